This is an optimization exercise on Yosys and OpenROAD, whose aim is small area, not a production implementation. Only simulation tests tie the RTL to the original design; equivalence was not proved. Order is by start time. A run may have started before the one above it ended, and the first run may already hold edits. Some runs may be left out. An edit can pass the tests and still lose a function that they never use. Power and IR drop assume default switching activity.

`flow/run.sh`:
```
#!/bin/bash
# synth_recipe.tcl (not shown) runs the flow's synth.tcl, then flattens the netlist and writes it again
# the make line also repeats each setting of config.mk as NAME=value (left out here)
make -C /OpenROAD-flow-scripts/flow DESIGN_CONFIG=/design/flow/config.mk WORK_HOME=/design/flow/orfs CLKGATE_MAP_FILE= SYNTH_SCRIPT=/design/flow/synth_recipe.tcl finish
```
`flow/config.mk`:
```
export PLATFORM = sky130hd
export DESIGN_NAME = NoC_flattened_butterfly
export DESIGN_NICKNAME = NoC_flattened_butterfly
export VERILOG_FILES = /design/flow/design.v
export SDC_FILE = /design/flow/constraint.sdc
export NUM_CORES = 8
export LEC_CHECK = 0
export CAP_MARGIN = 20
export CORE_MARGIN = 2
export CORE_UTILIZATION = 40
export SLEW_MARGIN = 20
```
`flow/constraint.sdc`:
```
create_clock -name core_clock -period 10.0 [get_ports {clk}]
set_input_delay 2.0000 -clock core_clock [delete_from_list [all_inputs] [get_ports {clk}]]
set_output_delay 2.0000 -clock core_clock [all_outputs]
set_load 0.01 [all_outputs]
```
`flow/design.v`:
```
`timescale 1ns / 1ps
module fifo #(
    parameter DATA_W = 8,
    parameter DEPTH = 8
)(
    input clk,
    input rst,
    input wr_en,
    input rd_en,
    input [0:DATA_W-1] data_i,
    output empty,
    output almost_full,
    output [0:DATA_W-1] data_o
    );
localparam ADDR_W = $clog2(DEPTH);
reg [0:DATA_W-1] fifo_memory [0 : DEPTH-1];
reg [0:ADDR_W-1] wr_addr;
reg [0:ADDR_W-1] rd_addr;
wire [0:ADDR_W-1] wr_addr_plus_one, wr_addr_plus_two;
wire wr_valid, rd_valid, full;
assign wr_valid =(full) ? 0 : wr_en;
assign rd_valid =(empty) ? 0 : rd_en;
genvar i;
always@(posedge clk) begin
    if(rst) begin
        wr_addr <= 0;
        rd_addr <= 0;
    end
    else begin
        if(wr_valid) begin
            wr_addr <= wr_addr + 1; 
        end
        if(rd_valid) begin
            rd_addr <= rd_addr + 1;
        end
    end
end
generate begin
for(i = 0; i < DEPTH; i = i+1) begin
    always@(posedge clk)
        if(rst) begin
            fifo_memory[i] <= 0;        
        end
        else begin
            if((wr_addr == i) & (wr_valid)) begin
                fifo_memory[i] <= data_i;    
            end
        end
    end
end
endgenerate
assign data_o = fifo_memory[rd_addr];
assign empty = (wr_addr == rd_addr) ? 1:0;
assign wr_addr_plus_one = wr_addr + 1;
assign wr_addr_plus_two = wr_addr + 2;
assign full = (wr_addr_plus_one == rd_addr) ? 1:0;
assign almost_full = (wr_addr_plus_two == rd_addr) ? 1:full;
endmodule
`timescale 1ns / 1ps
module roundrobin_arbiter #(
    parameter INPORT = 5
)(
    input clk,
    input rst,
    input off_sig,
    input [0:INPORT-1] requests,
    output [0:INPORT-1] grants_out
    );
wire [0:INPORT-1] grants_raw, grants_masked, mask, requests_masked, grants;
reg [0:INPORT-1] grants_reg;
assign mask = ~((grants_reg - 1) | grants_reg );
assign requests_masked = requests & mask;
assign grants = (grants_masked == 0) ? grants_raw : grants_masked;
assign grants_out = (off_sig == 1'b1) ? 'd0 : grants;
always @ (posedge clk) begin
    if (rst) begin
        grants_reg <= 0;
    end
    else begin
        if(off_sig) begin
            grants_reg <= grants_reg;
        end
        else begin
            grants_reg <= grants;
        end
    end
end
assign grants_raw = requests & (-requests);
assign grants_masked = requests_masked & (-requests_masked);
endmodule
`timescale 1ns / 1ps
module route_compute #(
    parameter NODE_PER_ROW = 4,
    parameter NODE_PER_COL = 4,
    parameter DESTID_W = $clog2(NODE_PER_ROW*NODE_PER_ROW),
    parameter OUTPORT = NODE_PER_ROW + NODE_PER_COL -1,
    parameter curr_dim0 = 1,
    parameter curr_dim1 = 1
)(
    input valid,
    input [DESTID_W-1:0] dest_node,
    output reg [0:OUTPORT-1] request_vec
    );
localparam OUTPORT_IDX_W = $clog2(OUTPORT);
localparam DIM0_W = $clog2(NODE_PER_ROW);
localparam DIM1_W = $clog2(NODE_PER_COL);
wire [DIM0_W-1:0] dim0_idx;
wire [DIM1_W-1:0] dim1_idx;
reg [0: OUTPORT_IDX_W-1] outport_idx;
wire [0:OUTPORT-1] outport_onehot;
assign dim0_idx = dest_node[0 +: DIM0_W];
assign dim1_idx = dest_node[DIM0_W +: DIM1_W];
always@(*) begin
    if(dim0_idx < curr_dim0) begin
        outport_idx <= {{(OUTPORT_IDX_W - DIM0_W){1'b0}}, dim0_idx};  
    end
    else if (dim0_idx > curr_dim0) begin
        outport_idx <= {{(OUTPORT_IDX_W - DIM0_W){1'b0}}, (dim0_idx-1) };  
    end
    else begin
        if(dim1_idx < curr_dim1) begin
            outport_idx <= {{(OUTPORT_IDX_W - DIM1_W){1'b0}}, dim1_idx} + 2**DIM0_W - 1;  
        end
        else if (dim1_idx > curr_dim1) begin
            outport_idx <= {{(OUTPORT_IDX_W - DIM1_W){1'b0}}, dim1_idx} + 2**DIM0_W - 2;  
        end
        else begin
            outport_idx <= OUTPORT-1;  
        end
    end
end
always @ (*) begin
    if (~valid) begin
        request_vec <= 0;
    end
    else begin
        request_vec <= outport_onehot;
    end
end
to_onehot #(
    .IDX_W(OUTPORT_IDX_W),
    .OUTPORT(OUTPORT)
) to_onehot_inst (
    .idx_i(outport_idx),
    .onehot_o(outport_onehot)
    );
endmodule
module to_onehot #(
    parameter IDX_W = 3,
    parameter OUTPORT = 7
) (
    input [0:IDX_W-1] idx_i,
    output reg [0:OUTPORT-1] onehot_o
    );
genvar i;
for ( i=0; i<OUTPORT; i = i+1) begin
    always@(*)begin
        if(idx_i == i) begin
            onehot_o[i] <= 'b1;
        end
        else begin
            onehot_o[i] <= 'b0;
        end
    end
end
endmodule
`timescale 1ns / 1ps
module xbar #(
    parameter DATA_W = 8,
    parameter INPORT = 5,
    parameter OUTPORT = 5
) (
    input [0:OUTPORT*INPORT-1] select_array,
    input [0:INPORT*DATA_W-1] data_i_array,
    output [0:OUTPORT*DATA_W-1] data_o_array
    );
genvar i;
for (i = 0; i < OUTPORT; i = i+1) begin
    MUX #(
        .DATA_W(DATA_W),
        .INPORT(INPORT),
        .OUTPORT(OUTPORT)
    ) MUX_inst(
        .select(select_array[i*INPORT +: INPORT]), 
        .data_i(data_i_array), 
        .data_o(data_o_array[i*DATA_W +: DATA_W])
        );
end
endmodule
module MUX #(
    parameter DATA_W = 8,
    parameter INPORT = 5,
    parameter OUTPORT = 5
) (
    input [0:INPORT-1] select,
    input [0:INPORT*DATA_W-1] data_i,
    output reg [0:DATA_W-1] data_o
    );
integer i;
always @ (*) begin
    data_o = 'd0;
    for(i = 0; i < INPORT; i = i+1) begin
        if (select[i]) begin
            data_o = data_i[i*DATA_W +: DATA_W];
        end
    end
end
endmodule
`timescale 1ns / 1ps
module router #(
    parameter DATA_W = 8,
    parameter FIFO_DEPTH = 8,
    parameter NODE_PER_ROW = 4,
    parameter NODE_PER_COL = 4,
    parameter INPORT = 7,  
    parameter OUTPORT = 7,  
    parameter curr_dim0 = 0,
    parameter curr_dim1 = 0
) (
    input clk,
    input rst,
    input [0:INPORT-1] valid_i,
    input [0:INPORT*DATA_W-1] data_i,
    input [0:OUTPORT-1] off_sigs_i,
    output reg [0:OUTPORT-1] valid_o,
    output [0:OUTPORT*DATA_W-1] data_o,
    output [0:INPORT-1] off_sigs_o
    );
localparam DIM0_W = $clog2(NODE_PER_ROW);
localparam DIM1_W = $clog2(NODE_PER_COL);
wire [0:INPORT*DATA_W-1] fifo_o;
reg [0:INPORT-1] rd_en;
wire [0:INPORT-1] fifo_invalid;
wire [0:INPORT*OUTPORT-1] request_inport;
wire [0:OUTPORT*INPORT-1] request_outport, grant_outport;
genvar v, w;
integer i, j;
always@(*) begin
    for(i = 0; i<INPORT; i=i+1) begin
        rd_en[i] = 'd0;
        for(j = 0; j<OUTPORT; j=j+1) begin
            rd_en[i] = rd_en[i] | grant_outport[j*INPORT+i];
        end
    end
end
always@(*) begin
    for(i = 0; i<OUTPORT; i=i+1) begin
        valid_o[i] = 'd0;
        for(j = 0; j<INPORT; j=j+1) begin
            valid_o[i] = valid_o[i] | grant_outport[i*INPORT+j];
        end
    end
end
for(v = 0; v<OUTPORT; v=v+1) begin
    for(w = 0; w<INPORT; w=w+1) begin
        assign request_outport[INPORT*v + w] = request_inport[OUTPORT*w + v];
    end
end    
for(v = 0; v<INPORT; v=v+1) begin
    fifo #( .DATA_W(DATA_W), .DEPTH(FIFO_DEPTH)
    ) fifo_inst ( .clk(clk), .rst(rst),
        .wr_en(valid_i[v]),
        .rd_en(rd_en[v]),
        .data_i(data_i[DATA_W*v +: DATA_W]),
        .empty(fifo_invalid[v]),
        .almost_full(off_sigs_o[v]),
        .data_o(fifo_o[DATA_W*v +: DATA_W])
        );
end
for(v = 0; v<INPORT; v=v+1) begin
    route_compute #( 
        .NODE_PER_ROW(NODE_PER_ROW), .NODE_PER_COL(NODE_PER_COL),
        .curr_dim0(curr_dim0), .curr_dim1(curr_dim1)
    ) route_compute_inst (
        .valid(~fifo_invalid[v]),
        .dest_node(fifo_o[DATA_W*v +: DIM0_W+DIM1_W]), 
        .request_vec(request_inport[OUTPORT*v +: OUTPORT])
        );
end
for(v = 0; v<OUTPORT; v=v+1) begin
    roundrobin_arbiter #(
        .INPORT(INPORT)
    ) rr_arbiter_inst ( .clk(clk), .rst(rst),
        .off_sig(off_sigs_i[v]),
        .requests(request_outport[v*INPORT +: INPORT]),
        .grants_out(grant_outport[v*INPORT +: INPORT])
        );
end
xbar #( .DATA_W(DATA_W),
        .INPORT(INPORT),
        .OUTPORT(OUTPORT)
) xbar_inst (
    .select_array(grant_outport),
    .data_i_array(fifo_o),
    .data_o_array(data_o)
    );
endmodule
`timescale 1ns / 1ps
module NoC_flattened_butterfly #(
    parameter DATA_W = 8,
    parameter FIFO_DEPTH = 8,
    parameter NODE_PER_ROW = 4,
    parameter NODE_PER_COL = 4
) (
    input clk,
    input rst,
    input [0:NODE_PER_ROW*NODE_PER_COL-1] valid_i_NoC,
    input [0:DATA_W*NODE_PER_ROW*NODE_PER_COL-1] data_i_NoC,
    input [0:NODE_PER_ROW*NODE_PER_COL-1] off_sigs_i_NoC,
    output [0:NODE_PER_ROW*NODE_PER_COL-1] valid_o_NoC,
    output [0:DATA_W*NODE_PER_ROW*NODE_PER_COL-1] data_o_NoC,
    output [0:NODE_PER_ROW*NODE_PER_COL-1] off_sigs_o_NoC
    );
localparam INPORT = NODE_PER_ROW + NODE_PER_COL -1;  
localparam OUTPORT = NODE_PER_ROW + NODE_PER_COL -1;  
localparam L_I = INPORT - 1;  
localparam L_O = OUTPORT - 1;  
localparam TOTAL_NODES = NODE_PER_ROW*NODE_PER_COL;
genvar i, j, k, m, n;
wire[0:INPORT-1] valid_i[0:TOTAL_NODES-1];
wire[0:INPORT*DATA_W-1] data_i[0:TOTAL_NODES-1];
wire[0:OUTPORT-1] off_sigs_i[0:TOTAL_NODES-1];
wire[0:OUTPORT-1] valid_o[0:TOTAL_NODES-1];
wire[0:OUTPORT*DATA_W-1] data_o[0:TOTAL_NODES-1];
wire[0:INPORT-1] off_sigs_o[0:TOTAL_NODES-1];
for (i = 0; i < TOTAL_NODES; i = i+1) begin
    assign off_sigs_i[i][L_O] = off_sigs_i_NoC[i];
    assign valid_i[i][L_I] = valid_i_NoC[i];
    assign data_i[i][L_I*DATA_W +: DATA_W] = data_i_NoC[DATA_W*i +: DATA_W];
    assign off_sigs_o_NoC[i] = off_sigs_o[i][L_I];
    assign valid_o_NoC[i] = valid_o[i][L_O];
    assign data_o_NoC[DATA_W*i +: DATA_W] = data_o[i][L_O*DATA_W +: DATA_W];
end
for (j = 0; j < NODE_PER_COL; j = j+1) begin
    for (i = 0; i < NODE_PER_ROW; i = i+1) begin  
        for (k = 0; k < NODE_PER_ROW; k = k+1) begin  
            if (k < i) begin
                localparam i_idx = k;
                localparam o_idx = i - 1;
                assign off_sigs_i[j*NODE_PER_ROW+i][i_idx] = off_sigs_o[j*NODE_PER_ROW+k][o_idx];
                assign valid_i[j*NODE_PER_ROW+i][i_idx] = valid_o[j*NODE_PER_ROW+k][o_idx];
                assign data_i[j*NODE_PER_ROW+i][i_idx*DATA_W +: DATA_W] = data_o[j*NODE_PER_ROW+k][o_idx*DATA_W +: DATA_W];
            end
            else if (k > i) begin
                localparam i_idx = k - 1;
                localparam o_idx = i;
                assign off_sigs_i[j*NODE_PER_ROW+i][i_idx] = off_sigs_o[j*NODE_PER_ROW+k][o_idx];
                assign valid_i[j*NODE_PER_ROW+i][i_idx] = valid_o[j*NODE_PER_ROW+k][o_idx];
                assign data_i[j*NODE_PER_ROW+i][i_idx*DATA_W +: DATA_W] = data_o[j*NODE_PER_ROW+k][o_idx*DATA_W +: DATA_W];
            end
        end
        for (k = 0; k < NODE_PER_COL; k = k+1) begin  
            if (k < j) begin
                localparam i_idx = k + NODE_PER_ROW - 1;
                localparam o_idx = j + NODE_PER_ROW - 2;
                assign off_sigs_i[j*NODE_PER_ROW+i][i_idx] = off_sigs_o[k*NODE_PER_ROW+i][o_idx];
                assign valid_i[j*NODE_PER_ROW+i][i_idx] = valid_o[k*NODE_PER_ROW+i][o_idx];
                assign data_i[j*NODE_PER_ROW+i][i_idx*DATA_W +: DATA_W] = data_o[k*NODE_PER_ROW+i][o_idx*DATA_W +: DATA_W];
            end
            else if (k > j) begin
                localparam i_idx = k + NODE_PER_ROW - 2;
                localparam o_idx = j + NODE_PER_ROW - 1;
                assign off_sigs_i[j*NODE_PER_ROW+i][i_idx] = off_sigs_o[k*NODE_PER_ROW+i][o_idx];
                assign valid_i[j*NODE_PER_ROW+i][i_idx] = valid_o[k*NODE_PER_ROW+i][o_idx];
                assign data_i[j*NODE_PER_ROW+i][i_idx*DATA_W +: DATA_W] = data_o[k*NODE_PER_ROW+i][o_idx*DATA_W +: DATA_W];
            end
        end
    end
end
for (j = 0; j < NODE_PER_COL; j = j+1) begin
    for (i = 0; i < NODE_PER_ROW; i = i+1) begin
        router #( 
            .DATA_W(DATA_W),
            .FIFO_DEPTH(FIFO_DEPTH),
            .NODE_PER_ROW(NODE_PER_ROW),
            .NODE_PER_COL(NODE_PER_COL),
            .INPORT(INPORT),
            .OUTPORT(OUTPORT),
            .curr_dim0(i), .curr_dim1(j)
        ) router_inst
            ( .clk(clk), .rst(rst),
            .valid_i(valid_i[j*NODE_PER_ROW+i]), 
            .data_i(data_i[j*NODE_PER_ROW+i]), 
            .off_sigs_i(off_sigs_i[j*NODE_PER_ROW+i]),
            .valid_o(valid_o[j*NODE_PER_ROW+i]), 
            .data_o(data_o[j*NODE_PER_ROW+i]), 
            .off_sigs_o(off_sigs_o[j*NODE_PER_ROW+i])
            );
    end
end
endmodule
```
==> tab_implementation.tex, run 1 <==
\begin{tabular}{lr}
\hline
Metric & Value \\
\hline
\multicolumn{2}{l}{\textbf{Outcome}} \\
\quad Result of the run & timing/DRC/antenna clean \\
\multicolumn{2}{l}{\textbf{Timing}} \\
\quad Final number of max-transition violations & 0 \\
\quad Final clock period utilization by the worst path & 98.4\% \\
\quad Worst Clk Skew & 0.150 ns \\
\quad Endpoints failing setup & 0 \\
\quad Worst slew slack as a fraction of its limit & 8.52\% \\
\quad Final hold violations & 0 \\
\quad Slew at the pin closest to its max-slew limit & 1.36 ns \\
\quad Post-route minimum period & 9.84 ns \\
\quad Achievable Freq & 0.102 GHz \\
\multicolumn{2}{l}{\textbf{Global route}} \\
\quad Aggregate global-route resource usage & 31.7\% \\
\quad Number of antenna violations at the first check in global routing & 84 \\
\quad Number of global-route vias before repair & 394,000 \\
\quad Maximum number of pins on one net before global-route repair & 192 \\
\quad First-pass GRT wire length & 2,730,000 um \\
\quad Overflow left after global routing & 0 \\
\multicolumn{2}{l}{\textbf{Drt}} \\
\quad Vias & 428,000 \\
\quad Average wire length per cell after detail routing & 27.5 um \\
\quad Number of design-rule violations left by the first detailed-router iteration & 54,200 \\
\quad Count of unresolved DRC violations after routing & 0 \\
\quad Routed vias/inst & 6.23 \\
\quad Number of detailed-routing iterations run before antenna repair & 14 \\
\quad Post-DRT Antenna Nets & 0 \\
\quad Total wire length & 1,890,000 um \\
\multicolumn{2}{l}{\textbf{Final layout}} \\
\quad Final cell count without fillers & 68,600 \\
\quad Area Growth Syn to Fin & 12.4\% \\
\quad Share of cells above drive strength 1 & 8.78\% \\
\quad Max reg flops & 7,168 \\
\quad Final layout net count & 54,700 \\
\quad Final Util & 45.1\% \\
\multicolumn{2}{l}{\textbf{Logic synthesis}} \\
\quad Top FF cell, synth & sky130\_fd\_sc\_hd\_\_dfxtp\_1 \\
\quad Most frequent cells after synthesis & 8,624 x sky130\_fd\_sc\_hd\_\_dfxtp\_1, 5,561 x sky130\_fd\_sc\_hd\_\_nor2\_1, 4,564 x sky130\_fd\_sc\_hd\_\_nand2\_1, 4,132 x sky130\_fd\_sc\_hd\_\_a21oi\_1, 2,937 x sky130\_fd\_sc\_hd\_\_clkbuf\_1 \\
\quad Yosys top cell by area & sky130\_fd\_sc\_hd\_\_dfxtp\_1 \\
\quad Number of instances in the synthesized netlist & 53,900 \\
\quad Syn Std Cell Area & 0.446 mm\^{}2 \\
\quad Mean post-synth cell area & 8.28 um\^{}2 \\
\quad Share of the synthesized area in the top cell type & 38.7\% \\
\quad Number of enable-type register cells in the synthesized netlist & 0 \\
\quad Largest cells by area after synthesis & sky130\_fd\_sc\_hd\_\_dfxtp\_1 39\%, sky130\_fd\_sc\_hd\_\_nor2\_1 4.7\%, sky130\_fd\_sc\_hd\_\_a21oi\_1 4.6\% \\
\quad Yosys cell types & 139 \\
\quad Cell with the most instances after synthesis & sky130\_fd\_sc\_hd\_\_dfxtp\_1 \\
\quad Synthesis Warnings & 38 \\
\quad Share of synthesized area occupied by flip-flops and latches & 38.7\% \\
\quad Register bit total from synthesis & 8,624 \\
\quad Proportion of register bits with asynchronous set or reset after synthesis & 0\% \\
\multicolumn{2}{l}{\textbf{Pwr}} \\
\quad Internal power summed over all cells & 86,700 uW \\
\quad Comb pwr share & 56.8\% \\
\quad Total net switching power & 93,800 uW \\
\quad Static power due to leakage & 0.184 uW \\
\quad Fraction of power consumed by sequential logic & 22.4\% \\
\quad Portion of total power attributed to the clock network & 20.8\% \\
\quad VDD IR max & 594 uV \\
\quad Net Sw Frac & 52.0\% \\
\quad Total power per unit cell area & 360 mW/mm\^{}2 \\
\multicolumn{2}{l}{\textbf{Floorplan}} \\
\quad Standard-cell rows & 387 \\
\quad Horizontal die dimension & 1060 um \\
\quad Io pins & 322 \\
\quad Core region area & 1.11 mm\^{}2 \\
\quad Starting utilization of the core area & 40.1\% \\
\quad Total die area & 1.12 mm\^{}2 \\
\quad Floorplan die height & 1060 um \\
\multicolumn{2}{l}{\textbf{Worst setup path}} \\
\quad Endpoint required time on the critical path & 8.00 ns \\
\quad Count of cell instances traversed by the critical path & 16 \\
\quad Critical path class & reg -> out \\
\quad Cell-by-cell listing of the critical path & ha\_1 -> ha\_1 -> or4\_4 -> or2\_1 -> o22ai\_4 -> inv\_2 -> ha\_1 -> or4\_4 -> o21a\_1 -> nand4\_1 -> o22ai\_1 -> o21a\_1 -> or3\_1 -> or3\_4 -> o211ai\_1 -> clkdlybuf4s50\_1 \\
\quad Category of the worst setup path launch point & register \\
\quad Longest individual stage delay on the worst path & 0.84 ns \\
\quad Most repeated library cell on the critical path & sky130\_fd\_sc\_hd\_\_ha\_1 \\
\quad CP Capture Type & primary output \\
\quad Highest fanout seen on the critical path & 13 \\
\quad Capture point of the worst path & data\_o\_NoC[116] \\
\quad WP data arrival & 7.84 ns \\
\quad Worst-path cell with the longest stage delay & sky130\_fd\_sc\_hd\_\_o211ai\_1 \\
\quad FF-to-FF path depth & 21 \\
\quad Buffers and inverters on the worst path & 2 \\
\quad Cell class contributing the biggest share of worst-path delay & simple AND/OR/NAND/NOR gates \\
\quad Reg-to-reg slack, setup & 1.96 ns \\
\multicolumn{2}{l}{\textbf{Placed design}} \\
\quad I/O Buffers & 298 \\
\quad Placed cell count & 66,800 \\
\quad Half-perimeter wire length after placement & 1,410,000 um \\
\quad Final GP Congestion & 1.05 \\
\multicolumn{2}{l}{\textbf{Clocking}} \\
\quad Number of buffers added by the clock tree synthesis step & 938 \\
\quad Number of buffers inserted for hold repair after clock tree synthesis & 0 \\
\quad Clock Tree Buf Depth & 5 \\
\quad Clock slew at the register clock pins of the worst setup and hold paths & 0.06 ns \\
\quad Htree depth & 6 \\
\quad Clock tree from TritonCTS & built \\
\quad TritonCTS Sinks & 8,624 \\
\quad Insertion delay to the later sink of the worst-skew pair & 1.25 ns \\
\quad Root buffer cell & sky130\_fd\_sc\_hd\_\_clkbuf\_16 \\
\multicolumn{2}{l}{\textbf{Hold path}} \\
\quad Class of the most critical hold timing path & reg -> reg \\
\multicolumn{2}{l}{\textbf{Job}} \\
\quad Max-cap violation count & 0 \\
\hline
\end{tabular}
[per-stage QoR]
stage	total power [uW]	worst slack, ns	TNS (ns)	area [um^2]	hold slack [ns]
final	180000	0.155	0	501000	0.432
after global routing	187000	-0.0380	-0.0380	501000	0.442
after CTS	177000	0.0141	0	501000	0.431
after detailed placement	139000	1.04	0	467000	0.421
after global placement	140000	1.06	0	467000	0.419
after floorplan	95000	2.24	0	446000	0.409
[layout make-up]
class | count | area, um^2
antenna | 40 | 100
clock buffer | 1288 | 26900
clock inverter | 448 | 6360
fill | 110000 | 610000
inverter | 1670 | 6280
multi-input combinational | 39900 | 255000
sequential | 8624 | 173000
tap | 14800 | 18500
timing repair buffer | 1863 | 15200
[timing repair]
item	CTS	global route
pin swaps	0	4
gates resized for setup	13	58
hold endpoints to repair	0	0
setup buffers	0	7
setup endpoints to repair	17	75
[worst min-delay path, stage by stage, from the launching register on]
cell                      delay (ns)
sky130_fd_sc_hd__dfxtp_1        0.31
sky130_fd_sc_hd__nand2_1        0.05
sky130_fd_sc_hd__a21oi_1        0.03
[routing by layer]
layer / up-vias / global-route usage (%) / wire length, um
met5: - / 0 / 296
met2: 18800 / 47.2 / 792000
met1: 207000 / 43.0 / 806000
li1: 198000 / - / -
met4: 40 / 16.5 / 118000
met3: 4152 / 6.93 / 173000
[cell usage in the layout (no fill, tap or decap), types with 645 or more instances in the layout]
cell type	n
sky130_fd_sc_hd__a22oi_1	893
sky130_fd_sc_hd__a21oi_1	4097
sky130_fd_sc_hd__inv_1	1630
sky130_fd_sc_hd__clkbuf_16	943
sky130_fd_sc_hd__nand3_1	2798
sky130_fd_sc_hd__buf_4	1514
sky130_fd_sc_hd__a22o_1	679
sky130_fd_sc_hd__nand2_1	4563
sky130_fd_sc_hd__o21ai_0	2266
sky130_fd_sc_hd__nor2_1	5536
sky130_fd_sc_hd__mux2i_1	1865
sky130_fd_sc_hd__ha_1	1543
sky130_fd_sc_hd__and3_1	829
sky130_fd_sc_hd__a221oi_1	896
sky130_fd_sc_hd__nor3_1	1050
sky130_fd_sc_hd__o22ai_1	845
sky130_fd_sc_hd__a222oi_1	671
sky130_fd_sc_hd__a211oi_1	1066
sky130_fd_sc_hd__dfxtp_1	8611
sky130_fd_sc_hd__and2_1	645
[worst min path at each step]
stage | end | slack, ns | cells after the start
after detailed placement | register | 0.42 | 2
after CTS | register | 0.43 | 2
after global routing | register | 0.44 | 2
after global placement | register | 0.42 | 2
after floorplan | register | 0.41 | 2
final | register | 0.43 | 2
[logic make-up after synthesis]
logic type,after synthesis,share of synthesized area [%]
buf+inv,5403,4.72
other cells,1,0.000841
mux,2261,5.18
xor+xnor,755,1.48
flops,8624,38.7
simple gates,19100,20.5
compound gates,16200,25.0
fa+ha+maj,1544,4.33
[power by group through the flow]
stage | Clock, uW | Combinational (uW) | Sequential, uW
after floorplan | 0 | 55200 | 39800
after global placement | 0 | 98500 | 41100
after detailed placement | 0 | 98300 | 41100
after CTS | 38000 | 98600 | 40400
after global routing | 39400 | 106000 | 40900
final | 37500 | 102000 | 40500
==> inputs of run 2 (changes only) <==
==> flow/design.v (replaced) <==
module fifo #(
    parameter DATA_W = 8
)(
    input clk,
    input rst,
    input wr_en,
    input rd_en,
    input [DATA_W-1:0] data_i,
    output empty,
    output almost_full,
    output reg [DATA_W-1:0] data_o
    );
reg [2:0] cnt;
reg [DATA_W-1:0] m0, m1, m2, m3, m4, m5;
always @(posedge clk) begin
    if (rst)
        cnt <= 3'd0;
    else if (wr_en & ~rd_en)
        cnt <= cnt + 3'd1;
    else if (rd_en & ~wr_en)
        cnt <= cnt - 3'd1;
end
always @(posedge clk) begin
    if (wr_en) begin
        m0 <= data_i;
        m1 <= m0;
        m2 <= m1;
        m3 <= m2;
        m4 <= m3;
        m5 <= m4;
    end
end
always @(*) begin
    case (cnt[1:0])
        2'd0: data_o = m3;
        2'd1: data_o = cnt[2] ? m4 : m0;
        2'd2: data_o = cnt[2] ? m5 : m1;
        default: data_o = m2;
    endcase
end
assign empty = (cnt == 3'd0);
assign almost_full = cnt[2] & cnt[1];
endmodule
module roundrobin_arbiter #(
    parameter N = 7,
    parameter PW = 3
)(
    input clk,
    input rst,
    input off_sig,
    input [N-1:0] requests,
    output [N-1:0] grants_out
    );
reg [PW-1:0] last;
reg [N-1:0] masked, grants;
reg [PW-1:0] idx;
integer k;
always @(*) begin
    for (k = 0; k < N; k = k + 1)
        masked[k] = requests[k] & (k < last);
    grants = {N{1'b0}};
    idx = {PW{1'b0}};
    if (|masked) begin
        for (k = 0; k < N; k = k + 1)
            if (masked[k]) begin
                grants = {N{1'b0}};
                grants[k] = 1'b1;
                idx = k;
            end
    end else begin
        for (k = 0; k < N; k = k + 1)
            if (requests[k]) begin
                grants = {N{1'b0}};
                grants[k] = 1'b1;
                idx = k;
            end
    end
end
assign grants_out = off_sig ? {N{1'b0}} : grants;
always @(posedge clk) begin
    if (rst)
        last <= {PW{1'b0}};
    else if (~off_sig)
        last <= idx;
end
endmodule
module router #(
    parameter ROW = 0,
    parameter COL = 0
) (
    input clk,
    input rst,
    input  [2:0]  row_v_i,
    input  [17:0] row_d_i,
    output [2:0]  row_af_o,
    input  [2:0]  col_v_i,
    input  [11:0] col_d_i,
    output [2:0]  col_af_o,
    input         loc_v_i,
    input  [7:0]  loc_d_i,
    output        loc_af_o,
    output [2:0]  row_v_o,
    output [5:0]  row_d_o,
    input  [2:0]  row_off_i,
    output [2:0]  col_v_o,
    output [11:0] col_d_o,
    input  [2:0]  col_off_i,
    output        loc_v_o,
    output [7:0]  loc_d_o,
    input         loc_off_i
    );
genvar p;
wire [2:0] row_empty, row_rd;
wire [17:0] row_head;
wire [2:0] col_empty, col_rd;
wire [11:0] col_head;
wire loc_empty, loc_rd;
wire [7:0] loc_head;
for (p = 0; p < 3; p = p + 1) begin : g_rowq
    fifo #(.DATA_W(6)) q (.clk(clk), .rst(rst),
        .wr_en(row_v_i[p]), .rd_en(row_rd[p]), .data_i(row_d_i[6*p +: 6]),
        .empty(row_empty[p]), .almost_full(row_af_o[p]),
        .data_o(row_head[6*p +: 6]));
end
for (p = 0; p < 3; p = p + 1) begin : g_colq
    fifo #(.DATA_W(4)) q (.clk(clk), .rst(rst),
        .wr_en(col_v_i[p]), .rd_en(col_rd[p]), .data_i(col_d_i[4*p +: 4]),
        .empty(col_empty[p]), .almost_full(col_af_o[p]),
        .data_o(col_head[4*p +: 4]));
end
fifo #(.DATA_W(8)) loc_q (.clk(clk), .rst(rst),
    .wr_en(loc_v_i), .rd_en(loc_rd), .data_i(loc_d_i),
    .empty(loc_empty), .almost_full(loc_af_o), .data_o(loc_head));
wire [1:0] loc_dr = loc_head[7:6];
wire [1:0] loc_dc = loc_head[5:4];
wire [2:0] loc_req_row, loc_req_col;
wire loc_req_loc;
for (p = 0; p < 3; p = p + 1) begin : g_lreq
    localparam integer NC = (p < COL) ? p : p + 1;
    localparam integer NR = (p < ROW) ? p : p + 1;
    assign loc_req_row[p] = ~loc_empty & (loc_dc == NC);
    assign loc_req_col[p] = ~loc_empty & (loc_dc == COL) & (loc_dr == NR);
end
assign loc_req_loc = ~loc_empty & (loc_dc == COL) & (loc_dr == ROW);
wire [2:0] row_req_loc;
wire [2:0] row_req_col [0:2];    
for (p = 0; p < 3; p = p + 1) begin : g_rreq
    wire [1:0] dr = row_head[6*p+4 +: 2];
    assign row_req_loc[p] = ~row_empty[p] & (dr == ROW);
    assign row_req_col[p][0] = ~row_empty[p] & (dr == ((0 < ROW) ? 0 : 1));
    assign row_req_col[p][1] = ~row_empty[p] & (dr == ((1 < ROW) ? 1 : 2));
    assign row_req_col[p][2] = ~row_empty[p] & (dr == ((2 < ROW) ? 2 : 3));
end
assign row_v_o = loc_req_row & ~row_off_i;
assign row_d_o = {loc_head[7:6], loc_head[3:0]};
wire [3:0] cg [0:2];
for (p = 0; p < 3; p = p + 1) begin : g_carb
    roundrobin_arbiter #(.N(4), .PW(2)) arb (.clk(clk), .rst(rst),
        .off_sig(col_off_i[p]),
        .requests({loc_req_col[p], row_req_col[2][p], row_req_col[1][p], row_req_col[0][p]}),
        .grants_out(cg[p]));
    assign col_v_o[p] = |cg[p];
    assign col_d_o[4*p +: 4] =
        ({4{cg[p][0]}} & row_head[3:0]) |
        ({4{cg[p][1]}} & row_head[9:6]) |
        ({4{cg[p][2]}} & row_head[15:12]) |
        ({4{cg[p][3]}} & loc_head[3:0]);
end
wire [6:0] lg;
roundrobin_arbiter #(.N(7), .PW(3)) loc_arb (.clk(clk), .rst(rst),
    .off_sig(loc_off_i),
    .requests({loc_req_loc, ~col_empty, row_req_loc}),
    .grants_out(lg));
assign loc_v_o = |lg;
wire [1:0] rowid = ROW;
wire [1:0] colid = COL;
assign loc_d_o[7:4] = {rowid, colid};
assign loc_d_o[3:0] =
    ({4{lg[0]}} & row_head[3:0]) |
    ({4{lg[1]}} & row_head[9:6]) |
    ({4{lg[2]}} & row_head[15:12]) |
    ({4{lg[3]}} & col_head[3:0]) |
    ({4{lg[4]}} & col_head[7:4]) |
    ({4{lg[5]}} & col_head[11:8]) |
    ({4{lg[6]}} & loc_head[3:0]);
assign col_rd = lg[5:3];
assign row_rd[0] = lg[0] | cg[0][0] | cg[1][0] | cg[2][0];
assign row_rd[1] = lg[1] | cg[0][1] | cg[1][1] | cg[2][1];
assign row_rd[2] = lg[2] | cg[0][2] | cg[1][2] | cg[2][2];
assign loc_rd = (|row_v_o) | cg[0][3] | cg[1][3] | cg[2][3] | lg[6];
endmodule
module NoC_flattened_butterfly #(
    parameter DATA_W = 8,
    parameter FIFO_DEPTH = 8,
    parameter NODE_PER_ROW = 4,
    parameter NODE_PER_COL = 4
) (
    input clk,
    input rst,
    input [0:NODE_PER_ROW*NODE_PER_COL-1] valid_i_NoC,
    input [0:DATA_W*NODE_PER_ROW*NODE_PER_COL-1] data_i_NoC,
    input [0:NODE_PER_ROW*NODE_PER_COL-1] off_sigs_i_NoC,
    output [0:NODE_PER_ROW*NODE_PER_COL-1] valid_o_NoC,
    output [0:DATA_W*NODE_PER_ROW*NODE_PER_COL-1] data_o_NoC,
    output [0:NODE_PER_ROW*NODE_PER_COL-1] off_sigs_o_NoC
    );
genvar r, c, p;
wire [2:0]  row_v_o  [0:15];
wire [5:0]  row_d_o  [0:15];
wire [2:0]  row_af_o [0:15];
wire [2:0]  col_v_o  [0:15];
wire [11:0] col_d_o  [0:15];
wire [2:0]  col_af_o [0:15];
wire [2:0]  row_v_i  [0:15];
wire [17:0] row_d_i  [0:15];
wire [2:0]  row_off_i[0:15];
wire [2:0]  col_v_i  [0:15];
wire [11:0] col_d_i  [0:15];
wire [2:0]  col_off_i[0:15];
for (r = 0; r < 4; r = r + 1) begin : g_r
    for (c = 0; c < 4; c = c + 1) begin : g_c
        localparam integer N = 4*r + c;
        for (p = 0; p < 3; p = p + 1) begin : g_p
            localparam integer NC = (p < c) ? p : p + 1;
            localparam integer BC = (c < NC) ? c : c - 1;
            localparam integer NR = (p < r) ? p : p + 1;
            localparam integer BR = (r < NR) ? r : r - 1;
            assign row_v_i[N][p]       = row_v_o[4*r + NC][BC];
            assign row_d_i[N][6*p +: 6] = row_d_o[4*r + NC];
            assign row_off_i[N][p]     = row_af_o[4*r + NC][BC];
            assign col_v_i[N][p]       = col_v_o[4*NR + c][BR];
            assign col_d_i[N][4*p +: 4] = col_d_o[4*NR + c][4*BR +: 4];
            assign col_off_i[N][p]     = col_af_o[4*NR + c][BR];
        end
        router #(.ROW(r), .COL(c)) router_inst (
            .clk(clk), .rst(rst),
            .row_v_i(row_v_i[N]), .row_d_i(row_d_i[N]), .row_af_o(row_af_o[N]),
            .col_v_i(col_v_i[N]), .col_d_i(col_d_i[N]), .col_af_o(col_af_o[N]),
            .loc_v_i(valid_i_NoC[N]), .loc_d_i(data_i_NoC[8*N +: 8]),
            .loc_af_o(off_sigs_o_NoC[N]),
            .row_v_o(row_v_o[N]), .row_d_o(row_d_o[N]), .row_off_i(row_off_i[N]),
            .col_v_o(col_v_o[N]), .col_d_o(col_d_o[N]), .col_off_i(col_off_i[N]),
            .loc_v_o(valid_o_NoC[N]), .loc_d_o(data_o_NoC[8*N +: 8]),
            .loc_off_i(off_sigs_i_NoC[N])
            );
    end
end
endmodule
--- a/flow/config.mk
+++ b/flow/config.mk
@@ -5,6 +5,7 @@
 export SDC_FILE = /design/flow/constraint.sdc
 export NUM_CORES = 8
 export LEC_CHECK = 0
+export ABC_AREA = 1
 export CAP_MARGIN = 20
 export CORE_MARGIN = 2
 export CORE_UTILIZATION = 40
==> tab_implementation.tex, run 2 <==
\begin{tabular}{lr}
\hline
Metric & Value \\
\hline
\multicolumn{2}{l}{\textbf{Logic synthesis}} \\
\quad Proportion of register bits with asynchronous set or reset after synthesis & 0\% (unchanged) \\
\quad Yosys cell types & 65 (-53\%) \\
\quad Yosys top cell by area & sky130\_fd\_sc\_hd\_\_edfxtp\_1 \\
\quad Number of instances in the synthesized netlist & 18,400 (-66\%) \\
\quad Mean post-synth cell area & 10.2 um\^{}2 (+23\%) \\
\quad Largest cells by area after synthesis & sky130\_fd\_sc\_hd\_\_edfxtp\_1 59\%, sky130\_fd\_sc\_hd\_\_nand2\_1 8.2\%, sky130\_fd\_sc\_hd\_\_dfxtp\_1 5.1\% \\
\quad Synthesis Warnings & 22 (-42\%) \\
\quad Top FF cell, synth & sky130\_fd\_sc\_hd\_\_edfxtp\_1 \\
\quad Share of the synthesized area in the top cell type & 58.7\% (+20 points) \\
\quad Number of enable-type register cells in the synthesized netlist & 3,648 (+3,648) \\
\quad Syn Std Cell Area & 0.187 mm\^{}2 (-58\%) \\
\quad Share of synthesized area occupied by flip-flops and latches & 63.8\% (+25 points) \\
\quad Most frequent cells after synthesis & 4,094 x sky130\_fd\_sc\_hd\_\_nand2\_1, 3,648 x sky130\_fd\_sc\_hd\_\_edfxtp\_1, 2,276 x sky130\_fd\_sc\_hd\_\_nor2\_1, 1,588 x sky130\_fd\_sc\_hd\_\_inv\_1, 1,510 x sky130\_fd\_sc\_hd\_\_o21ai\_0 \\
\quad Cell with the most instances after synthesis & sky130\_fd\_sc\_hd\_\_nand2\_1 \\
\quad Register bit total from synthesis & 4,128 (-52\%) \\
\multicolumn{2}{l}{\textbf{Clocking}} \\
\quad TritonCTS Sinks & 4,128 (-52\%) \\
\quad Insertion delay to the later sink of the worst-skew pair & 1.05 ns (-0.20 ns) \\
\quad Number of post-CTS setup repair buffers & 0 (unchanged) \\
\quad Number of buffers inserted for hold repair after clock tree synthesis & 0 (unchanged) \\
\quad PostCTS Resize Cnt & 0 (-13) \\
\quad Clock Tree Buf Depth & 4 (-1) \\
\quad Htree depth & 5 (-1) \\
\quad Root buffer cell & sky130\_fd\_sc\_hd\_\_clkbuf\_16 \\
\quad Number of buffers added by the clock tree synthesis step & 439 (-53\%) \\
\quad Clock slew at the register clock pins of the worst setup and hold paths & 0.06 ns (about the same) \\
\quad Clock tree from TritonCTS & built \\
\multicolumn{2}{l}{\textbf{Worst setup path}} \\
\quad Highest fanout seen on the critical path & 21 (+8) \\
\quad Cell-by-cell listing of the critical path & inv\_1 -> nand2\_1 -> nand2\_1 -> nand2\_1 -> nand2\_1 -> inv\_1 -> nand3\_1 -> nor2\_1 -> nand2\_1 -> nand2\_1 -> nor2\_1 -> nand2\_1 -> nand2\_1 -> nand3\_1 -> nand2\_1 -> nor2\_1 -> nand2\_1 -> clkdlybuf4s50\_1 \\
\quad Critical R2R Launch & g\_r[3].g\_c[0].router\_inst.loc\_q.cnt[2] \\
\quad Reg-to-reg slack, setup & 4.77 ns (+2.81 ns) \\
\quad CP Capture Type & primary output \\
\quad Critical path class & reg -> out \\
\quad Most repeated library cell on the critical path & sky130\_fd\_sc\_hd\_\_nand2\_1 \\
\quad FF-to-FF path depth & 21 (unchanged) \\
\quad Category of the worst setup path launch point & register \\
\quad WP data arrival & 5.30 ns (-2.54 ns) \\
\quad Endpoint required time on the critical path & 8.00 ns (about the same) \\
\quad Reg-to-reg critical path endpoint & g\_r[0].g\_c[0].router\_inst.g\_colq[2].q.cnt[2] \\
\quad Worst-path cell with the longest stage delay & sky130\_fd\_sc\_hd\_\_dfxtp\_1 \\
\quad Longest individual stage delay on the worst path & 0.75 ns (-0.09 ns) \\
\multicolumn{2}{l}{\textbf{Hold path}} \\
\quad Hold Path End & g\_r[2].g\_c[1].router\_inst.g\_colq[2].q.m3[1] \\
\quad Hold path depth & 0 (-2) \\
\quad Startpoint of the tightest hold check path & g\_r[2].g\_c[1].router\_inst.g\_colq[2].q.m2[1] \\
\quad Class of the most critical hold timing path & reg -> reg \\
\multicolumn{2}{l}{\textbf{Final layout}} \\
\quad Count of fill cells added during filler insertion & 43,100 (-61\%) \\
\quad Highest-count cells in the layout ignoring fill and taps & 4,094 x sky130\_fd\_sc\_hd\_\_nand2\_1, 3,648 x sky130\_fd\_sc\_hd\_\_edfxtp\_1, 2,270 x sky130\_fd\_sc\_hd\_\_nor2\_1 \\
\quad Area Growth Syn to Fin & 13.7\% \\
\quad Seq. cell area & 0.119 mm\^{}2 (-31\%) \\
\quad Leading cell type in the layout, fill and taps excluded & sky130\_fd\_sc\_hd\_\_nand2\_1 \\
\quad Final layout net count & 19,300 (-65\%) \\
\quad Area occupied by multi-input gates & 0.0597 mm\^{}2 (-77\%) \\
\quad Share of cells above drive strength 1 & 7.09\% (-1.7 points) \\
\multicolumn{2}{l}{\textbf{Floorplan}} \\
\quad Total die area & 0.472 mm\^{}2 (-58\%) \\
\quad Standard-cell rows & 250 (-35\%) \\
\quad Horizontal die dimension & 687 um (-35\%) \\
\quad Core region area & 0.464 mm\^{}2 (-58\%) \\
\quad Floorplan die height & 687 um (-35\%) \\
\quad Io pins & 322 (unchanged) \\
\quad Starting utilization of the core area & 40.2\% (+0.082 points) \\
\multicolumn{2}{l}{\textbf{Drt}} \\
\quad Post-DRT Antenna Nets & 0 (unchanged) \\
\quad Number of detailed-routing iterations run before antenna repair & 8 (-6) \\
\quad Count of unresolved DRC violations after routing & 0 (unchanged) \\
\quad Total wire length & 568,000 um (-70\%) \\
\quad Number of design-rule violations left by the first detailed-router iteration & 16,900 (-69\%) \\
\quad Vias & 139,000 (-68\%) \\
\quad Average wire length per cell after detail routing & 22.3 um (-19\%) \\
\quad Routed vias/inst & 5.43 (-13\%) \\
\multicolumn{2}{l}{\textbf{Placed design}} \\
\quad Half-perimeter wire length after placement & 409,000 um (-71\%) \\
\quad Final GP Congestion & 0.957 (-8.7\%) \\
\quad I/O Buffers & 257 (-14\%) \\
\multicolumn{2}{l}{\textbf{Global route}} \\
\quad Number of antenna violations at the first check in global routing & 67 (-20\%) \\
\quad Maximum number of pins on one net before global-route repair & 141 (-27\%) \\
\quad Aggregate global-route resource usage & 23.2\% (-8.5 points) \\
\quad First-pass GRT wire length & 830,000 um (-70\%) \\
\quad Number of global-route vias before repair & 128,000 (-68\%) \\
\quad Overflow left after global routing & 0 (unchanged) \\
\multicolumn{2}{l}{\textbf{Timing}} \\
\quad Worst slew slack as a fraction of its limit & 13.2\% (+4.7 points) \\
\quad Worst Clk Skew & 0.103 ns (-0.0466 ns) \\
\quad RSZ-0062 raised after global routing & false \\
\quad Final number of max-transition violations & 0 (unchanged) \\
\quad Post-route minimum period & 7.30 ns (-2.55 ns) \\
\quad Final sum of negative setup slack & 0 ns (unchanged) \\
\quad Slew at the pin closest to its max-slew limit & 1.30 ns (-0.0630 ns) \\
\quad Endpoints failing setup & 0 (unchanged) \\
\quad Final clock period utilization by the worst path & 73.0\% (-25 points) \\
\quad Achievable Freq & 0.137 GHz (+35\%) \\
\quad Final hold violations & 0 (unchanged) \\
\multicolumn{2}{l}{\textbf{Job}} \\
\quad Max-cap violation count & 0 (unchanged) \\
\multicolumn{2}{l}{\textbf{Outcome}} \\
\quad Result of the run & timing/DRC/antenna clean \\
\hline
\end{tabular}
[run 2: cell types whose count changed after synthesis, moves of 824 or more]
cell	before	now
sky130_fd_sc_hd__dfxtp_1	8624	480
sky130_fd_sc_hd__edfxtp_1	0	3648
sky130_fd_sc_hd__a21oi_1	4132	827
sky130_fd_sc_hd__nor2_1	5561	2276
sky130_fd_sc_hd__clkbuf_1	2937	267
sky130_fd_sc_hd__mux2i_1	1874	9
sky130_fd_sc_hd__ha_1	1544	112
sky130_fd_sc_hd__nand3_1	2806	1492
sky130_fd_sc_hd__a211oi_1	1083	27
sky130_fd_sc_hd__nor3_1	1082	81
sky130_fd_sc_hd__a221oi_1	912	9
sky130_fd_sc_hd__a22oi_1	896	1
sky130_fd_sc_hd__and3_1	829	5
[run 2: how the worst max path moves through the flow]
stage                                                 from                                      endpoint  slack, ns  depth (start not counted)
floorplan           g_r[3].g_c[1].router_inst.loc_q.cnt[0]  g_r[3].g_c[3].router_inst.g_rowq[1].q.cnt[2]       1.27                         13
global placement                         off_sigs_i_NoC[6]                                valid_o_NoC[6]       3.49                          9
detailed placement                       off_sigs_i_NoC[6]                                valid_o_NoC[6]       3.53                          9
CTS                 g_r[1].g_c[1].router_inst.loc_q.cnt[2]                                data_o_NoC[46]       2.59                         19
global route        g_r[1].g_c[1].router_inst.loc_q.cnt[2]                                data_o_NoC[47]       2.25                         18
finish              g_r[1].g_c[1].router_inst.loc_q.cnt[2]                                data_o_NoC[47]       2.70                         18
[run 2: final cells by class]
class / count / area share [%]
antenna: 23 / 0.0271
clock inverter: 271 / 1.56
multi-input combinational: 12200 / 28.1
sequential: 4128 / 56.1
tap: 6174 / 3.64
timing repair buffer: 463 / 1.92
clock buffer: 562 / 5.63
inverter: 1677 / 2.97
[run 2: per-stage QoR]
step                      instance area [um^2]  setup slack, ns  utilization, %  std cells  hold slack, ns
after global routing                    212000             2.25            45.7      25500           0.373
after global placement                  197000             3.49            42.4      24700           0.420
after detailed placement                197000             3.53            42.4      24700           0.424
final                                   212000             2.70            45.7      25500           0.360
after CTS                               212000             2.59            45.7      25500           0.353
after floorplan                         187000             1.27               -      18400           0.417
[run 2: metal layers]
layer  vias to the layer above  wire, um  track usage, %
met1                     66900    250000            33.4
met2                      5452    252000            35.7
met5                         -       126               0
li1                      65300         -               -
met3                       906     42100            3.09
met4                        18     23100            8.86
[run 2: cells by family after synthesis]
kind of cell | count (synthesis) | synth area share [%]
other cells | 2 | 0.00402
simple gates | 8668 | 19.7
buf+inv | 2100 | 4.48
fa+ha+maj | 224 | 1.95
xor+xnor | 51 | 0.239
compound gates | 3195 | 9.76
flops | 4128 | 63.8
mux | 9 | 0.0482
[run 2: critical path: cells and delay by family (launching register included)]
kind	cells	cell delay (ns)
and+or+nand+nor	15	2.43
buffers and inverters	3	1.04
DFF	1	0.75
Power of run 2 is not shown: the default activity estimate is doubtful for this run.
==> inputs of run 3 (changes only) <==
--- a/flow/design.v
+++ b/flow/design.v
@@ -1,45 +1,27 @@
-module fifo #(
-    parameter DATA_W = 8
-)(
-    input clk,
-    input rst,
-    input wr_en,
-    input rd_en,
-    input [DATA_W-1:0] data_i,
-    output empty,
-    output almost_full,
-    output reg [DATA_W-1:0] data_o
-    );
-reg [2:0] cnt;
+module fifo #(parameter DATA_W = 8)(input clk, input rst, input wr_en, input rd_en, input [DATA_W-1:0] data_i,
+    output empty, output almost_full, output [DATA_W-1:0] data_o);
+reg [2:0] b;
 reg [DATA_W-1:0] m0, m1, m2, m3, m4, m5;
+wire u = wr_en & ~rd_en;
+wire d = rd_en & ~wr_en;
+wire n0 = b[0] ? (b[1] ? ~u : ~d) : (b[1] ? (~b[2] & d) : u);
+wire n1 = b[1] ? ((b[0] & ~d) | (~b[0] & ~b[2]) | (b[2] & ~u)) : ((~b[2] & b[0] & u) | (b[2] & ~b[0] & d));
+wire n2 = (b[2] & ~(b[1] & d)) | (~b[2] & b[1] & ~b[0] & u);
 always @(posedge clk) begin
-    if (rst)
-        cnt <= 3'd0;
-    else if (wr_en & ~rd_en)
-        cnt <= cnt + 3'd1;
-    else if (rd_en & ~wr_en)
-        cnt <= cnt - 3'd1;
-end
-always @(posedge clk) begin
-    if (wr_en) begin
-        m0 <= data_i;
-        m1 <= m0;
-        m2 <= m1;
-        m3 <= m2;
-        m4 <= m3;
-        m5 <= m4;
-    end
-end
-always @(*) begin
-    case (cnt[1:0])
-        2'd0: data_o = m3;
-        2'd1: data_o = cnt[2] ? m4 : m0;
-        2'd2: data_o = cnt[2] ? m5 : m1;
-        default: data_o = m2;
-    endcase
-end
-assign empty = (cnt == 3'd0);
-assign almost_full = cnt[2] & cnt[1];
+    if (rst) b <= 3'b000;
+    else b <= {n2, n1, n0};
+end
+always @(posedge clk) if (wr_en) begin m0 <= data_i; m1 <= m0; m2 <= m1; m3 <= m2; m4 <= m3; m5 <= m4; end
+wire s0 = ~b[2] & ~b[1];
+wire s1 = b[1] & b[0];
+wire s2 = ~b[2] & ~b[0];
+wire s3 = b[2] & b[1];
+wire s4 = ~b[1] & ~b[0];
+wire s5 = b[2] & b[0];
+assign data_o = ({DATA_W{s0}} & m0) | ({DATA_W{s1}} & m1) | ({DATA_W{s2}} & m2) |
+                ({DATA_W{s3}} & m3) | ({DATA_W{s4}} & m4) | ({DATA_W{s5}} & m5);
+assign empty = ~|b;
+assign almost_full = b[2] & b[0];
 endmodule
 module roundrobin_arbiter #(
     parameter N = 7,
@@ -52,31 +34,31 @@
     output [N-1:0] grants_out
     );
 reg [PW-1:0] last;
-reg [N-1:0] masked, grants;
+wire [N-1:0] req = requests & {N{~off_sig}};
+wire [N-1:0] m, sm, h, g;
 reg [PW-1:0] idx;
-integer k;
+genvar k;
+for (k = 0; k < N; k = k + 1) begin : g_k
+    assign m[k] = req[k] & (k < last);
+    if (k == N-1) begin
+        assign sm[k] = 1'b0;
+        assign h[k] = 1'b0;
+    end else begin
+        assign sm[k] = sm[k+1] | m[k+1];
+        assign h[k] = h[k+1] | req[k+1];
+    end
+end
+wire a = sm[0] | m[0];
+for (k = 0; k < N; k = k + 1) begin : g_g
+    assign g[k] = (m[k] & ~sm[k]) | (req[k] & ~a & ~h[k]);
+end
+integer i;
 always @(*) begin
-    for (k = 0; k < N; k = k + 1)
-        masked[k] = requests[k] & (k < last);
-    grants = {N{1'b0}};
     idx = {PW{1'b0}};
-    if (|masked) begin
-        for (k = 0; k < N; k = k + 1)
-            if (masked[k]) begin
-                grants = {N{1'b0}};
-                grants[k] = 1'b1;
-                idx = k;
-            end
-    end else begin
-        for (k = 0; k < N; k = k + 1)
-            if (requests[k]) begin
-                grants = {N{1'b0}};
-                grants[k] = 1'b1;
-                idx = k;
-            end
-    end
-end
-assign grants_out = off_sig ? {N{1'b0}} : grants;
+    for (i = 0; i < N; i = i + 1)
+        if (g[i]) idx = idx | i;
+end
+assign grants_out = g;
 always @(posedge clk) begin
     if (rst)
         last <= {PW{1'b0}};
==> flow/flow/run.sh (new file) <==
#!/bin/bash
# Layout flow: the standard ORFS flow (standard.sh), with two changes:
#  - Yosys maps the logic with an area-oriented ABC script (flow/area.abc);
#    the synthesis script, flip-flop mapping, flattening and renaming are
#    the standard flow's own.
#  - extra ORFS variables from flow/make.args are added to the make call
#    (clock tree buffers, port buffer cell).
# Each tool's full output is in orfs/logs/; make's own output is in flow.log.
set -euo pipefail
here=$(pwd)

# Synthesis script: the standard flow's, with abc's -script argument replaced.
{
  head -n 1 synth_recipe.tcl
  cat <<TCL
proc abc {args} {
  set i [lsearch -exact \$args -script]
  if {\$i >= 0} { lset args [expr {\$i + 1}] $here/flow/area.abc }
  puts "abc called with script $here/flow/area.abc"
  yosys abc {*}\$args
}
TCL
  tail -n +2 synth_recipe.tcl
} > my_synth.tcl

extra=""
if [[ -f flow/make.args ]]; then
  extra=$(grep -v '^#' flow/make.args | tr '\n' ' ')
fi
sed "s#SYNTH_SCRIPT=[^ ]*#SYNTH_SCRIPT=$here/my_synth.tcl $extra#" standard.sh > my_standard.sh
grep -q "SYNTH_SCRIPT=$here/my_synth.tcl" my_standard.sh

bash my_standard.sh "$@" > flow.log 2>&1
==> flow/flow/area.abc (new file) <==
strash
dch -f
amap
topo
==> flow/flow/make.args (new file) <==
CTS_ARGS='-sink_clustering_enable -repair_clock_nets -dont_use_dummy_load -sink_clustering_size 15 -sink_clustering_max_diameter 65 -buf_list {sky130_fd_sc_hd__clkbuf_8}'
BUFFER_PORTS_ARGS='-buffer_cell sky130_fd_sc_hd__buf_1'
==> flow/standard.sh (new file) <==
#!/bin/bash
# synth_recipe.tcl (not shown) runs the flow's synth.tcl, then flattens the netlist and writes it again
# the make line also repeats each setting of config.mk as NAME=value (left out here)
make -C /OpenROAD-flow-scripts/flow DESIGN_CONFIG=/design/flow/config.mk WORK_HOME=/design/flow/orfs CLKGATE_MAP_FILE= SYNTH_SCRIPT=/design/flow/synth_recipe.tcl "${@:-finish}"
--- a/flow/config.mk
+++ b/flow/config.mk
@@ -6,7 +6,7 @@
 export NUM_CORES = 8
 export LEC_CHECK = 0
 export ABC_AREA = 1
-export CAP_MARGIN = 20
+export CAP_MARGIN = 10
 export CORE_MARGIN = 2
 export CORE_UTILIZATION = 40
-export SLEW_MARGIN = 20
+export SLEW_MARGIN = 10
removed: flow/run.sh
==> tab_implementation.tex, run 3 <==
\begin{tabular}{lr}
\hline
Metric & Value \\
\hline
\multicolumn{2}{l}{\textbf{Timing}} \\
\quad Post-route setup slack & 0.825 ns (-1.88 ns) \\
\quad Final worst hold slack & 0.292 ns (-0.0684 ns) \\
\quad Worst Clk Skew & 0.173 ns (+0.0694 ns) \\
\quad Final hold violations & 0 (unchanged) \\
\quad Slew at the pin closest to its max-slew limit & 1.32 ns (+0.0167 ns) \\
\quad Endpoints failing setup & 0 (unchanged) \\
\quad Final clock period utilization by the worst path & 91.8\% (+19 points) \\
\quad Worst slew slack as a fraction of its limit & 9.88\% (-3.3 points) \\
\quad RSZ-0062 raised after global routing & false \\
\quad Post-route minimum period & 9.18 ns (+1.88 ns) \\
\quad Final number of max-transition violations & 0 (unchanged) \\
\quad Achievable Freq & 0.109 GHz (-20\%) \\
\quad Final sum of negative setup slack & 0 ns (unchanged) \\
\multicolumn{2}{l}{\textbf{Floorplan}} \\
\quad Starting utilization of the core area & 40.1\% (-0.11 points) \\
\quad Total die area & 0.426 mm\^{}2 (-9.7\%) \\
\quad Standard-cell rows & 238 (-4.8\%) \\
\quad Io pins & 322 (unchanged) \\
\quad Horizontal die dimension & 653 um (-5.0\%) \\
\quad Floorplan die height & 653 um (-5.0\%) \\
\quad Core region area & 0.420 mm\^{}2 (-9.5\%) \\
\multicolumn{2}{l}{\textbf{Final layout}} \\
\quad Seq. cell area & 0.119 mm\^{}2 (unchanged) \\
\quad Leading cell type in the layout, fill and taps excluded & sky130\_fd\_sc\_hd\_\_edfxtp\_1 \\
\quad Count of fill cells added during filler insertion & 38,100 (-12\%) \\
\quad Share of cells above drive strength 1 & 5.84\% (-1.3 points) \\
\quad Area occupied by multi-input gates & 0.0451 mm\^{}2 (-24\%) \\
\quad Highest-count cells in the layout ignoring fill and taps & 3,648 x sky130\_fd\_sc\_hd\_\_edfxtp\_1, 1,647 x sky130\_fd\_sc\_hd\_\_nor2\_1, 1,149 x sky130\_fd\_sc\_hd\_\_nand2\_1 \\
\quad Final layout net count & 13,900 (-28\%) \\
\quad Area Growth Syn to Fin & 9.21\% \\
\quad Finished Cell Area & 0.184 mm\^{}2 (-13\%) \\
\multicolumn{2}{l}{\textbf{Worst setup path}} \\
\quad CP Capture Type & primary output \\
\quad Critical R2R Launch & g\_r[0].g\_c[2].router\_inst.loc\_q.b[1] \\
\quad WP data arrival & 7.18 ns (+1.88 ns) \\
\quad Worst-path cell with the longest stage delay & sky130\_fd\_sc\_hd\_\_o211ai\_1 \\
\quad Endpoint required time on the critical path & 8.00 ns (about the same) \\
\quad Buffers and inverters on the worst path & 4 (+1) \\
\quad Category of the worst setup path launch point & register \\
\quad FF-to-FF path depth & 20 (-4.8\%) \\
\quad Most repeated library cell on the critical path & sky130\_fd\_sc\_hd\_\_or2\_0 \\
\quad Cell class contributing the biggest share of worst-path delay & simple AND/OR/NAND/NOR gates \\
\quad Critical path class & reg -> out \\
\quad Reg-to-reg critical path endpoint & g\_r[0].g\_c[2].router\_inst.loc\_q.b[1] \\
\quad Highest fanout seen on the critical path & 8 (-62\%) \\
\quad Longest individual stage delay on the worst path & 0.92 ns (+0.17 ns) \\
\quad Cell-by-cell listing of the critical path & clkinv\_1 -> nor2\_1 -> a222oi\_1 -> and2\_0 -> o21ai\_0 -> or2\_0 -> nor4\_1 -> and3\_1 -> or2\_0 -> nand2b\_1 -> or2\_0 -> nand2b\_1 -> or2\_0 -> nor2\_1 -> clkinv\_1 -> o32ai\_1 -> clkinv\_1 -> o211ai\_1 -> buf\_1 \\
\quad Reg-to-reg slack, setup & 3.62 ns (-1.15 ns) \\
\multicolumn{2}{l}{\textbf{Global route}} \\
\quad Aggregate global-route resource usage & 22.7\% (-0.51 points) \\
\quad Number of global-route vias before repair & 109,000 (-15\%) \\
\quad Number of antenna violations at the first check in global routing & 68 (+1.5\%) \\
\quad First-pass GRT wire length & 728,000 um (-12\%) \\
\quad Overflow left after global routing & 0 (unchanged) \\
\quad Maximum number of pins on one net before global-route repair & 134 (-5.0\%) \\
\multicolumn{2}{l}{\textbf{Placed design}} \\
\quad I/O Buffers & 257 (unchanged) \\
\quad Final GP Congestion & 0.962 (+0.54\%) \\
\quad Placement Setup Slack & 1.87 ns (-1.66 ns) \\
\quad Half-perimeter wire length after placement & 360,000 um (-12\%) \\
\quad Instance area after placement & 0.179 mm\^{}2 (-9.1\%) \\
\multicolumn{2}{l}{\textbf{Clocking}} \\
\quad Clock Tree Buf Depth & 4 (unchanged) \\
\quad PostCTS Resize Cnt & 0 (unchanged) \\
\quad Htree depth & 5 (unchanged) \\
\quad Insertion delay to the later sink of the worst-skew pair & 1.19 ns (+0.14 ns) \\
\quad Number of post-CTS setup repair buffers & 0 (unchanged) \\
\quad Clock tree from TritonCTS & built \\
\quad Clock slew at the register clock pins of the worst setup and hold paths & 0.09 ns (+0.03 ns) \\
\quad TritonCTS Sinks & 4,128 (unchanged) \\
\quad Number of buffers added by the clock tree synthesis step & 355 (-19\%) \\
\quad Number of buffers inserted for hold repair after clock tree synthesis & 0 (unchanged) \\
\quad Root buffer cell & sky130\_fd\_sc\_hd\_\_clkbuf\_8 \\
\multicolumn{2}{l}{\textbf{Hold path}} \\
\quad Hold Path End & g\_r[3].g\_c[1].router\_inst.g\_colq[1].q.m3[3] \\
\quad Hold path depth & 0 (unchanged) \\
\quad Startpoint of the tightest hold check path & g\_r[3].g\_c[1].router\_inst.g\_colq[1].q.m2[3] \\
\quad Class of the most critical hold timing path & reg -> reg \\
\multicolumn{2}{l}{\textbf{Pwr}} \\
\quad VDD IR max & 157 uV \\
\quad Static power due to leakage & 0.0571 uW \\
\quad Total power per unit cell area & 236 mW/mm\^{}2 \\
\quad Comb pwr share & 24.3\% \\
\quad Fraction of power consumed by sequential logic & 55.9\% \\
\quad Net Sw Frac & 34.1\% \\
\quad Total net switching power & 14,800 uW \\
\quad Portion of total power attributed to the clock network & 19.8\% \\
\quad Internal power summed over all cells & 28,600 uW \\
\multicolumn{2}{l}{\textbf{Logic synthesis}} \\
\quad Share of the synthesized area in the top cell type & 65.0\% (+6.4 points) \\
\quad Top FF cell, synth & sky130\_fd\_sc\_hd\_\_edfxtp\_1 \\
\quad Cell with the most instances after synthesis & sky130\_fd\_sc\_hd\_\_edfxtp\_1 \\
\quad Most frequent cells after synthesis & 3,648 x sky130\_fd\_sc\_hd\_\_edfxtp\_1, 1,649 x sky130\_fd\_sc\_hd\_\_nor2\_1, 1,149 x sky130\_fd\_sc\_hd\_\_nand2\_1, 1,068 x sky130\_fd\_sc\_hd\_\_clkinv\_1, 550 x sky130\_fd\_sc\_hd\_\_a21oi\_1 \\
\quad Number of instances in the synthesized netlist & 12,800 (-31\%) \\
\quad Mean post-synth cell area & 13.2 um\^{}2 (+30\%) \\
\quad Synthesis Warnings & 22 (unchanged) \\
\quad Largest cells by area after synthesis & sky130\_fd\_sc\_hd\_\_edfxtp\_1 65\%, sky130\_fd\_sc\_hd\_\_dfxtp\_1 5.7\%, sky130\_fd\_sc\_hd\_\_nor2\_1 3.7\% \\
\quad Share of synthesized area occupied by flip-flops and latches & 70.7\% (+6.9 points) \\
\quad Syn Std Cell Area & 0.168 mm\^{}2 (-9.8\%) \\
\quad Proportion of register bits with asynchronous set or reset after synthesis & 0\% (unchanged) \\
\quad Number of enable-type register cells in the synthesized netlist & 3,648 (unchanged) \\
\quad Yosys top cell by area & sky130\_fd\_sc\_hd\_\_edfxtp\_1 \\
\quad Yosys cell types & 49 (-25\%) \\
\quad Register bit total from synthesis & 4,128 (unchanged) \\
\multicolumn{2}{l}{\textbf{Drt}} \\
\quad Number of design-rule violations left by the first detailed-router iteration & 17,200 (+1.8\%) \\
\quad Count of unresolved DRC violations after routing & 0 (unchanged) \\
\quad Highest metal layer with signal wires & met5 \\
\quad Detailed route wirelength on metal3 & 45,000 um (+6.8\%) \\
\quad Post-DRT Antenna Nets & 0 (unchanged) \\
\quad Number of detailed-routing iterations run before antenna repair & 9 (+1) \\
\quad Detailed-routed wire length on met2 & 221,000 um (-12\%) \\
\quad M1 wire length & 213,000 um (-15\%) \\
\quad Total wire length & 505,000 um (-11\%) \\
\quad Vias & 119,000 (-14\%) \\
\quad Routed vias/inst & 6.15 (+13\%) \\
\quad Average wire length per cell after detail routing & 26.2 um (+18\%) \\
\multicolumn{2}{l}{\textbf{Job}} \\
\quad Max-cap violation count & 0 (unchanged) \\
\multicolumn{2}{l}{\textbf{Outcome}} \\
\quad Result of the run & timing/DRC/antenna clean \\
\hline
\end{tabular}
==> run 3: cells by family (layout without fill, tap and decap cells) <==
group | Yosys count | in the layout | share of synthesized area (%)
AOI/OAI and AO/OA | 3393 | 3393 | 15.8
other | 2 | 97 | 0.00446
DFF | 4128 | 4128 | 70.7
buffers and inverters | 1164 | 2053 | 2.81
and+or+nand+nor | 4084 | 4084 | 10.7
==> run 3: metal layers <==
metal / global-route usage, % / vias to the layer above
li1: - / 53100
met4: 10.2 / 30
met3: 3.82 / 964
met2: 34.0 / 5920
met1: 32.3 / 58500
met5: 0 / -
==> run 3: layout make-up <==
cell class	count	share of cell area [%]
sequential	4128	64.8
multi-input combinational	7541	24.5
tap	5520	3.75
clock buffer	355	2.66
inverter	1068	2.18
timing repair buffer	630	2.07
antenna	33	0.0449
==> run 3: power groups by stage <==
stage / logic, uW / clock network [uW] / registers, uW
3_5_place_dp: 10400 / 0 / 24600
2_1_floorplan: 5770 / 0 / 24100
6_report: 10500 / 8590 / 24200
4_1_cts: 10500 / 8870 / 24200
3_3_place_gp: 10400 / 0 / 24500
5_1_grt: 11300 / 9410 / 24500
==> run 3: stage by stage <==
stage | power, uW | util (%) | cells
2_1_floorplan | 29900 | - | 12800
3_3_place_gp | 34900 | 42.6 | 18900
3_5_place_dp | 35000 | 42.6 | 18900
4_1_cts | 43600 | 43.8 | 19200
5_1_grt | 45200 | 43.8 | 19200
6_report | 43400 | 43.8 | 19300
==> run 3: how the worst max path moves through the flow <==
stage | from | to | cells after the start
after floorplan | g_r[2].g_c[0].router_inst.loc_q.b[1] | g_r[2].g_c[0].router_inst.loc_q.b[1] | 13
after global placement | off_sigs_i_NoC[14] | data_o_NoC[118] | 15
after detailed placement | off_sigs_i_NoC[14] | data_o_NoC[118] | 15
after CTS | g_r[0].g_c[1].router_inst.loc_q.b[1] | data_o_NoC[14] | 21
after global routing | g_r[0].g_c[1].router_inst.loc_q.b[1] | data_o_NoC[14] | 21
final | g_r[3].g_c[2].router_inst.loc_q.b[1] | data_o_NoC[118] | 19
==> inputs of run 4 (changes only) <==
--- a/flow/design.v
+++ b/flow/design.v
@@ -1,27 +1,47 @@
-module fifo #(parameter DATA_W = 8)(input clk, input rst, input wr_en, input rd_en, input [DATA_W-1:0] data_i,
-    output empty, output almost_full, output [DATA_W-1:0] data_o);
+module fifo #(
+    parameter DATA_W = 8
+)(
+    input clk,
+    input rst,
+    input wr_en,
+    input rd_en,
+    input [DATA_W-1:0] data_i,
+    output empty,
+    output almost_full,
+    output [DATA_W-1:0] data_o
+    );
 reg [2:0] b;
 reg [DATA_W-1:0] m0, m1, m2, m3, m4, m5;
-wire u = wr_en & ~rd_en;
-wire d = rd_en & ~wr_en;
-wire n0 = b[0] ? (b[1] ? ~u : ~d) : (b[1] ? (~b[2] & d) : u);
-wire n1 = b[1] ? ((b[0] & ~d) | (~b[0] & ~b[2]) | (b[2] & ~u)) : ((~b[2] & b[0] & u) | (b[2] & ~b[0] & d));
-wire n2 = (b[2] & ~(b[1] & d)) | (~b[2] & b[1] & ~b[0] & u);
+wire n0 = wr_en ? (rd_en ? b[0] : ~b[1]) : (rd_en ? b[1] : b[0]);
+wire n1 = wr_en ? (rd_en ? b[1] : b[0]) : (rd_en ? ~b[0] : b[1]);
+wire n2 = wr_en ? (b[2] | (~rd_en & b[1] & ~b[0])) : (b[2] & ~(rd_en & ~b[0]));
 always @(posedge clk) begin
-    if (rst) b <= 3'b000;
-    else b <= {n2, n1, n0};
-end
-always @(posedge clk) if (wr_en) begin m0 <= data_i; m1 <= m0; m2 <= m1; m3 <= m2; m4 <= m3; m5 <= m4; end
-wire s0 = ~b[2] & ~b[1];
-wire s1 = b[1] & b[0];
-wire s2 = ~b[2] & ~b[0];
-wire s3 = b[2] & b[1];
-wire s4 = ~b[1] & ~b[0];
-wire s5 = b[2] & b[0];
-assign data_o = ({DATA_W{s0}} & m0) | ({DATA_W{s1}} & m1) | ({DATA_W{s2}} & m2) |
-                ({DATA_W{s3}} & m3) | ({DATA_W{s4}} & m4) | ({DATA_W{s5}} & m5);
-assign empty = ~|b;
-assign almost_full = b[2] & b[0];
+    if (rst)
+        b <= 3'b000;
+    else
+        b <= {n2, n1, n0};
+end
+always @(posedge clk) begin
+    if (wr_en) begin
+        m0 <= data_i;
+        m1 <= m0;
+        m2 <= m1;
+        m3 <= m2;
+        m4 <= m3;
+        m5 <= m4;
+    end
+end
+wire s0 = ~b[2] & ~b[1];                 
+wire s1 = ~b[2] & b[1] & b[0];           
+wire s2 = b[1] & ~b[0];                  
+wire s3 = ~b[1] & ~b[0];                 
+wire s4 = b[2] & ~b[1] & b[0];           
+wire s5 = b[2] & b[1];                   
+wire [DATA_W-1:0] t0 = ~(({DATA_W{s0}} & m0) | ({DATA_W{s1}} & m1) | ({DATA_W{s2}} & m2));
+wire [DATA_W-1:0] t1 = ~(({DATA_W{s3}} & m3) | ({DATA_W{s4}} & m4) | ({DATA_W{s5}} & m5));
+assign data_o = ~(t0 & t1);
+assign empty = ~(b[2] | b[1] | b[0]);
+assign almost_full = b[2] & b[1];
 endmodule
 module roundrobin_arbiter #(
     parameter N = 7,
==> tab_implementation.tex, run 4 <==
\begin{tabular}{lr}
\hline
Metric & Value \\
\hline
\multicolumn{2}{l}{\textbf{Final layout}} \\
\quad Count of fill cells added during filler insertion & 37,100 (-2.5\%) \\
\quad Area Growth Syn to Fin & 8.94\% \\
\quad Share of cells above drive strength 1 & 5.53\% (-0.31 points) \\
\quad Final layout net count & 13,300 (-3.9\%) \\
\quad Highest-count cells in the layout ignoring fill and taps & 3,648 x sky130\_fd\_sc\_hd\_\_edfxtp\_1, 1,573 x sky130\_fd\_sc\_hd\_\_nor2\_1, 1,109 x sky130\_fd\_sc\_hd\_\_clkinv\_1 \\
\quad Leading cell type in the layout, fill and taps excluded & sky130\_fd\_sc\_hd\_\_edfxtp\_1 \\
\multicolumn{2}{l}{\textbf{Hold path}} \\
\quad Startpoint of the tightest hold check path & g\_r[0].g\_c[1].router\_inst.g\_rowq[2].q.m4[2] \\
\quad Class of the most critical hold timing path & reg -> reg \\
\quad Hold path depth & 0 (unchanged) \\
\quad Hold Path End & g\_r[0].g\_c[1].router\_inst.g\_rowq[2].q.m5[2] \\
\multicolumn{2}{l}{\textbf{Logic synthesis}} \\
\quad Register bit total from synthesis & 4,128 (unchanged) \\
\quad Cell with the most instances after synthesis & sky130\_fd\_sc\_hd\_\_edfxtp\_1 \\
\quad Share of the synthesized area in compound gates (AO/OA/AOI/OAI) & 15.2\% (-0.62 points) \\
\quad Combinational family with the most area after synthesis & compound AO/OA/AOI/OAI gates \\
\quad Proportion of register bits with asynchronous set or reset after synthesis & 0\% (unchanged) \\
\quad Number of instances in the synthesized netlist & 12,300 (-3.6\%) \\
\quad Share of the synthesized area in the top cell type & 65.8\% (+0.77 points) \\
\quad Share of synthesized area occupied by flip-flops and latches & 71.6\% (+0.84 points) \\
\quad Mean post-synth cell area & 13.5 um\^{}2 (+2.5\%) \\
\quad XOR/XNOR Fraction of Synth Area & 0\% (unchanged) \\
\quad Largest cells by area after synthesis & sky130\_fd\_sc\_hd\_\_edfxtp\_1 66\%, sky130\_fd\_sc\_hd\_\_a222oi\_1 5.9\%, sky130\_fd\_sc\_hd\_\_dfxtp\_1 5.8\% \\
\quad Number of enable-type register cells in the synthesized netlist & 3,648 (unchanged) \\
\quad Simple-gate portion of the synthesized area & 10.3\% (-0.35 points) \\
\quad Fraction of synthesized area in multiplexers & 0\% (unchanged) \\
\quad Adder and majority cell fraction of the synthesized area & 0\% (unchanged) \\
\quad Yosys top cell by area & sky130\_fd\_sc\_hd\_\_edfxtp\_1 \\
\quad Yosys cell types & 51 (+4.1\%) \\
\quad Most frequent cells after synthesis & 3,648 x sky130\_fd\_sc\_hd\_\_edfxtp\_1, 1,581 x sky130\_fd\_sc\_hd\_\_nor2\_1, 1,110 x sky130\_fd\_sc\_hd\_\_clkinv\_1, 986 x sky130\_fd\_sc\_hd\_\_a222oi\_1, 621 x sky130\_fd\_sc\_hd\_\_nand2\_1 \\
\quad Synthesis Warnings & 22 (unchanged) \\
\quad Top FF cell, synth & sky130\_fd\_sc\_hd\_\_edfxtp\_1 \\
\quad Syn Std Cell Area & 0.166 mm\^{}2 (-1.2\%) \\
\multicolumn{2}{l}{\textbf{Pwr}} \\
\quad VDD IR max & 181 uV (+15\%) \\
\quad Static power due to leakage & 0.0576 uW (+0.89\%) \\
\quad Total Power & 60,000 uW (+38\%) \\
\quad Total power per unit cell area & 331 mW/mm\^{}2 (+40\%) \\
\multicolumn{2}{l}{\textbf{Drt}} \\
\quad Count of unresolved DRC violations after routing & 0 (unchanged) \\
\quad Vias & 115,000 (-3.1\%) \\
\quad Average wire length per cell after detail routing & 26.3 um (+0.25\%) \\
\quad Post-DRT Antenna Nets & 0 (unchanged) \\
\quad Total wire length & 491,000 um (-2.8\%) \\
\quad Routed vias/inst & 6.14 (about the same) \\
\quad Number of detailed-routing iterations run before antenna repair & 13 (+4) \\
\quad Number of design-rule violations left by the first detailed-router iteration & 19,000 (+10\%) \\
\multicolumn{2}{l}{\textbf{Global route}} \\
\quad First-pass GRT wire length & 709,000 um (-2.7\%) \\
\quad Number of global-route vias before repair & 105,000 (-3.0\%) \\
\quad Overflow left after global routing & 0 (unchanged) \\
\quad Maximum number of pins on one net before global-route repair & 110 (-18\%) \\
\quad Aggregate global-route resource usage & 22.2\% (-0.46 points) \\
\quad Number of antenna violations at the first check in global routing & 54 (-21\%) \\
\multicolumn{2}{l}{\textbf{Worst setup path}} \\
\quad CP Capture Type & primary output \\
\quad WP data arrival & 7.60 ns (+0.42 ns) \\
\quad Category of the worst setup path launch point & register \\
\quad Critical Path Start & g\_r[0].g\_c[1].router\_inst.loc\_q.b[0] \\
\quad Critical R2R Launch & g\_r[2].g\_c[3].router\_inst.loc\_q.b[1] \\
\quad Reg-to-reg slack, setup & 3.30 ns (-0.32 ns) \\
\quad Critical path class & reg -> out \\
\quad FF-to-FF path depth & 24 (+20\%) \\
\quad Endpoint required time on the critical path & 8.00 ns (about the same) \\
\quad Highest fanout seen on the critical path & 8 (unchanged) \\
\quad Reg-to-reg critical path endpoint & g\_r[2].g\_c[3].router\_inst.loc\_q.b[0] \\
\multicolumn{2}{l}{\textbf{Timing}} \\
\quad Post-route minimum period & 9.60 ns (+0.424 ns) \\
\quad Final number of max-transition violations & 0 (unchanged) \\
\quad Final worst hold slack & 0.382 ns (+0.0905 ns) \\
\quad Final hold violations & 0 (unchanged) \\
\quad Final clock period utilization by the worst path & 96.0\% (+4.2 points) \\
\quad Worst Clk Skew & 0.142 ns (-0.0306 ns) \\
\quad Endpoints failing setup & 0 (unchanged) \\
\quad Final sum of negative setup slack & 0 ns (unchanged) \\
\quad Slew at the pin closest to its max-slew limit & 1.34 ns (+0.0205 ns) \\
\quad Worst slew slack as a fraction of its limit & 10.8\% (+0.90 points) \\
\quad Achievable Freq & 0.104 GHz (-4.4\%) \\
\multicolumn{2}{l}{\textbf{Floorplan}} \\
\quad Io pins & 322 (unchanged) \\
\quad Starting utilization of the core area & 40.2\% (+0.12 points) \\
\quad Horizontal die dimension & 649 um (-0.59\%) \\
\quad Core region area & 0.414 mm\^{}2 (-1.5\%) \\
\quad Total die area & 0.421 mm\^{}2 (-1.2\%) \\
\quad Standard-cell rows & 236 (-0.84\%) \\
\quad Floorplan die height & 649 um (-0.59\%) \\
\multicolumn{2}{l}{\textbf{Clocking}} \\
\quad Insertion delay to the later sink of the worst-skew pair & 1.16 ns (-0.03 ns) \\
\quad Clock Tree Buf Depth & 4 (unchanged) \\
\quad TritonCTS Sinks & 4,128 (unchanged) \\
\quad Number of buffers added by the clock tree synthesis step & 357 (+0.56\%) \\
\quad Htree depth & 5 (unchanged) \\
\quad Clock tree from TritonCTS & built \\
\quad Root buffer cell & sky130\_fd\_sc\_hd\_\_clkbuf\_8 \\
\quad Number of post-CTS setup repair buffers & 0 (unchanged) \\
\quad Clock slew at the register clock pins of the worst setup and hold paths & 0.10 ns (about the same) \\
\multicolumn{2}{l}{\textbf{Placed design}} \\
\quad Half-perimeter wire length after placement & 351,000 um (-2.5\%) \\
\quad Final GP Congestion & 0.973 (+1.2\%) \\
\quad I/O Buffers & 257 (unchanged) \\
\multicolumn{2}{l}{\textbf{Job}} \\
\quad Max-cap violation count & 0 (unchanged) \\
\multicolumn{2}{l}{\textbf{Outcome}} \\
\quad Result of the run & timing/DRC/antenna clean \\
\hline
\end{tabular}
==> run 4: final cells by class <==
type                       instances  area, um^2  share of cell area [%]
inverter                        1110        4170                    2.30
multi-input combinational       7043       43100                    23.7
sequential                      4128      119000                    65.7
tap                             5474        6850                    3.78
clock buffer                     357        4910                    2.71
timing repair buffer             542        3140                    1.73
antenna                           31        77.6                  0.0428
==> run 4: timing repair <==
item	CTS	global route
resized for setup	0	3
hold buffers	0	0
setup endpoints to repair	0	5
==> run 4: worst max-delay path: stages, from the launching register on <==
cell                        delay [ns]
sky130_fd_sc_hd__dfxtp_1          0.48
sky130_fd_sc_hd__clkinv_1         0.16
sky130_fd_sc_hd__nor3_1           0.81
sky130_fd_sc_hd__a222oi_1         0.21
sky130_fd_sc_hd__and2_0           0.27
sky130_fd_sc_hd__o21ai_0          0.15
sky130_fd_sc_hd__or2_0            0.46
sky130_fd_sc_hd__nor4_1           0.20
sky130_fd_sc_hd__and3_1           0.26
sky130_fd_sc_hd__or2_0            0.26
sky130_fd_sc_hd__nand2b_1         0.18
sky130_fd_sc_hd__o21bai_1         0.18
sky130_fd_sc_hd__nand2b_1         0.19
sky130_fd_sc_hd__or2_0            0.23
sky130_fd_sc_hd__nor2_1           0.20
sky130_fd_sc_hd__clkinv_1         0.19
sky130_fd_sc_hd__o32ai_1          0.62
sky130_fd_sc_hd__clkinv_1         0.43
sky130_fd_sc_hd__a21oi_1          0.25
sky130_fd_sc_hd__nor2_1           0.09
sky130_fd_sc_hd__o2111ai_1        0.38
sky130_fd_sc_hd__buf_1            0.23
==> run 4: logic make-up after synthesis <==
kind of cell           count (synthesis)
flip-flops                          4128
AND/OR/NAND/NOR                     3714
AO/OA/AOI/OAI                       3265
buffers and inverters               1206
other                                  2
==> run 4: how the worst max path moves through the flow <==
stage | cells past startpoint | endpoint | slack (ns)
2_1_floorplan | 15 | g_r[0].g_c[1].router_inst.loc_q.b[0] | 2.65
3_3_place_gp | 15 | data_o_NoC[117] | 1.57
3_5_place_dp | 19 | data_o_NoC[117] | 1.37
4_1_cts | 19 | data_o_NoC[117] | 0.16
5_1_grt | 19 | data_o_NoC[117] | -0.0004
6_report | 21 | data_o_NoC[13] | 0.40
==> run 4: through the flow <==
step / instances / area [um^2] / util (%) / worst slack, ns
3_3_place_gp: 18300 / 176000 / 42.6 / 1.57
2_1_floorplan: 12400 / 167000 / - / 2.65
4_1_cts: 18700 / 181000 / 43.8 / 0.156
3_5_place_dp: 18300 / 176000 / 42.6 / 1.37
6_report: 18700 / 181000 / 43.8 / 0.401
5_1_grt: 18700 / 181000 / 43.8 / -0.000354
==> run 4: layer usage <==
metal	track usage (%)	vias to the layer above	share of wire (%)
met5	0	-	0.030
met4	10.5	24	5.2
met3	3.55	959	8.7
met1	31.5	56800	42
li1	-	51300	-
met2	33.4	5742	44
==> run 4: power by group <==
part	internal, uW	switching [uW]	leakage, uW
combinational	5810	16100	0.0170
clock	3180	5420	0.00257
sequential	26500	3130	0.0380
==> inputs of run 5 (changes only) <==
==> flow/flow/area.abc (replaced) <==
strash
dch -f
amap -F 16 -A 16 -C 2000
topo
--- a/flow/config.mk
+++ b/flow/config.mk
@@ -8,5 +8,6 @@
 export ABC_AREA = 1
 export CAP_MARGIN = 10
 export CORE_MARGIN = 2
-export CORE_UTILIZATION = 40
+export CORE_UTILIZATION = 70
+export PLACE_DENSITY = 0.8
 export SLEW_MARGIN = 10
==> tab_implementation.tex, run 5 <==
\begin{tabular}{lr}
\hline
Metric & Value \\
\hline
\multicolumn{2}{l}{\textbf{Outcome}} \\
\quad Result of the run & timing/DRC/antenna clean \\
\multicolumn{2}{l}{\textbf{Logic synthesis}} \\
\quad Proportion of register bits with asynchronous set or reset after synthesis & 0\% (unchanged) \\
\quad Yosys top cell by area & sky130\_fd\_sc\_hd\_\_edfxtp\_1 \\
\quad Register bit total from synthesis & 4,128 (unchanged) \\
\quad Number of enable-type register cells in the synthesized netlist & 3,648 (unchanged) \\
\quad Synthesis Warnings & 22 (unchanged) \\
\quad Cell with the most instances after synthesis & sky130\_fd\_sc\_hd\_\_edfxtp\_1 \\
\quad Most frequent cells after synthesis & 3,648 x sky130\_fd\_sc\_hd\_\_edfxtp\_1, 1,457 x sky130\_fd\_sc\_hd\_\_a222oi\_1, 1,409 x sky130\_fd\_sc\_hd\_\_nor2\_1, 1,172 x sky130\_fd\_sc\_hd\_\_clkinv\_1, 826 x sky130\_fd\_sc\_hd\_\_nand2\_1 \\
\quad Share of the synthesized area in the top cell type & 66.5\% (+0.74 points) \\
\quad Number of instances in the synthesized netlist & 12,000 (-2.7\%) \\
\quad Largest cells by area after synthesis & sky130\_fd\_sc\_hd\_\_edfxtp\_1 67\%, sky130\_fd\_sc\_hd\_\_a222oi\_1 8.9\%, sky130\_fd\_sc\_hd\_\_dfxtp\_1 5.8\% \\
\quad Yosys cell types & 44 (-14\%) \\
\quad Share of synthesized area occupied by flip-flops and latches & 72.4\% (+0.80 points) \\
\quad Top FF cell, synth & sky130\_fd\_sc\_hd\_\_edfxtp\_1 \\
\quad Mean post-synth cell area & 13.7 um\^{}2 (+1.7\%) \\
\quad Syn Std Cell Area & 0.165 mm\^{}2 (-1.1\%) \\
\multicolumn{2}{l}{\textbf{Clocking}} \\
\quad TritonCTS Sinks & 4,128 (unchanged) \\
\quad Clock Tree Buf Depth & 4 (unchanged) \\
\quad PostCTS Resize Cnt & 0 (unchanged) \\
\quad Root buffer cell & sky130\_fd\_sc\_hd\_\_clkbuf\_8 \\
\quad Clock slew at the register clock pins of the worst setup and hold paths & 0.10 ns (about the same) \\
\quad Number of buffers inserted for hold repair after clock tree synthesis & 0 (unchanged) \\
\quad Number of post-CTS setup repair buffers & 0 (unchanged) \\
\quad Number of buffers added by the clock tree synthesis step & 332 (-7.0\%) \\
\quad Htree depth & 5 (unchanged) \\
\quad Insertion delay to the later sink of the worst-skew pair & 1.15 ns (about the same) \\
\quad Clock tree from TritonCTS & built \\
\multicolumn{2}{l}{\textbf{Final layout}} \\
\quad Final layout net count & 12,900 (-3.1\%) \\
\quad Count of fill cells added during filler insertion & 14,100 (-62\%) \\
\quad Final cell count without fillers & 16,000 (-15\%) \\
\quad Highest-count cells in the layout ignoring fill and taps & 3,648 x sky130\_fd\_sc\_hd\_\_edfxtp\_1, 1,457 x sky130\_fd\_sc\_hd\_\_a222oi\_1, 1,398 x sky130\_fd\_sc\_hd\_\_nor2\_1 \\
\quad Finished Cell Area & 0.176 mm\^{}2 (-2.9\%) \\
\quad Seq. cell area & 0.119 mm\^{}2 (unchanged) \\
\quad Leading cell type in the layout, fill and taps excluded & sky130\_fd\_sc\_hd\_\_edfxtp\_1 \\
\quad Area Growth Syn to Fin & 6.97\% \\
\quad Final Util & 75.1\% (+31 points) \\
\quad Share of cells above drive strength 1 & 5.37\% (-0.16 points) \\
\quad Area occupied by multi-input gates & 0.0412 mm\^{}2 (-4.3\%) \\
\multicolumn{2}{l}{\textbf{Hold path}} \\
\quad Class of the most critical hold timing path & reg -> reg \\
\quad Hold path depth & 0 (unchanged) \\
\quad Startpoint of the tightest hold check path & g\_r[0].g\_c[0].router\_inst.g\_colq[1].q.m2[2] \\
\quad Hold Path End & g\_r[0].g\_c[0].router\_inst.g\_colq[1].q.m3[2] \\
\multicolumn{2}{l}{\textbf{Floorplan}} \\
\quad Horizontal die dimension & 489 um (-25\%) \\
\quad Total die area & 0.239 mm\^{}2 (-43\%) \\
\quad Floorplan die height & 489 um (-25\%) \\
\quad Core region area & 0.235 mm\^{}2 (-43\%) \\
\quad Io pins & 322 (unchanged) \\
\quad Starting utilization of the core area & 70.2\% (+30 points) \\
\quad Standard-cell rows & 178 (-25\%) \\
\multicolumn{2}{l}{\textbf{Worst setup path}} \\
\quad Buffers and inverters on the worst path & 4 (unchanged) \\
\quad Critical path class & reg -> out \\
\quad Category of the worst setup path launch point & register \\
\quad FF-to-FF path depth & 19 (-21\%) \\
\quad Longest individual stage delay on the worst path & 0.84 ns (+0.03 ns) \\
\quad Critical R2R Launch & g\_r[0].g\_c[1].router\_inst.loc\_q.b[1] \\
\quad Most repeated library cell on the critical path & sky130\_fd\_sc\_hd\_\_clkinv\_1 \\
\quad WP data arrival & 7.21 ns (-0.39 ns) \\
\quad CP Capture Type & primary output \\
\quad Cell class contributing the biggest share of worst-path delay & simple AND/OR/NAND/NOR gates \\
\quad Worst-path cell with the longest stage delay & sky130\_fd\_sc\_hd\_\_nor3\_1 \\
\quad Reg-to-reg critical path endpoint & g\_r[0].g\_c[1].router\_inst.g\_rowq[2].q.b[0] \\
\quad Critical Path Start & g\_r[0].g\_c[1].router\_inst.loc\_q.b[1] \\
\quad Endpoint required time on the critical path & 8.00 ns (about the same) \\
\quad Reg-to-reg slack, setup & 3.18 ns (-0.12 ns) \\
\quad Highest fanout seen on the critical path & 8 (unchanged) \\
\quad Cell-by-cell listing of the critical path & clkinv\_1 -> nor3\_1 -> a222oi\_1 -> nand2\_1 -> clkinv\_1 -> or3\_1 -> nor4\_1 -> a31oi\_1 -> o211ai\_1 -> nand2b\_1 -> nor2b\_1 -> nand2b\_1 -> nor3\_1 -> a21oi\_1 -> clkinv\_1 -> a21oi\_1 -> o2111ai\_1 -> buf\_1 \\
\multicolumn{2}{l}{\textbf{Drt}} \\
\quad Post-DRT Antenna Nets & 0 (unchanged) \\
\quad Number of design-rule violations left by the first detailed-router iteration & 26,200 (+38\%) \\
\quad Average wire length per cell after detail routing & 30.0 um (+14\%) \\
\quad Vias & 119,000 (+3.7\%) \\
\quad Count of unresolved DRC violations after routing & 0 (unchanged) \\
\quad Routed vias/inst & 7.46 (+21\%) \\
\quad Total wire length & 479,000 um (-2.4\%) \\
\quad Number of detailed-routing iterations run before antenna repair & 15 (+2) \\
\multicolumn{2}{l}{\textbf{Timing}} \\
\quad Worst Clk Skew & 0.113 ns (-0.0289 ns) \\
\quad Slew at the pin closest to its max-slew limit & 1.35 ns (+0.00971 ns) \\
\quad Final worst hold slack & 0.403 ns (+0.0207 ns) \\
\quad Final number of max-transition violations & 0 (unchanged) \\
\quad Final hold violations & 0 (unchanged) \\
\quad Post-route minimum period & 9.21 ns (-0.390 ns) \\
\quad Endpoints failing setup & 0 (unchanged) \\
\quad Final sum of negative setup slack & 0 ns (unchanged) \\
\quad Final clock period utilization by the worst path & 92.1\% (-3.9 points) \\
\quad Achievable Freq & 0.109 GHz (+4.2\%) \\
\quad RSZ-0062 raised after global routing & false \\
\quad Worst slew slack as a fraction of its limit & 9.54\% (-1.3 points) \\
\multicolumn{2}{l}{\textbf{Global route}} \\
\quad Maximum number of pins on one net before global-route repair & 142 (+29\%) \\
\quad Number of antenna violations at the first check in global routing & 58 (+7.4\%) \\
\quad First-pass GRT wire length & 694,000 um (-2.0\%) \\
\quad Number of global-route vias before repair & 111,000 (+5.0\%) \\
\quad Overflow left after global routing & 0 (unchanged) \\
\quad Aggregate global-route resource usage & 39.0\% (+17 points) \\
\multicolumn{2}{l}{\textbf{Pwr}} \\
\quad VDD IR max & 249 uV (+38\%) \\
\quad Static power due to leakage & 0.0557 uW (-3.3\%) \\
\quad Total power per unit cell area & 341 mW/mm\^{}2 (+2.9\%) \\
\multicolumn{2}{l}{\textbf{Job}} \\
\quad Max-cap violation count & 0 (unchanged) \\
\multicolumn{2}{l}{\textbf{Placed design}} \\
\quad Half-perimeter wire length after placement & 350,000 um (-0.33\%) \\
\quad Placed cell count & 15,600 (-15\%) \\
\quad Final GP Congestion & 1.01 (+4.2\%) \\
\quad Instance area after placement & 0.171 mm\^{}2 (-2.8\%) \\
\quad I/O Buffers & 257 (unchanged) \\
\hline
\end{tabular}
## run 5: cells by family (layout without fill, tap and decap cells)
kind of cell    after synthesis  in the layout  synth area share [%]
simple gates               3663           3663                  9.97
compound gates             2918           2918                  14.5
buf+inv                    1268           1990                  3.11
other cells                   2            115               0.00456
flops                      4128           4128                  72.4
## run 5: worst max-delay path by stage
| stage | endpoint | slack (ns) | cells after the start |
|---|---|---|---|
| 3_5_place_dp | data_o_NoC[20] | 2.13 | 11 |
| 2_1_floorplan | g_r[1].g_c[1].router_inst.loc_q.b[0] | 2.72 | 14 |
| 3_3_place_gp | data_o_NoC[20] | 2.22 | 11 |
| 6_report | data_o_NoC[12] | 0.79 | 18 |
| 4_1_cts | data_o_NoC[12] | 0.98 | 18 |
| 5_1_grt | data_o_NoC[12] | 0.33 | 18 |
## run 5: final cells by class
class                      count  area share, %
clock buffer                 332           2.59
sequential                  4128           67.7
inverter                    1172           2.50
multi-input combinational   6645           23.4
timing repair buffer         486           1.54
antenna                       51         0.0725
tap                         3150           2.24
## run 5: through the flow
step / total power, uW / setup slack [ns]
floorplan: 41000 / 2.72
global placement: 49900 / 2.22
detailed placement: 51100 / 2.13
CTS: 59100 / 0.977
global route: 62100 / 0.331
finish: 60000 / 0.791
## run 5: routing by layer
metal	part of all wire, %	global-route usage (%)	vias up
li1	-	-	50400
met1	35	52.7	57500
met2	44	56.8	9599
met3	14	10.5	1596
met4	7.2	24.7	32
met5	0.048	0	-
## run 5: report_power, final
part	total [uW]	internal (uW)	switching [uW]
Combinational	22500	5830	16700
Clock	8120	2980	5130
Sequential	29400	26400	2960
Total	60000	35200	24800
==> inputs of run 6 (changes only) <==
--- a/flow/design.v
+++ b/flow/design.v
@@ -56,10 +56,25 @@
 reg [PW-1:0] last;
 wire [N-1:0] req = requests & {N{~off_sig}};
 wire [N-1:0] m, sm, h, g;
-reg [PW-1:0] idx;
+wire [PW-1:0] idx;
+generate if (N == 7) begin : g_n7
+    assign m[0] = req[0] & ((last[2]) | (last[0]) | (last[1]));
+    assign m[1] = req[1] & ((last[2]) | (last[1]));
+    assign m[2] = req[2] & ((~last[0] & last[1]) | (last[2]));
+    assign m[3] = req[3] & ((~last[0] & last[1]) | (~last[0] & last[2]));
+    assign m[4] = req[4] & ((~last[0] & last[2]));
+    assign m[5] = req[5] & ((~last[0] & ~last[1] & last[2]));
+    assign m[6] = 1'b0;
+    assign idx = {(g[3] | g[5] | g[6]), (g[2] | g[4] | g[5]), (g[1] | g[2] | g[3])};
+ end else begin : g_n4
+    assign m[0] = req[0] & ((last[0]) | (last[1]));
+    assign m[1] = req[1] & ((last[1]));
+    assign m[2] = req[2] & ((last[0] & last[1]));
+    assign m[3] = 1'b0;
+    assign idx = {(g[2] | g[3]), (g[1] | g[3])};
+ end endgenerate
 genvar k;
 for (k = 0; k < N; k = k + 1) begin : g_k
-    assign m[k] = req[k] & (k < last);
     if (k == N-1) begin
         assign sm[k] = 1'b0;
         assign h[k] = 1'b0;
@@ -71,12 +86,6 @@
 wire a = sm[0] | m[0];
 for (k = 0; k < N; k = k + 1) begin : g_g
     assign g[k] = (m[k] & ~sm[k]) | (req[k] & ~a & ~h[k]);
-end
-integer i;
-always @(*) begin
-    idx = {PW{1'b0}};
-    for (i = 0; i < N; i = i + 1)
-        if (g[i]) idx = idx | i;
 end
 assign grants_out = g;
 always @(posedge clk) begin
==> tab_implementation.tex, run 6 <==
\begin{tabular}{lr}
\hline
Metric & Value \\
\hline
\multicolumn{2}{l}{\textbf{Outcome}} \\
\quad Result of the run & timing/DRC/antenna clean \\
\multicolumn{2}{l}{\textbf{Worst setup path}} \\
\quad Longest individual stage delay on the worst path & 0.85 ns (about the same) \\
\quad Category of the worst setup path launch point & register \\
\quad WP data arrival & 6.59 ns (-0.62 ns) \\
\quad Critical Path Start & g\_r[3].g\_c[3].router\_inst.loc\_q.b[1] \\
\quad CP Capture Type & primary output \\
\quad Most repeated library cell on the critical path & sky130\_fd\_sc\_hd\_\_clkinv\_1 \\
\quad Highest fanout seen on the critical path & 8 (unchanged) \\
\quad Critical R2R Launch & g\_r[2].g\_c[1].router\_inst.loc\_q.b[1] \\
\quad Worst-path cell with the longest stage delay & sky130\_fd\_sc\_hd\_\_nor3\_1 \\
\quad Critical path class & reg -> out \\
\quad Endpoint required time on the critical path & 8.00 ns (about the same) \\
\quad Cell-by-cell listing of the critical path & clkinv\_1 -> nor3\_1 -> a222oi\_1 -> nand2\_1 -> clkinv\_1 -> or2\_0 -> nor4\_1 -> clkinv\_1 -> nand3\_1 -> nor3\_1 -> a31oi\_1 -> a21oi\_1 -> a2111oi\_0 -> nand2\_1 -> buf\_1 \\
\multicolumn{2}{l}{\textbf{Clocking}} \\
\quad TritonCTS Sinks & 4,128 (unchanged) \\
\quad Insertion delay to the later sink of the worst-skew pair & 1.10 ns (-0.05 ns) \\
\quad Number of buffers inserted for hold repair after clock tree synthesis & 0 (unchanged) \\
\quad Number of post-CTS setup repair buffers & 0 (unchanged) \\
\quad Clock Tree Buf Depth & 4 (unchanged) \\
\quad PostCTS Resize Cnt & 0 (unchanged) \\
\quad Root buffer cell & sky130\_fd\_sc\_hd\_\_clkbuf\_8 \\
\quad Number of buffers added by the clock tree synthesis step & 330 (-0.60\%) \\
\quad Htree depth & 5 (unchanged) \\
\quad Clock slew at the register clock pins of the worst setup and hold paths & 0.11 ns (about the same) \\
\quad Clock tree from TritonCTS & built \\
\multicolumn{2}{l}{\textbf{Logic synthesis}} \\
\quad Yosys top cell by area & sky130\_fd\_sc\_hd\_\_edfxtp\_1 \\
\quad Top FF cell, synth & sky130\_fd\_sc\_hd\_\_edfxtp\_1 \\
\quad Cell with the most instances after synthesis & sky130\_fd\_sc\_hd\_\_edfxtp\_1 \\
\quad Synthesis Warnings & 22 (unchanged) \\
\quad Register bit total from synthesis & 4,128 (unchanged) \\
\quad Syn Std Cell Area & 0.164 mm\^{}2 (-0.39\%) \\
\quad Most frequent cells after synthesis & 3,648 x sky130\_fd\_sc\_hd\_\_edfxtp\_1, 1,472 x sky130\_fd\_sc\_hd\_\_a222oi\_1, 1,315 x sky130\_fd\_sc\_hd\_\_nor2\_1, 1,182 x sky130\_fd\_sc\_hd\_\_clkinv\_1, 752 x sky130\_fd\_sc\_hd\_\_nand2\_1 \\
\quad Number of instances in the synthesized netlist & 11,800 (-1.5\%) \\
\quad Share of synthesized area occupied by flip-flops and latches & 72.7\% (+0.28 points) \\
\quad Proportion of register bits with asynchronous set or reset after synthesis & 0\% (unchanged) \\
\quad Largest cells by area after synthesis & sky130\_fd\_sc\_hd\_\_edfxtp\_1 67\%, sky130\_fd\_sc\_hd\_\_a222oi\_1 9.0\%, sky130\_fd\_sc\_hd\_\_dfxtp\_1 5.9\% \\
\quad Number of enable-type register cells in the synthesized netlist & 3,648 (unchanged) \\
\quad Share of the synthesized area in the top cell type & 66.8\% (+0.26 points) \\
\quad Mean post-synth cell area & 13.9 um\^{}2 (+1.1\%) \\
\quad Yosys cell types & 49 (+11\%) \\
\multicolumn{2}{l}{\textbf{Drt}} \\
\quad Average wire length per cell after detail routing & 29.8 um (-0.61\%) \\
\quad M1 wire length & 167,000 um (-0.65\%) \\
\quad Detailed route wirelength on metal3 & 64,200 um (-4.1\%) \\
\quad Post-DRT Antenna Nets & 0 (unchanged) \\
\quad Number of design-rule violations left by the first detailed-router iteration & 26,800 (+2.1\%) \\
\quad Routed vias/inst & 7.47 (about the same) \\
\quad Detailed-routed wire length on met2 & 205,000 um (-1.9\%) \\
\quad Vias & 118,000 (-1.2\%) \\
\quad Total wire length & 470,000 um (-1.9\%) \\
\quad Number of detailed-routing iterations run before antenna repair & 17 (+2) \\
\quad Highest metal layer with signal wires & met5 \\
\quad Count of unresolved DRC violations after routing & 0 (unchanged) \\
\multicolumn{2}{l}{\textbf{Pwr}} \\
\quad Total power per unit cell area & 346 mW/mm\^{}2 (+1.5\%) \\
\quad Net Sw Frac & 41.4\% (+0.13 points) \\
\quad Internal power summed over all cells & 35,500 uW (+0.76\%) \\
\quad Comb pwr share & 37.4\% (about the same) \\
\quad Portion of total power attributed to the clock network & 13.4\% (about the same) \\
\quad Total net switching power & 25,100 uW (+1.3\%) \\
\quad Static power due to leakage & 0.0552 uW (-0.93\%) \\
\quad VDD IR max & 236 uV (-5.3\%) \\
\quad Fraction of power consumed by sequential logic & 49.2\% (+0.2 points) \\
\multicolumn{2}{l}{\textbf{Hold path}} \\
\quad Class of the most critical hold timing path & reg -> reg \\
\quad Startpoint of the tightest hold check path & g\_r[1].g\_c[1].router\_inst.g\_rowq[1].q.m0[0] \\
\multicolumn{2}{l}{\textbf{Final layout}} \\
\quad Count of fill cells added during filler insertion & 13,900 (-1.6\%) \\
\quad Final layout net count & 12,700 (-1.6\%) \\
\quad Highest-count cells in the layout ignoring fill and taps & 3,648 x sky130\_fd\_sc\_hd\_\_edfxtp\_1, 1,472 x sky130\_fd\_sc\_hd\_\_a222oi\_1, 1,307 x sky130\_fd\_sc\_hd\_\_nor2\_1 \\
\quad Area Growth Syn to Fin & 6.79\% \\
\quad Final cell count without fillers & 15,800 (-1.3\%) \\
\quad Leading cell type in the layout, fill and taps excluded & sky130\_fd\_sc\_hd\_\_edfxtp\_1 \\
\quad Share of cells above drive strength 1 & 5.03\% (-0.33 points) \\
\multicolumn{2}{l}{\textbf{Timing}} \\
\quad Worst slew slack as a fraction of its limit & 10.2\% (+0.61 points) \\
\quad Final sum of negative setup slack & 0 ns (unchanged) \\
\quad Worst Clk Skew & 0.118 ns (+0.00500 ns) \\
\quad Post-route minimum period & 8.59 ns (-0.615 ns) \\
\quad Final hold violations & 0 (unchanged) \\
\quad RSZ-0062 raised after global routing & false \\
\quad Final number of max-transition violations & 0 (unchanged) \\
\quad Final clock period utilization by the worst path & 85.9\% (-6.1 points) \\
\quad Endpoints failing setup & 0 (unchanged) \\
\quad Achievable Freq & 0.116 GHz (+7.1\%) \\
\quad Slew at the pin closest to its max-slew limit & 1.34 ns (-0.00915 ns) \\
\multicolumn{2}{l}{\textbf{Placed design}} \\
\quad I/O Buffers & 257 (unchanged) \\
\quad Final GP Congestion & 1.02 (+0.89\%) \\
\quad Placed cell count & 15,400 (-1.4\%) \\
\quad Half-perimeter wire length after placement & 342,000 um (-2.3\%) \\
\multicolumn{2}{l}{\textbf{Global route}} \\
\quad First-pass GRT wire length & 683,000 um (-1.7\%) \\
\quad Overflow left after global routing & 0 (unchanged) \\
\quad Number of global-route vias before repair & 109,000 (-1.5\%) \\
\quad Aggregate global-route resource usage & 38.4\% (-0.67 points) \\
\quad Maximum number of pins on one net before global-route repair & 144 (+1.4\%) \\
\quad Number of antenna violations at the first check in global routing & 67 (+16\%) \\
\multicolumn{2}{l}{\textbf{Job}} \\
\quad Max-cap violation count & 0 (unchanged) \\
\multicolumn{2}{l}{\textbf{Floorplan}} \\
\quad Standard-cell rows & 177 (-0.56\%) \\
\quad Floorplan die height & 488 um (-0.19\%) \\
\quad Io pins & 322 (unchanged) \\
\quad Horizontal die dimension & 488 um (-0.19\%) \\
\quad Core region area & 0.233 mm\^{}2 (-0.75\%) \\
\quad Total die area & 0.238 mm\^{}2 (-0.38\%) \\
\quad Starting utilization of the core area & 70.5\% (+0.26 points) \\
\hline
\end{tabular}
-- run 6: changes by cell type in the layout (fill, tap and decap cells not counted), moves of 23 or more --
cell	delta
sky130_fd_sc_hd__nor2_1	-91
sky130_fd_sc_hd__o21ai_1	-28
sky130_fd_sc_hd__o22ai_1	+76
sky130_fd_sc_hd__o32ai_1	-27
sky130_fd_sc_hd__diode_2	+24
sky130_fd_sc_hd__a22oi_1	-54
sky130_fd_sc_hd__a211oi_1	-24
sky130_fd_sc_hd__nand3_1	-26
sky130_fd_sc_hd__nand2_1	-74
sky130_fd_sc_hd__nand4_1	-32
sky130_fd_sc_hd__nor4_1	+77
sky130_fd_sc_hd__nor3_1	-23
sky130_fd_sc_hd__a21oi_1	+45
sky130_fd_sc_hd__buf_4	-30
-- run 6: stage by stage --
stage	power (uW)	area [um^2]	hold WS, ns	util [%]	worst slack (ns)
floorplan	42000	164000	0.425	-	2.71
global placement	50600	170000	0.427	73.2	2.39
detailed placement	51700	170000	0.432	73.2	2.30
CTS	59600	175000	0.382	75.1	1.48
global route	62700	175000	0.404	75.2	0.978
finish	60600	175000	0.386	75.2	1.41
-- run 6: worst paths after layout --
path                                                               endpoint  slack (ns)  cells past startpoint
worst max-delay path                                        data_o_NoC[125]        1.41                     15
worst max register to register   g_r[0].g_c[1].router_inst.g_colq[1].q.b[2]        3.33                     13
worst min register to register  g_r[1].g_c[1].router_inst.g_rowq[1].q.m1[0]        0.39                      0
worst min-delay path            g_r[1].g_c[1].router_inst.g_rowq[1].q.m1[0]        0.39                      0
-- run 6: layer usage --
metal  up-vias  track usage (%)
met5         -                0
met2      9498             55.5
met1     56700             52.8
li1      49900                -
met4        18             24.6
met3      1539             9.15
-- run 6: power by group through the flow --
stage          clock [uW]  sequential (uW)  combinational (uW)
2_1_floorplan           0            28900               13100
3_3_place_gp            0            29600               21000
3_5_place_dp            0            29900               21800
4_1_cts              8160            29700               21800
5_1_grt              8670            30300               23800
6_report             8120            29800               22700
-- run 6: final cells by class --
class,count,area (um^2),area share [%]
diodes,75,188,0.107
clock buffers,330,4540,2.59
inverters,1182,4440,2.53
multi-input cells,6460,40400,23.1
flip-flops and latches,4128,119000,68.0
well taps,3132,3920,2.24
repair buffers,453,2470,1.41
-- run 6: logic make-up after synthesis --
| family | Yosys count | share of synthesized area [%] |
|---|---|---|
| simple gates | 3446 | 9.49 |
| flops | 4128 | 72.7 |
| other cells | 2 | 0.00458 |
| buf+inv | 1278 | 3.15 |
| compound gates | 2950 | 14.7 |
-- run 6: worst max-delay path, delay by kind of cell (launching register included) --
| family | cells | cell delay, ns |
|---|---|---|
| buffers and inverters | 4 | 0.79 |
| DFF | 1 | 0.46 |
| AOI/OAI and AO/OA | 4 | 1.47 |
| and+or+nand+nor | 7 | 2.79 |
==> inputs of run 7 (changes only) <==
--- a/flow/design.v
+++ b/flow/design.v
@@ -12,9 +12,9 @@
     );
 reg [2:0] b;
 reg [DATA_W-1:0] m0, m1, m2, m3, m4, m5;
-wire n0 = wr_en ? (rd_en ? b[0] : ~b[1]) : (rd_en ? b[1] : b[0]);
-wire n1 = wr_en ? (rd_en ? b[1] : b[0]) : (rd_en ? ~b[0] : b[1]);
-wire n2 = wr_en ? (b[2] | (~rd_en & b[1] & ~b[0])) : (b[2] & ~(rd_en & ~b[0]));
+wire n0 = (b[1] & ~wr_en & rd_en) | (~b[1] & wr_en & ~rd_en) | (b[0] & wr_en & rd_en) | (b[0] & ~wr_en & ~rd_en);
+wire n1 = (b[1] & ~wr_en & ~rd_en) | (b[0] & wr_en & ~rd_en) | (b[1] & wr_en & rd_en) | (~b[0] & ~wr_en & rd_en);
+wire n2 = (b[2] & wr_en) | (b[0] & b[2]) | (~b[0] & b[1] & wr_en & ~rd_en) | (b[2] & ~rd_en);
 always @(posedge clk) begin
     if (rst)
         b <= 3'b000;
@@ -31,17 +31,17 @@
         m5 <= m4;
     end
 end
-wire s0 = ~b[2] & ~b[1];                 
-wire s1 = ~b[2] & b[1] & b[0];           
-wire s2 = b[1] & ~b[0];                  
-wire s3 = ~b[1] & ~b[0];                 
-wire s4 = b[2] & ~b[1] & b[0];           
-wire s5 = b[2] & b[1];                   
+wire s0 = (~b[1] & ~b[2]);
+wire s1 = (b[0] & b[1] & ~b[2]);
+wire s2 = (~b[0] & b[1]);
+wire s3 = (~b[0] & ~b[1]);
+wire s4 = (b[0] & ~b[1] & b[2]);
+wire s5 = (b[1] & b[2]);
 wire [DATA_W-1:0] t0 = ~(({DATA_W{s0}} & m0) | ({DATA_W{s1}} & m1) | ({DATA_W{s2}} & m2));
 wire [DATA_W-1:0] t1 = ~(({DATA_W{s3}} & m3) | ({DATA_W{s4}} & m4) | ({DATA_W{s5}} & m5));
 assign data_o = ~(t0 & t1);
-assign empty = ~(b[2] | b[1] | b[0]);
-assign almost_full = b[2] & b[1];
+assign empty = (~b[0] & ~b[1] & ~b[2]);
+assign almost_full = (b[1] & b[2]);
 endmodule
 module roundrobin_arbiter #(
     parameter N = 7,
--- a/flow/config.mk
+++ b/flow/config.mk
@@ -8,6 +8,6 @@
 export ABC_AREA = 1
 export CAP_MARGIN = 10
 export CORE_MARGIN = 2
-export CORE_UTILIZATION = 70
-export PLACE_DENSITY = 0.8
+export CORE_UTILIZATION = 55
+export PLACE_DENSITY = 0.7
 export SLEW_MARGIN = 10
==> tab_implementation.tex, run 7 <==
\begin{tabular}{lr}
\hline
Metric & Value \\
\hline
\multicolumn{2}{l}{\textbf{Outcome}} \\
\quad Result of the run & timing/DRC/antenna clean \\
\multicolumn{2}{l}{\textbf{Logic synthesis}} \\
\quad Fraction of synthesized area in multiplexers & 0\% (unchanged) \\
\quad Syn Std Cell Area & 0.163 mm\^{}2 (-0.70\%) \\
\quad Share of the synthesized area in the top cell type & 67.3\% (+0.47 points) \\
\quad Synthesis Warnings & 22 (unchanged) \\
\quad Largest cells by area after synthesis & sky130\_fd\_sc\_hd\_\_edfxtp\_1 67\%, sky130\_fd\_sc\_hd\_\_a222oi\_1 9.0\%, sky130\_fd\_sc\_hd\_\_dfxtp\_1 5.9\% \\
\quad Mean post-synth cell area & 14.2 um\^{}2 (+2.0\%) \\
\quad Simple-gate portion of the synthesized area & 8.68\% (-0.81 points) \\
\quad Yosys top cell by area & sky130\_fd\_sc\_hd\_\_edfxtp\_1 \\
\quad Most frequent cells after synthesis & 3,648 x sky130\_fd\_sc\_hd\_\_edfxtp\_1, 1,470 x sky130\_fd\_sc\_hd\_\_a222oi\_1, 1,220 x sky130\_fd\_sc\_hd\_\_clkinv\_1, 1,090 x sky130\_fd\_sc\_hd\_\_nor2\_1, 667 x sky130\_fd\_sc\_hd\_\_nand2\_1 \\
\quad Cell with the most instances after synthesis & sky130\_fd\_sc\_hd\_\_edfxtp\_1 \\
\quad Yosys cell types & 42 (-14\%) \\
\quad Share of the synthesized area in compound gates (AO/OA/AOI/OAI) & 14.9\% (+0.19 points) \\
\quad Proportion of register bits with asynchronous set or reset after synthesis & 0\% (unchanged) \\
\quad Adder and majority cell fraction of the synthesized area & 0\% (unchanged) \\
\quad XOR/XNOR Fraction of Synth Area & 0\% (unchanged) \\
\quad Share of synthesized area occupied by flip-flops and latches & 73.2\% (+0.51 points) \\
\quad Number of instances in the synthesized netlist & 11,500 (-2.7\%) \\
\quad Top FF cell, synth & sky130\_fd\_sc\_hd\_\_edfxtp\_1 \\
\quad Register bit total from synthesis & 4,128 (unchanged) \\
\quad Number of enable-type register cells in the synthesized netlist & 3,648 (unchanged) \\
\quad Combinational family with the most area after synthesis & compound AO/OA/AOI/OAI gates \\
\multicolumn{2}{l}{\textbf{Floorplan}} \\
\quad Floorplan die height & 548 um (+12\%) \\
\quad Io pins & 322 (unchanged) \\
\quad Total die area & 0.300 mm\^{}2 (+26\%) \\
\quad Standard-cell rows & 199 (+12\%) \\
\quad Core region area & 0.294 mm\^{}2 (+26\%) \\
\quad Starting utilization of the core area & 55.3\% (-15 points) \\
\quad Horizontal die dimension & 548 um (+12\%) \\
\multicolumn{2}{l}{\textbf{Worst setup path}} \\
\quad Reg-to-reg critical path endpoint & g\_r[2].g\_c[0].router\_inst.g\_colq[1].q.b[0] \\
\quad Highest fanout seen on the critical path & 8 (unchanged) \\
\quad Critical R2R Launch & g\_r[1].g\_c[0].router\_inst.loc\_q.b[1] \\
\quad Category of the worst setup path launch point & register \\
\quad FF-to-FF path depth & 15 (+2) \\
\quad WP data arrival & 6.60 ns (about the same) \\
\quad Endpoint required time on the critical path & 8.00 ns (about the same) \\
\quad Critical path class & reg -> out \\
\quad CP Capture Type & primary output \\
\quad Reg-to-reg slack, setup & 3.15 ns (-0.18 ns) \\
\multicolumn{2}{l}{\textbf{Clocking}} \\
\quad Clock tree from TritonCTS & built \\
\quad Number of buffers inserted for hold repair after clock tree synthesis & 0 (unchanged) \\
\quad Insertion delay to the later sink of the worst-skew pair & 1.12 ns (+0.02 ns) \\
\quad Htree depth & 5 (unchanged) \\
\quad Number of post-CTS setup repair buffers & 0 (unchanged) \\
\quad Number of buffers added by the clock tree synthesis step & 324 (-1.8\%) \\
\quad TritonCTS Sinks & 4,128 (unchanged) \\
\quad PostCTS Resize Cnt & 0 (unchanged) \\
\quad Root buffer cell & sky130\_fd\_sc\_hd\_\_clkbuf\_8 \\
\quad Clock Tree Buf Depth & 4 (unchanged) \\
\quad Clock slew at the register clock pins of the worst setup and hold paths & 0.09 ns (-0.02 ns) \\
\multicolumn{2}{l}{\textbf{Drt}} \\
\quad Total wire length & 471,000 um (+0.24\%) \\
\quad Post-DRT Antenna Nets & 0 (unchanged) \\
\quad Routed vias/inst & 7.04 (-5.7\%) \\
\quad Average wire length per cell after detail routing & 29.0 um (-2.7\%) \\
\quad Vias & 114,000 (-2.8\%) \\
\quad Count of unresolved DRC violations after routing & 0 (unchanged) \\
\quad Number of design-rule violations left by the first detailed-router iteration & 24,100 (-10\%) \\
\quad Number of detailed-routing iterations run before antenna repair & 15 (-2) \\
\multicolumn{2}{l}{\textbf{Global route}} \\
\quad Aggregate global-route resource usage & 30.2\% (-8.2 points) \\
\quad Maximum number of pins on one net before global-route repair & 138 (-4.2\%) \\
\quad Number of global-route vias before repair & 106,000 (-2.8\%) \\
\quad Overflow left after global routing & 0 (unchanged) \\
\quad Number of antenna violations at the first check in global routing & 64 (-4.5\%) \\
\quad First-pass GRT wire length & 683,000 um (about the same) \\
\multicolumn{2}{l}{\textbf{Final layout}} \\
\quad Highest-count cells in the layout ignoring fill and taps & 3,648 x sky130\_fd\_sc\_hd\_\_edfxtp\_1, 1,470 x sky130\_fd\_sc\_hd\_\_a222oi\_1, 1,219 x sky130\_fd\_sc\_hd\_\_clkinv\_1 \\
\quad Area Growth Syn to Fin & 7.50\% \\
\quad Final layout net count & 12,400 (-2.3\%) \\
\quad Final Util & 59.5\% (-16 points) \\
\quad Share of cells above drive strength 1 & 5.31\% (+0.27 points) \\
\quad Area occupied by multi-input gates & 0.0391 mm\^{}2 (-3.3\%) \\
\quad Leading cell type in the layout, fill and taps excluded & sky130\_fd\_sc\_hd\_\_edfxtp\_1 \\
\quad Finished Cell Area & 0.175 mm\^{}2 (about the same) \\
\quad Seq. cell area & 0.119 mm\^{}2 (unchanged) \\
\quad Count of fill cells added during filler insertion & 22,400 (+61\%) \\
\multicolumn{2}{l}{\textbf{Hold path}} \\
\quad Class of the most critical hold timing path & reg -> reg \\
\quad Hold Path End & g\_r[2].g\_c[1].router\_inst.g\_colq[0].q.m5[3] \\
\quad Hold path depth & 0 (unchanged) \\
\quad Startpoint of the tightest hold check path & g\_r[2].g\_c[1].router\_inst.g\_colq[0].q.m4[3] \\
\multicolumn{2}{l}{\textbf{Timing}} \\
\quad Final clock period utilization by the worst path & 86.0\% (about the same) \\
\quad Achievable Freq & 0.116 GHz (about the same) \\
\quad Slew at the pin closest to its max-slew limit & 1.38 ns (+0.0446 ns) \\
\quad RSZ-0062 raised after global routing & false \\
\quad Final hold violations & 0 (unchanged) \\
\quad Final number of max-transition violations & 0 (unchanged) \\
\quad Worst slew slack as a fraction of its limit & 7.07\% (-3.1 points) \\
\quad Endpoints failing setup & 0 (unchanged) \\
\quad Worst Clk Skew & 0.127 ns (+0.00900 ns) \\
\quad Post-route minimum period & 8.60 ns (+0.00537 ns) \\
\quad Final sum of negative setup slack & 0 ns (unchanged) \\
\multicolumn{2}{l}{\textbf{Placed design}} \\
\quad Half-perimeter wire length after placement & 340,000 um (-0.60\%) \\
\quad I/O Buffers & 257 (unchanged) \\
\quad Instance area after placement & 0.170 mm\^{}2 (about the same) \\
\quad Final GP Congestion & 1.01 (-0.76\%) \\
\multicolumn{2}{l}{\textbf{Job}} \\
\quad Max-cap violation count & 0 (unchanged) \\
\hline
\end{tabular}
[run 7: cell types whose count changed after synthesis, sizes merged, moves of 38 or more]
cell    before   now
nor2      1315  1090
nand3       75   143
o21ai      324   270
nor3       639   560
nand2      752   667
a22oi       23   222
o22ai      155    59
a31oi      179   128
a221oi      46    98
clkinv    1182  1220
[run 7: worst max path at each step]
stage / depth (start not counted) / slack [ns] / from / end
after detailed placement: 15 / 1.87 / off_sigs_i_NoC[6] / data_o_NoC[53]
after global placement: 15 / 1.87 / off_sigs_i_NoC[6] / data_o_NoC[52]
after global routing: 15 / 0.97 / g_r[2].g_c[1].router_inst.loc_q.b[1] / valid_o_NoC[9]
after floorplan: 11 / 3.20 / g_r[2].g_c[1].router_inst.loc_q.b[1] / g_r[2].g_c[1].router_inst.loc_q.b[2]
final: 14 / 1.40 / g_r[3].g_c[3].router_inst.loc_q.b[1] / valid_o_NoC[15]
after CTS: 14 / 1.46 / g_r[3].g_c[3].router_inst.loc_q.b[0] / valid_o_NoC[15]
[run 7: worst max-delay path, stage by stage, from the launching register on]
cell and delay [ns]:
sky130_fd_sc_hd__dfxtp_1 0.40, sky130_fd_sc_hd__clkinv_1 0.17, sky130_fd_sc_hd__nor3_1 0.93, sky130_fd_sc_hd__a222oi_1 0.29, sky130_fd_sc_hd__nand2_1 0.21, sky130_fd_sc_hd__clkinv_1 0.11, sky130_fd_sc_hd__or2_0 0.50, sky130_fd_sc_hd__nor4_1 0.76
sky130_fd_sc_hd__or3_1 0.24, sky130_fd_sc_hd__nor3_1 0.05, sky130_fd_sc_hd__a31oi_1 0.61, sky130_fd_sc_hd__clkinv_1 0.36, sky130_fd_sc_hd__nor3_1 0.32, sky130_fd_sc_hd__nand4b_1 0.31, sky130_fd_sc_hd__buf_1 0.22
[run 7: routing by layer]
layer	routed length [um]	up-vias	global-route usage [%]
met2	207000	7698	44.6
met1	182000	56700	42.9
met5	79	-	0
met4	27200	12	15.7
li1	-	48900	-
met3	54200	1057	5.78
[run 7: area by class of cell]
| cell class | instances | share of cell area [%] |
|---|---|---|
| antenna | 57 | 0.0815 |
| clock buffer | 324 | 2.55 |
| inverter | 1220 | 2.62 |
| multi-input combinational | 6105 | 22.3 |
| sequential | 4128 | 68.1 |
| tap | 3919 | 2.80 |
| timing repair buffer | 488 | 1.56 |
[run 7: cell families after synthesis]
| logic type | count (synthesis) |
|---|---|
| AO/OA/AOI/OAI | 2947 |
| buffers and inverters | 1316 |
| flip-flops | 4128 |
| other | 2 |
| AND/OR/NAND/NOR | 3094 |
[run 7: per-stage QoR]
stage	setup slack [ns]	hold WS, ns	cells
CTS	1.46	0.391	16200
global placement	1.87	0.427	15900
floorplan	3.20	0.425	11500
finish	1.40	0.396	16200
detailed placement	1.87	0.431	15900
global route	0.968	0.414	16200
Power of run 7 is not shown: the default activity estimate is doubtful for this run.
==> inputs of run 8 (changes only) <==
==> flow/flow/make.args (replaced) <==
CTS_ARGS='-sink_clustering_enable -repair_clock_nets -dont_use_dummy_load -sink_clustering_size 17 -sink_clustering_max_diameter 65 -buf_list {sky130_fd_sc_hd__clkbuf_8}'
BUFFER_PORTS_ARGS='-buffer_cell sky130_fd_sc_hd__buf_1'
--- a/flow/config.mk
+++ b/flow/config.mk
@@ -6,8 +6,8 @@
 export NUM_CORES = 8
 export LEC_CHECK = 0
 export ABC_AREA = 1
-export CAP_MARGIN = 10
+export CAP_MARGIN = 20
 export CORE_MARGIN = 2
 export CORE_UTILIZATION = 55
 export PLACE_DENSITY = 0.7
-export SLEW_MARGIN = 10
+export SLEW_MARGIN = 20
==> tab_implementation.tex, run 8 <==
\begin{tabular}{lr}
\hline
Metric & Value \\
\hline
\multicolumn{2}{l}{\textbf{Outcome}} \\
\quad Result of the run & timing/DRC/antenna clean \\
\multicolumn{2}{l}{\textbf{Worst setup path}} \\
\quad Longest individual stage delay on the worst path & 0.89 ns (-0.04 ns) \\
\quad Cell class contributing the biggest share of worst-path delay & simple AND/OR/NAND/NOR gates \\
\quad Highest fanout seen on the critical path & 8 (unchanged) \\
\quad CP Capture Type & primary output \\
\quad Worst-path cell with the longest stage delay & sky130\_fd\_sc\_hd\_\_nor3\_1 \\
\quad Buffers and inverters on the worst path & 5 (+1) \\
\quad WP data arrival & 6.61 ns (about the same) \\
\quad Endpoint required time on the critical path & 8.00 ns (about the same) \\
\quad Critical path class & reg -> out \\
\quad Cell-by-cell listing of the critical path & clkinv\_1 -> nor3\_1 -> a222oi\_1 -> nand2\_1 -> clkinv\_1 -> or3\_1 -> nor4\_1 -> clkinv\_1 -> nand3\_1 -> nor3\_1 -> a31oi\_1 -> clkinv\_1 -> nor3\_1 -> nand4b\_1 -> buf\_1 \\
\quad Most repeated library cell on the critical path & sky130\_fd\_sc\_hd\_\_clkinv\_1 \\
\quad Category of the worst setup path launch point & register \\
\multicolumn{2}{l}{\textbf{Logic synthesis}} \\
\quad Largest cells by area after synthesis & sky130\_fd\_sc\_hd\_\_edfxtp\_1 67\%, sky130\_fd\_sc\_hd\_\_a222oi\_1 9.0\%, sky130\_fd\_sc\_hd\_\_dfxtp\_1 5.9\% \\
\quad Number of instances in the synthesized netlist & 11,500 (unchanged) \\
\quad Syn Std Cell Area & 0.163 mm\^{}2 (unchanged) \\
\quad Share of synthesized area occupied by flip-flops and latches & 73.2\% (unchanged) \\
\quad Top FF cell, synth & sky130\_fd\_sc\_hd\_\_edfxtp\_1 \\
\quad Mean post-synth cell area & 14.2 um\^{}2 (unchanged) \\
\quad XOR/XNOR Fraction of Synth Area & 0\% (unchanged) \\
\quad Fraction of synthesized area in multiplexers & 0\% (unchanged) \\
\quad Most frequent cells after synthesis & 3,648 x sky130\_fd\_sc\_hd\_\_edfxtp\_1, 1,470 x sky130\_fd\_sc\_hd\_\_a222oi\_1, 1,220 x sky130\_fd\_sc\_hd\_\_clkinv\_1, 1,090 x sky130\_fd\_sc\_hd\_\_nor2\_1, 667 x sky130\_fd\_sc\_hd\_\_nand2\_1 \\
\quad Register bit total from synthesis & 4,128 (unchanged) \\
\quad Share of the synthesized area in the top cell type & 67.3\% (unchanged) \\
\quad Synthesis Warnings & 22 (unchanged) \\
\quad Share of the synthesized area in compound gates (AO/OA/AOI/OAI) & 14.9\% (unchanged) \\
\quad Simple-gate portion of the synthesized area & 8.68\% (unchanged) \\
\quad Yosys cell types & 42 (unchanged) \\
\quad Adder and majority cell fraction of the synthesized area & 0\% (unchanged) \\
\quad Cell with the most instances after synthesis & sky130\_fd\_sc\_hd\_\_edfxtp\_1 \\
\quad Proportion of register bits with asynchronous set or reset after synthesis & 0\% (unchanged) \\
\quad Yosys top cell by area & sky130\_fd\_sc\_hd\_\_edfxtp\_1 \\
\quad Number of enable-type register cells in the synthesized netlist & 3,648 (unchanged) \\
\quad Combinational family with the most area after synthesis & compound AO/OA/AOI/OAI gates \\
\multicolumn{2}{l}{\textbf{Global route}} \\
\quad Aggregate global-route resource usage & 30.2\% (about the same) \\
\quad GRT met2 Usage & 44.2\% (-0.36 points) \\
\quad Number of global-route vias before repair & 106,000 (+0.083\%) \\
\quad Busiest metal layer after global routing & met2 \\
\quad Number of antenna violations at the first check in global routing & 60 (-6.3\%) \\
\quad Overflow left after global routing & 0 (unchanged) \\
\quad Met3 demand-to-capacity share in global routing & 5.82\% (+0.036 points) \\
\quad Met1 usage in global routing & 42.8\% (-0.093 points) \\
\quad Maximum number of pins on one net before global-route repair & 138 (unchanged) \\
\quad First-pass GRT wire length & 682,000 um (-0.17\%) \\
\multicolumn{2}{l}{\textbf{Floorplan}} \\
\quad Core region area & 0.294 mm\^{}2 (unchanged) \\
\quad Total die area & 0.300 mm\^{}2 (unchanged) \\
\quad Io pins & 322 (unchanged) \\
\quad Horizontal die dimension & 548 um (unchanged) \\
\quad Starting utilization of the core area & 55.3\% (unchanged) \\
\quad Floorplan die height & 548 um (unchanged) \\
\quad Standard-cell rows & 199 (unchanged) \\
\multicolumn{2}{l}{\textbf{Clocking}} \\
\quad Root buffer cell & sky130\_fd\_sc\_hd\_\_clkbuf\_8 \\
\quad Clock slew at the register clock pins of the worst setup and hold paths & 0.11 ns (+0.02 ns) \\
\quad PostCTS Resize Cnt & 0 (unchanged) \\
\quad Clock Tree Buf Depth & 4 (unchanged) \\
\quad Insertion delay to the later sink of the worst-skew pair & 1.11 ns (about the same) \\
\quad Clock tree from TritonCTS & built \\
\quad TritonCTS Sinks & 4,128 (unchanged) \\
\quad Number of buffers inserted for hold repair after clock tree synthesis & 0 (unchanged) \\
\quad Number of buffers added by the clock tree synthesis step & 299 (-7.7\%) \\
\quad Htree depth & 5 (unchanged) \\
\quad Number of post-CTS setup repair buffers & 0 (unchanged) \\
\multicolumn{2}{l}{\textbf{Hold path}} \\
\quad Class of the most critical hold timing path & reg -> reg \\
\multicolumn{2}{l}{\textbf{Timing}} \\
\quad Final number of max-transition violations & 0 (unchanged) \\
\quad Final clock period utilization by the worst path & 86.1\% (+0.091 points) \\
\quad Slew at the pin closest to its max-slew limit & 1.26 ns (-0.119 ns) \\
\quad RSZ-0062 raised after global routing & false \\
\quad Achievable Freq & 0.116 GHz (-0.11\%) \\
\quad Post-route minimum period & 8.61 ns (+0.00907 ns) \\
\quad Worst Clk Skew & 0.138 ns (+0.0104 ns) \\
\quad Endpoints failing setup & 0 (unchanged) \\
\quad Final hold violations & 0 (unchanged) \\
\quad Worst slew slack as a fraction of its limit & 15.0\% (+8.0 points) \\
\quad Final sum of negative setup slack & 0 ns (unchanged) \\
\multicolumn{2}{l}{\textbf{Drt}} \\
\quad Average wire length per cell after detail routing & 29.1 um (+0.17\%) \\
\quad Number of detailed-routing iterations run before antenna repair & 15 (unchanged) \\
\quad Number of design-rule violations left by the first detailed-router iteration & 24,300 (+0.80\%) \\
\quad Total wire length & 471,000 um (-0.13\%) \\
\quad Routed vias/inst & 7.01 (-0.51\%) \\
\quad Post-DRT Antenna Nets & 0 (unchanged) \\
\quad Vias & 113,000 (-0.80\%) \\
\quad Count of unresolved DRC violations after routing & 0 (unchanged) \\
\multicolumn{2}{l}{\textbf{Placed design}} \\
\quad Final GP Congestion & 1.01 (unchanged) \\
\quad I/O Buffers & 257 (unchanged) \\
\quad Half-perimeter wire length after placement & 340,000 um (about the same) \\
\multicolumn{2}{l}{\textbf{Final layout}} \\
\quad Area Growth Syn to Fin & 7.31\% \\
\quad Final layout net count & 12,400 (-0.15\%) \\
\quad Highest-count cells in the layout ignoring fill and taps & 3,648 x sky130\_fd\_sc\_hd\_\_edfxtp\_1, 1,470 x sky130\_fd\_sc\_hd\_\_a222oi\_1, 1,219 x sky130\_fd\_sc\_hd\_\_clkinv\_1 \\
\quad Share of cells above drive strength 1 & 5.24\% (-0.065 points) \\
\quad Count of fill cells added during filler insertion & 22,500 (+0.37\%) \\
\quad Leading cell type in the layout, fill and taps excluded & sky130\_fd\_sc\_hd\_\_edfxtp\_1 \\
\multicolumn{2}{l}{\textbf{Job}} \\
\quad Max-cap violation count & 0 (unchanged) \\
\hline
\end{tabular}
run 8: cell counts after synthesis:
Identical to the previous run, type by type.
run 8: logic make-up (layout without fill, tap and decap cells):
| group | after synthesis | count (layout) |
|---|---|---|
| DFF | 4128 | 4128 |
| other | 2 | 92 |
| buffers and inverters | 1316 | 2013 |
| AOI/OAI and AO/OA | 2947 | 2947 |
| and+or+nand+nor | 3094 | 3094 |
run 8: cell type report:
type	count	area, um^2	share of cell area [%]
multi-input combinational	6105	39100	22.4
tap	3919	4900	2.81
antenna	28	70.1	0.0401
clock buffer	299	4120	2.35
sequential	4128	119000	68.2
timing repair buffer	494	2780	1.59
inverter	1220	4580	2.62
run 8: per-stage QoR:
stage / hold WS [ns] / instance area [um^2] / std cells / worst slack [ns] / utilization, %
after floorplan: 0.425 / 163000 / 11500 / 3.20 / -
after global placement: 0.427 / 170000 / 15900 / 1.87 / 57.9
after detailed placement: 0.431 / 170000 / 15900 / 1.87 / 57.9
after CTS: 0.354 / 175000 / 16200 / 1.42 / 59.3
after global routing: 0.366 / 175000 / 16200 / 0.987 / 59.4
final: 0.374 / 175000 / 16200 / 1.39 / 59.4
run 8: worst paths after layout:
| path | cells past startpoint | endpoint | slack [ns] | startpoint |
|---|---|---|---|---|
| worst max-delay path | 15 | valid_o_NoC[9] | 1.39 | g_r[2].g_c[1].router_inst.loc_q.b[1] |
| worst min-delay path | 0 | g_r[3].g_c[2].router_inst.g_colq[1].q.m2[0] | 0.37 | g_r[3].g_c[2].router_inst.g_colq[1].q.m1[0] |
| worst max register to register | 16 | g_r[0].g_c[3].router_inst.g_colq[0].q.b[0] | 3.27 | g_r[1].g_c[3].router_inst.loc_q.b[1] |
| worst min register to register | 0 | g_r[3].g_c[2].router_inst.g_colq[1].q.m2[0] | 0.37 | g_r[3].g_c[2].router_inst.g_colq[1].q.m1[0] |
run 8: worst register-to-register path: cells and delay by family (launching register included):
| family | cells | cell delay (ns) |
|---|---|---|
| and+or+nand+nor | 7 | 3.36 |
| buffers and inverters | 5 | 2.08 |
| AOI/OAI and AO/OA | 4 | 0.75 |
| DFF | 1 | 0.39 |
run 8: metal layers:
| layer | up-vias | wire [um] | part of all wire (%) |
|---|---|---|---|
| met1 | 56300 | 181000 | 38 |
| met3 | 1007 | 54800 | 12 |
| met4 | 10 | 28300 | 6.0 |
| li1 | 48800 | - | - |
| met2 | 7381 | 206000 | 44 |
| met5 | - | 100 | 0.021 |
Power of run 8 is not shown: the default activity estimate is doubtful for this run.

-- separate check: timing with driven ports --
The flow's constraints put no driver on any port. The routed layouts listed below were extracted and timed again, unchanged, in two steps.
Step 1, drivers: a clkbuf_16 drives clk and a buf_2 each remaining input, both assumed.
Step 2 times the ports against the registers' clock, not the clock port: input delays grow and output delays shrink by t, the midpoint of the rising clock arrivals with the driver on.
Three values: ideal, step 1, step 2; two values: the first two.
| run | t (ns) | setup WS [ns] | worst hold slack (ns) | worst setup path at the end | cell pins on the clock port's net |
|---|---|---|---|---|---|
| run 1 | 1.341 | 0.155 / -0.012 / 1.329 | 0.432 / 0.432 / 0.432 | register to output | 1 |
| run 2 | 1.119 | 2.701 / 2.581 / 3.378 | 0.360 / 0.360 / 0.360 | input to output | 1 |
| run 3 | 1.211 | 0.825 / 0.719 / 1.512 | 0.292 / 0.292 / 0.292 | input to output | 1 |
| run 4 | 1.192 | 0.401 / 0.294 / 1.357 | 0.382 / 0.382 / 0.382 | input to output | 1 |
| run 5 | 1.176 | 0.791 / 0.698 / 1.856 | 0.403 / 0.403 / 0.403 | input to output | 1 |
| run 6 | 1.143 | 1.406 / 1.305 / 2.056 | 0.386 / 0.386 / 0.386 | input to output | 1 |
| run 7 | 1.166 | 1.400 / 1.294 / 1.593 | 0.396 / 0.396 / 0.396 | input to output | 1 |
| run 8 | 1.130 | 1.391 / 1.290 / 1.629 | 0.374 / 0.374 / 0.374 | input to output | 1 |
After both steps setup and hold are still met in every run listed.
